What follows belongs to an exercise in optimizing a design on an open flow for small area; a production flow would make more cautious choices. Where RTL was checked, it was by simulation tests only, not by an equivalence proof against the original. Runs are listed by start time; runs that overlapped did not see each other's results, and the first one shown may already differ from the original design. Some runs may be left out. An edit can pass the tests and still lose a function that they never use. Only the layout flow was run in runs 9 to 11; the RTL was not checked for function there. The flow treats the clock pin as an ideal source, which a real chip does not have. Power is estimated from default activity; no workload was simulated.

===== design/flow/run.sh =====
#!/bin/bash
# synth_recipe.tcl (not shown) runs the flow's synth.tcl, then flattens the netlist and writes it again
# the make line also repeats each setting of config.mk as NAME=value (left out here)
make -C /OpenROAD-flow-scripts/flow DESIGN_CONFIG=/design/flow/config.mk WORK_HOME=/design/flow/orfs CLKGATE_MAP_FILE= SYNTH_SCRIPT=/design/flow/synth_recipe.tcl finish

===== design/flow/config.mk =====
export PLATFORM = sky130hd
export DESIGN_NAME = apb_logi
export DESIGN_NICKNAME = apb_logi
export VERILOG_FILES = /design/flow/design.v
export SDC_FILE = /design/flow/constraint.sdc
export NUM_CORES = 4
export LEC_CHECK = 0
export CAP_MARGIN = 20
export CORE_MARGIN = 2
export CORE_UTILIZATION = 40
export SLEW_MARGIN = 20

===== design/flow/constraint.sdc =====
create_clock -name core_clock -period 5.0 [get_ports {pclk}]
set_input_delay 1.0000 -clock core_clock [delete_from_list [all_inputs] [get_ports {pclk}]]
set_output_delay 1.0000 -clock core_clock [all_outputs]
set_load 0.01 [all_outputs]

===== design/flow/design.v =====
module apb_logi (input pclk,
                  input reset_n,
                  input [31:0]paddress,
                  input pwrite,
                  input pselx,
                  input penable,
                  input [31:0]pwdata,
                  output reg pslverr,                 
                  output reg pready,
                  output reg [31:0]prdata
                  );
reg [31:0]read_only;
reg [31:0]write_only;
reg [31:0]read_write;
reg [31:0]fixed_only;
reg psel1;
reg penable1;
reg [31:0]address1;
reg pwrite1;
reg [31:0]pwdata1;
always@(posedge pclk)
begin
   psel1<=pselx;
   penable1<=penable;
   address1<=paddress;
   pwrite1<=pwrite;
   pwdata1<=pwdata;
end
always@(posedge pclk)
begin
   read_only<=write_only;
   if(~reset_n)
      begin
      prdata<=0;
      pslverr<=0;
      pready<=0;
      read_only<=0;
      write_only<=0;
      read_write<=0;
      fixed_only<=32'hAA;
      end
   else if(penable && pselx && ~penable1 && psel1 &&(pwdata==pwdata1) && (paddress==address1) && (pwrite==pwrite1))
    begin
           pslverr<=0;
           pready<=0;
           prdata<=0;    
           case(paddress)
               32'd0:     begin 
                              if(pwrite)
                                    begin
                                    pready<=1;
                                    pslverr<=0;
                                    end
                             else
                                    begin
                                    pready<=1;
                                    prdata<=read_only;
                                    end 
                            end
              32'd4:      begin
                                if(pwrite)
                                    begin
                                    pready<=1;
                                    read_write<=pwdata;
                                    end
                                else
                                    begin
                                   	pready<=1;
	                                prdata<=read_write;
                                    end
                         end
               32'd8:     begin
                                if(pwrite)
                                    begin
                                    pready<=1;
                                    write_only<=pwdata;
                                    end
                                else
                                    begin
                                    pready<=1; 
                                    pslverr<=1;
                                    prdata<=32'd0;
                                    end
                           end
             32'd12:      begin
                               if(pwrite)
                                    begin
                                    pready<=1;
                                    pslverr<=1;              
                                    end
                               else
                                    begin
                                    pready<=1;
                                    prdata<=fixed_only;
                                    end
                          end
             default:     begin
                                   if(pwrite)
                                    begin
                                    pready<=1;
                                    pslverr<=1;              
                                    end
                               else
                                    begin
                                    pready<=1;
                                    pslverr<=1;              
                                    prdata<=32'h40;
													                 end
                       end
              endcase
      end
  else if( penable && pselx && ~penable1 && psel1 && ((pwdata!=pwdata1) || (paddress!=address1) || (pwrite!=pwrite1)))
            begin
             pready<=1;
              pslverr<=1;
	    if(!pwrite1)
		prdata<=32'h0;
           end
   else if( penable && pselx && ~penable1 && ~psel1 )
            begin
             pready<=1;
              pslverr<=1;
		 if(!pwrite1)
		prdata<=32'h0;	  
           end
   else if( ~penable)
           begin
            pready<=0;
            pslverr<=0;
            prdata<=0;
          end
               else
                        begin
                        pready<=0;
                        pslverr<=0;
                        prdata<=0;
                        end               
end
endmodule

==> run notes, run 1 <==
* Actual transition at the worst max-transition pin: between 800 and 900 ps
- Worst Hold Launch: write_only[29]$_SDFFE_PN0P_
- The area growth from synthesis to layout is 24.2%.
- Worst Reg-to-Reg Cells: 7
- HPWL after detailed placement: 11.4 mm
- Pin count of the biggest net entering global routing: 80
* Dpl cells: 969
- For this run, the number of Yosys warnings is 1.
- The first detailed-routing pass ran for 4 iterations.
- Maximum buffer depth of the clock tree: 2
* Simple-gate portion of the synthesized area: 0.131
* Flip-flop and latch count after synthesis: 197
- Sink of the worst hold path: read_only[29]$_SDFF_PN0_
- Top Family by Delay on Critical Path: simple AND/OR/NAND/NOR gates
- Share of the synthesized netlist area taken by xor and xnor gates: 0.0813
* Hold/Removal Path Class: reg2reg
- The finished layout holds 1001 standard cells, fillers aside.
- Type of element capturing the critical path: flip-flop
* Final Hold Viols: 0
- In this run the critical register-to-register path is captured at read_write[27]$_SDFFE_PN0P_.
- In the final layout, the share of cells above drive strength 1 is 0.0941.
* Post-route cell area: between 8000 and 9000 um^2
* Final setup violating endpoints: 0
- After filler insertion, the fill cell instance count of the layout stands at 1578.
- Full die area: 18800 um^2
- After layout, the design draws a total of 0.00303 W.
- Main combinational cell family by area after synthesis: multiplexers
- The worst setup path is of the in2reg kind.
* Critical path required time: ~5300 ps
- The first routing iteration left around 220 violations.
- The via count of the first global-routing pass was 4868.
- DIE HEIGHT: 137 um
- The H-tree generated during clock tree synthesis spans 4 levels.
- At the placement stage, the worst setup path has a slack of 975 ps.
- Critical Path Slowest Stage Cell: sky130_fd_sc_hd__clkdlybuf4s50_1
- TritonCTS built the clock tree.
* Worst rel slew slack: 0.464
* Post-synthesis sequential area ratio: 0.555
- The congestion estimate from routability-driven global placement came to 0.807.
* Gate count after technology mapping: 665
- Layout net count: 832
* Startpoint type of the worst setup path: input port
- Derived from the worst setup path, the maximum achievable clock frequency is 277 MHz.
- In this design, the stage delay of the slowest critical-path cell is 650 ps.
- In the routed design, unresolved DRC markers number 0.
- Summed over all failing endpoints, the final setup total negative slack is 0 ps.
- Yosys attributes the largest share of cell area to sky130_fd_sc_hd__dfxtp_1 (55%), sky130_fd_sc_hd__mux2i_1 (14%), sky130_fd_sc_hd__nand2_1 (8.3%).
- Post-synth top area share: 0.555
- Once detail routing completed, the nets flagged for antenna violations numbered 0.
* Top_reg_cell synth: sky130_fd_sc_hd__dfxtp_1
- The repair_antennas step left the layout with diodes totalling 0.
* Post-CTS setup repair buffer count: 0
- Total global routing overflow: 0
- Placed standard-cell area: 8280 um^2
- PortBufs: 102
- The number of clock buffers added by TritonCTS is 17.
- In this run the power density over the cells is between 300 and 400 nW/um^2.
- Number of buffers inserted by hold repair at cts: 0
* Vias per cell: 4.67
- Outcome: complete, no violations
* Total I/O pin count: 103
- The total area inside the core boundary comes to 17400 um^2.
* Share of synthesized area spent on multiplexers: 0.179
- Clock skew on the completed layout was measured at 10.3 ps.
- Walking the worst path, the cells encountered are clkdlybuf4s50_1, xor2_1, nor4_1, nand2_1, nor4_4, nand4_2, buf_12, mux2i_1.
* Synthesized cell area: 7110 um^2
* Final period demand of the worst path: between 3000 and 4000 ps
* Antenna violations before repair: 0
* Mean Syn Cell Area: ~11 um^2
- The fraction of the mapped netlist area in compound gates is 0.00669.
* Synth Net Count: about 730
- Counting every sink on the clock net gives 197.
* Pins Over Slew Limit: 0
* List of most frequent post-synthesis cells: sky130_fd_sc_hd__dfxtp_1 (197), sky130_fd_sc_hd__nand2_1 (158), sky130_fd_sc_hd__mux2i_1 (97)
* Number of gates resized after CTS: 0
* Period Utilization, post-route: 0.721
* Cell type with the highest aggregate area in the netlist: sky130_fd_sc_hd__dfxtp_1
- sky130_fd_sc_hd__dfxtp_1 is the most common cell in the netlist.
- For flop-to-flop paths, the worst setup slack is 2170 ps.
- Wire length of the first global-routing pass: 25.1 mm
* Critical path buffers and inverters: 2
- Maximum resistive drop on vdd: 0.240 mV
- Summed over all layers, the routed wires come to ~16 mm.
- Worst-Skew Late Latency: 430 ps
- The initial utilization of the core area, before any placement, comes to 0.409.
* Row count: 48
- Adder-cell share of the synthesized area: 0
- Of all flip-flops after synthesis, the portion carrying an async set or reset was 0.
- Across the run, the number of max-cap violations was 0.
- The tree is rooted in a sky130_fd_sc_hd__clkbuf_16.
* Worst hold path cell count: 2
- Number of enable flip-flop cells after synthesis: 0
- After layout, the worst setup slack is 1390 ps.
- Setup repair after global routing left no endpoint under its margin.
* Biggest fanout along the worst timing path: 24
- After clock tree synthesis, the clock-pin slew on the worst setup and hold paths is ~70 ps.
- Critical path data arrival time: 3920 ps
- Horiz. Die Dim: roughly 140 um
- Yosys cell types: 32
* Leakage dissipation: 3.95 nW
- Critical R2R Launch: pwdata1[23]$_DFF_P_
- After detailed routing, the average wire length per cell comes to ~16 um.
- All-layer global routing usage: 0.179
- The routed layout has 4672 vias.
-- metal layers --
| layer | GRT usage | vias up | part of all wire |
|---|---|---|---|
| met3 | 0.0456 | 18 | 0.036 |
| met5 | 0 | - | 0 |
| li1 | - | 2366 | - |
| met1 | 0.225 | 2210 | 0.47 |
| met2 | 0.300 | 78 | 0.48 |
| met4 | 0.0544 | 0 | 0.013 |
-- metrics by stage --
step / hold WS (ps) / util
5_1_grt: 449 / 0.508
4_1_cts: 436 / 0.508
3_5_place_dp: 417 / 0.477
2_1_floorplan: 404 / -
3_3_place_gp: 410 / 0.477
6_report: 433 / 0.508
-- cell families after synthesis --
| logic type | Yosys count |
|---|---|
| buf+inv | 64 |
| simple gates | 208 |
| mux | 124 |
| flops | 197 |
| xor+xnor | 66 |
| compound gates | 6 |
-- sequential cells by signal, indices dropped and copies added (netlist names) --
name,count
pwdata1,32
pslverr,1
pwrite1,1
pready,1
read_write,32
read_only,32
write_only,32
psel1,1
penable1,1
prdata,32
address1,32
-- worst min-delay path, cell delays in order (launching register included) --
cell                      delay (ps)
sky130_fd_sc_hd__dfxtp_1         310
sky130_fd_sc_hd__nand2_1          50
sky130_fd_sc_hd__inv_1            50
-- worst max path at each step --
stage,start,endpoint,slack [ps],cells past startpoint
4_1_cts,paddress[3],read_write[27]$_SDFFE_PN0P_,1430,8
5_1_grt,paddress[3],read_write[16]$_SDFFE_PN0P_,1240,8
6_report,paddress[3],read_write[27]$_SDFFE_PN0P_,1390,8
3_5_place_dp,paddress[3],read_write[27]$_SDFFE_PN0P_,980,8
3_3_place_gp,pwdata[24],read_write[24]$_SDFFE_PN0P_,1040,8
2_1_floorplan,paddress[3],write_only[10]$_SDFFE_PN0P_,2340,9
-- final cells by class --
cell class / instances / area, um^2 / area share
multi-input cells: 404 / 2840 / 0.322
repair buffers: 111 / 1100 / 0.124
inverters: 32 / 120 / 0.0136
clock inverters: 11 / 78.8 / 0.00893
clock buffers: 21 / 460 / 0.0522
well taps: 225 / 282 / 0.0319
flip-flops and latches: 197 / 3940 / 0.447
-- placed cells by master (no fill, tap or decap), drive strengths merged, types with 7 or more instances in the layout --
cell type      count
clkbuf            21
dfxtp            197
mux2i             97
xnor2             10
nand4              7
inv               33
xor2              56
buf               10
nand2            159
mux2              27
clkdlybuf4s50    101
nor4              23
-- where the power goes --
part	switching, W	internal, W
sequential	0.0000118	0.00160
clock	0.000587	0.000663
combinational	0.0000894	0.0000838
==> run 2: changes to the inputs <==
==> design/flow/design.v (replaced) <==
module apb_logi (input pclk,
                 input reset_n,
                 input [31:0] paddress,
                 input pwrite,
                 input pselx,
                 input penable,
                 input [31:0] pwdata,
                 output reg pslverr,
                 output reg pready,
                 output [31:0] prdata
                 );
reg        en1;
reg [2:0]  code1;
reg [31:0] wd1;
reg [31:0] rw;
reg [31:0] wo;
reg        zrw, zwo;
reg        srw, swo, saa;
wire adr_ok = ~|{paddress[31:4], paddress[1:0]};
wire refused = (paddress[3] & ~paddress[2] & ~pwrite) |
               (paddress[3] &  paddress[2] &  pwrite);
wire valid = pselx & adr_ok & ~refused;
wire [2:0] code = valid ? {paddress[3:2], pwrite} : 3'b100;
wire first = penable & pselx & ~en1;
wire match = valid & (code1 == code) & (pwdata == wd1);
wire ok = first & match;
always @(posedge pclk) begin
   en1   <= penable;
   code1 <= code;
   wd1   <= pwdata;
   pready  <= reset_n & first;
   pslverr <= reset_n & first & ~match;
   srw <= ok & (code == 3'b010) & ~zrw;
   swo <= ok & (code == 3'b000) & ~zwo;
   saa <= ok & (code == 3'b110);
   if (ok & (code == 3'b011))
      rw <= pwdata;
   if (ok & (code == 3'b101))
      wo <= pwdata;
   if (~reset_n) begin
      zrw <= 1'b1;
      zwo <= 1'b1;
   end else begin
      if (ok & (code == 3'b011))
         zrw <= 1'b0;
      if (ok & (code == 3'b101))
         zwo <= 1'b0;
   end
end
assign prdata = ({32{srw}} & rw) | ({32{swo}} & wo) | ({32{saa}} & 32'h000000AA);
endmodule
==> run notes, run 2 <==
- Worst Reg-to-Reg Cells: 5 (-2)
- The worst hold path begins at zwo$_SDFFE_PN1P_.
* # H-tree levels: 3 (-1)
- The startpoint identified for the worst register-to-register timing path is wd1[23]$_DFF_P_.
- Pin count of the biggest net entering global routing: 33 (-59%)
- Antenna violations before repair: 0 (unchanged)
- Core footprint: 9200 um^2 (-47%)
- Post-synthesis sequential area ratio: 0.738 (+0.183)
* Pins Over Slew Limit: 0 (unchanged)
- The number of different library cells in the post-synthesis netlist came to 29 (-9.4%).
* Count of inserted antenna diode cells: 0 (unchanged)
- Overall Power: 0.00161 W (-47%)
- The power density over the cells came to 310 nW/um^2 (-9.8%).
- Num CTS Buffers: 9 (-8)
* Worst setup skew after layout: 10.5 ps (+0.253 ps)
* Full die area: 10200 um^2 (-46%)
- Largest registers: rw: 32 flops, wd1: 32 flops, wo: 32 flops
- Gate count after technology mapping: 230 (-65%)
* Final period demand of the worst path: 3460 ps (-147 ps)
- Hold/Removal Path Class: reg2reg
- The largest fanout of any net on the critical path came to 25 (+4.2%).
* Number of DRC markers after the initial detailed-route iteration: 33 (-85%)
- Area growth from synthesis to layout: 37.5%
- Critical path data arrival time: 3510 ps (-410 ps)
* List of most frequent post-synthesis cells: sky130_fd_sc_hd__edfxtp_1 (64), sky130_fd_sc_hd__dfxtp_1 (43), sky130_fd_sc_hd__a22o_1 (28)
- Vias per cell: 5.08 (+8.9%)
* First drt pass iteration count: 4 (unchanged)
* Total I/O pin count: 103 (unchanged)
* Endpoint of the most critical register-to-register path: rw[7]$_DFFE_PP_
* Critical path required time: 5050 ps (-260 ps)
* DIE HEIGHT: 101 um (-26%)
- The max-cap violation count was 0 (unchanged).
- The cell row count was 35 (-27%).
- Final Routed Wirelength: 7.25 mm (-55%)
- Number of synthesis warnings: 1 (unchanged)
* Type of element capturing the critical path: flip-flop
* Sink of the worst hold path: zwo$_SDFFE_PN1P_
* TritonCTS clock tree: done
- Routability Congestion: 0.785 (-2.7%)
- Vias in the first global route: 2350 (-52%)
- Total global routing overflow: 0 (unchanged)
* Post-route cell area: 5180 um^2 (-41%)
* Share of post-route cells with drive strength above 1: 0.0780 (-0.0160)
- Top area cells in the synthesized netlist: sky130_fd_sc_hd__edfxtp_1 (51%), sky130_fd_sc_hd__dfxtp_1 (23%), sky130_fd_sc_hd__a22o_1 (6.5%)
- The chip width came to 101 um (-26%).
* Final std cells w/o fill: 457 (-54%)
* Flip-flop and latch count after synthesis: 107 (-46%)
- The final clock period utilization by the worst path was 0.692 (-0.0293).
- Maximum buffer depth of the clock tree: 2 (unchanged)
- Cell type with the highest aggregate area in the netlist: sky130_fd_sc_hd__edfxtp_1
- Slack of the worst reg-to-reg path: 2370 ps (+200 ps)
- All-layer global routing usage: 0.150 (-0.0287)
- Most frequent cell after synthesis: sky130_fd_sc_hd__edfxtp_1
- The run finished with no timing, DRC or antenna violations.
* Placed standard-cell area: 4970 um^2 (-40%)
- Initial core utilization: 0.410 (about the same)
- Maximum resistive drop on vdd: 0.185 mV (-23%)
* Post-CTS setup repair buffer count: 0 (unchanged)
- The area share of the largest cell type after synthesis came to 0.510 (-0.0450).
- Largest stage delay on the critical path: 700 ps (+50 ps)
- Walking the worst path, the cells encountered are clkdlybuf4s50_1, xor2_1, nor4_1, nand4_1, nor4_4, buf_12.
- Antenna Violating Nets Remaining: 0 (unchanged)
* Buffer cell driving the clock tree root: sky130_fd_sc_hd__clkbuf_8
- The global-route wire length before repair came to 11.4 mm (-55%).
- Setup TNS: 0 ps (unchanged)
* Actual transition at the worst max-transition pin: 758 ps (-46.0 ps)
- Routed length per instance: 15.9 um (-1.0%)
- Worst-Skew Late Latency: 350 ps (-80 ps)
* Synth async-reset ratio: 0 (unchanged)
* Fmax: 289 MHz (+4.2%)
- Critical Path Slowest Stage Cell: sky130_fd_sc_hd__nor4_4
* Leading cell types in the layout, fill and taps excluded: sky130_fd_sc_hd__clkdlybuf4s50_1 (102), sky130_fd_sc_hd__edfxtp_1 (64), sky130_fd_sc_hd__dfxtp_1 (43), sky130_fd_sc_hd__a22o_1 (28), sky130_fd_sc_hd__xor2_1 (24)
- Leaving out fill and tap cells, the most frequent cell in the layout is sky130_fd_sc_hd__clkdlybuf4s50_1.
- RSZ-0062 raised after global routing: false
* Final Hold Viols: 0 (unchanged)
* Number of enable flip-flop cells after synthesis: 64 (+64)
- Leakage dissipation: 1.80 nW (-54%)
- Final worst slack: 1540 ps (+147 ps)
* Dpl cells: 441 (-54%)
* Number of gates resized after CTS: 0 (unchanged)
- Filler cell count in the final layout: 773 (-51%)
- PortBufs: 102 (unchanged)
- Synthesized cell area: 3770 um^2 (-47%)
* Worst hold path cell count: 2 (unchanged)
- The clock net sink count is 107 (-46%).
* Startpoint type of the worst setup path: input port
- The half-perimeter wire length after detailed placement is 5.02 mm (-56%).
- The total vias in the final route was 2322 (-50%).
* Clock-pin slew on the worst setup and hold paths: 90 ps (+20 ps)
- The average instance area after synthesis was 16.4 um^2 (+53%).
- Residual DRC count: 0 (unchanged)
* Placement Setup Slack: 1110 ps (+136 ps)
- Synth Net Count: 299 (-59%)
* Final setup violating endpoints: 0 (unchanged)
- Layout net count: 410 (-51%)
- Critical path type: in2reg
* Launching instance or port of the critical path: pwdata[15]
- Worst rel slew slack: 0.490 (+0.0260)
* Top_reg_cell synth: sky130_fd_sc_hd__edfxtp_1
* Number of buffers inserted by hold repair at cts: 0 (unchanged)
==> run 2: cell types whose count changed in the layout (fill, tap and decap cells not counted), moves of 30 or more <==
cell | before | now
sky130_fd_sc_hd__inv_1 | 32 | 2
sky130_fd_sc_hd__xor2_1 | 56 | 24
sky130_fd_sc_hd__mux2i_1 | 97 | 0
sky130_fd_sc_hd__edfxtp_1 | 0 | 64
sky130_fd_sc_hd__dfxtp_1 | 197 | 43
sky130_fd_sc_hd__nand2_1 | 158 | 2
==> run 2: stage by stage <==
step / util / hold slack, ps
floorplan: - / 432
global placement: 0.540 / 449
detailed placement: 0.540 / 450
CTS: 0.563 / 465
global route: 0.563 / 503
finish: 0.563 / 468
==> run 2: critical path, delay by kind of cell <==
| kind | cells | cell delay [ps] |
|---|---|---|
| xor gates and xnor gates | 1 | 170 |
| buffers and inverters | 2 | 760 |
| and+or+nand+nor | 3 | 1560 |
==> run 2: per-layer routing <==
layer / wire length (um) / share of wire / GRT usage
met5: 0 / 0 / 0
met3: 425 / 0.059 / 0.0298
met2: 3520 / 0.49 / 0.251
met4: 148 / 0.020 / 0.0717
met1: 3150 / 0.44 / 0.186
==> run 2: kinds of logic (layout without fill, tap and decap cells) <==
kind of cell           Yosys count  after routing  share of synthesized area
flip-flops                     107            107                      0.738
AND/OR/NAND/NOR                 42             42                     0.0860
buffers and inverters            9            125                    0.00930
AO/OA/AOI/OAI                   36             36                     0.0827
XOR/XNOR                        36             36                     0.0837
==> run 2: area by class of cell <==
class | count | area [um^2] | area share
Sequential cell | 107 | 2780 | 0.537
Tap cell | 111 | 139 | 0.0268
Inverter | 2 | 7.51 | 0.00145
Timing Repair Buffer | 107 | 1070 | 0.207
Multi-Input combinational cell | 114 | 968 | 0.187
Clock buffer | 12 | 135 | 0.0261
Clock inverter | 4 | 76.3 | 0.0147
==> run 2: how the worst max path moves through the flow <==
stage / end / cells past startpoint / slack, ps
2_1_floorplan: rw[0]$_DFFE_PP_ / 4 / 780
3_3_place_gp: rw[16]$_DFFE_PP_ / 6 / 1160
3_5_place_dp: rw[15]$_DFFE_PP_ / 6 / 1110
4_1_cts: rw[7]$_DFFE_PP_ / 6 / 1480
5_1_grt: rw[12]$_DFFE_PP_ / 6 / 1340
6_report: rw[7]$_DFFE_PP_ / 6 / 1540
==> run 2: power by group <==
part	switching [W]	leakage, nW	total [W]	internal (W)
clock	0.000269	0.101	0.000554	0.000285
sequential	0.00000610	0.934	0.000952	0.000946
combinational	0.0000362	0.768	0.000100	0.0000643
==> run 3: changes to the inputs <==
==> design/flow/flow/run.sh (new file) <==
#!/bin/bash
set -euo pipefail
export BUFFER_PORTS_ARGS="-buffer_cell sky130_fd_sc_hd__buf_1"
export CTS_ARGS="-sink_clustering_enable -repair_clock_nets -dont_use_dummy_load -buf_list sky130_fd_sc_hd__clkbuf_8 -sink_clustering_size 40 -sink_clustering_max_diameter 150"
bash standard.sh > standard.log 2>&1
==> design/flow/standard.sh (new file) <==
#!/bin/bash
# synth_recipe.tcl (not shown) runs the flow's synth.tcl, then flattens the netlist and writes it again
# the make line also repeats each setting of config.mk as NAME=value (left out here)
make -C /OpenROAD-flow-scripts/flow DESIGN_CONFIG=/design/flow/config.mk WORK_HOME=/design/flow/orfs CLKGATE_MAP_FILE= SYNTH_SCRIPT=/design/flow/synth_recipe.tcl "${@:-finish}"
--- a/design/flow/config.mk
+++ b/design/flow/config.mk
@@ -7,5 +7,5 @@
 export LEC_CHECK = 0
-export CAP_MARGIN = 20
+export CAP_MARGIN = 0
 export CORE_MARGIN = 2
 export CORE_UTILIZATION = 40
-export SLEW_MARGIN = 20
+export SLEW_MARGIN = 0
removed: design/flow/run.sh
==> run notes, run 3 <==
* Synth Net Count: 299 (unchanged)
- The worst hold path begins at zwo$_SDFFE_PN1P_.
* Fmax: 328 MHz (+13%)
- The wire length per cell after detailed routing came to 15.8 um (-0.13%).
- Vias in the first global route: 2241 (-4.6%)
* DIE HEIGHT: 101 um (unchanged)
* Yosys cell types: 29 (unchanged)
- In this run the critical register-to-register path is captured at wo[9]$_DFFE_PP_.
- The number of DRC markers in iteration 0 was 58 (+76%).
- Leakage dissipation: 1.50 nW (-17%)
- The core occupancy in the finished layout came to 0.483 (-0.0803).
- The maximum clock skew at final layout is 35.5 ps (+25.0 ps).
* Layout net count: 410 (unchanged)
- Synth async-reset ratio: 0 (unchanged)
- The antenna cell count came to 0 (unchanged).
- Clock-pin slew on the worst setup and hold paths: 70 ps (-20 ps)
* Routability Congestion: 0.739 (-5.9%)
* Area growth from synthesis to layout: 17.9%
- The total vias in the final route was 2290 (-1.4%).
- Pin count of the biggest net entering global routing: 29 (-12%)
- Period Utilization, post-route: 0.610 (-0.0820)
* # H-tree levels: 3 (unchanged)
* Actual transition at the worst max-transition pin: 726 ps (-32.4 ps)
* Flip-flop and latch count after synthesis: 107 (unchanged)
- Hold/Removal Path Class: reg2reg
- The cell count after synthesis is 230 (unchanged).
- The total setup buffers inserted after CTS is 0 (unchanged).
* Horiz. Die Dim: 101 um (unchanged)
* Total I/O pin count: 103 (unchanged)
- STA classifies the critical path startpoint as an input port.
- The largest fanout of any net on the critical path is 28 (+12%).
- Largest registers: rw: 32 flops, wd1: 32 flops, wo: 32 flops
* RSZ-0062 raised after global routing: false
- All-layer global routing usage: 0.142 (-0.00816)
- The number of failing setup endpoints in the final timing report was 0 (unchanged).
* Leading cell types in the layout, fill and taps excluded: sky130_fd_sc_hd__buf_1 (102), sky130_fd_sc_hd__edfxtp_1 (64), sky130_fd_sc_hd__dfxtp_1 (43), sky130_fd_sc_hd__a22o_1 (28), sky130_fd_sc_hd__xor2_1 (24)
- Vias per cell: 5.09 (+0.16%)
- TritonCTS clock tree: done
- First drt pass iteration count: 4 (unchanged)
- Final Routed Wirelength: 7.13 mm (-1.7%)
- Top_reg_cell synth: sky130_fd_sc_hd__edfxtp_1
* Pins Over Slew Limit: 0 (unchanged)
- Initial core utilization: 0.410 (unchanged)
- Row count: 35 (unchanged)
- Share of post-route cells with drive strength above 1: 0.0678 (-0.0102)
- Critical Path Slowest Stage Cell: sky130_fd_sc_hd__nor4_4
* Mean Syn Cell Area: 16.4 um^2 (unchanged)
- Filler cell count in the final layout: 831 (+7.5%)
* Count of maximum capacitance violations: 0 (unchanged)
* Antenna Violating Nets Remaining: 0 (unchanged)
* Number of gates resized after CTS: 0 (unchanged)
- Top Family by Delay on Critical Path: simple AND/OR/NAND/NOR gates
- The total overflow reported by the global router is 0 (unchanged).
* Synthesized cell area: 3770 um^2 (unchanged)
- The slack of the worst reg-to-reg path was 2400 ps (+30 ps).
- Number of enable flip-flop cells after synthesis: 64 (unchanged)
- Buffer cell driving the clock tree root: sky130_fd_sc_hd__clkbuf_8
* Num CTS Buffers: 9 (unchanged)
- The yosys synthesis warning count is 1 (unchanged).
- The number of buffers inserted by hold repair at cts was 0 (unchanged).
- STA classifies the critical path endpoint as a flip-flop.
* Maximum resistive drop on vdd: 0.119 mV (-36%)
- Core footprint: 9200 um^2 (unchanged)
* Post-synthesis sequential area ratio: 0.738 (unchanged)
- Worst hold path cell count: 2 (unchanged)
- Critical path buffers and inverters: 2 (unchanged)
* Post-route cell area: 4440 um^2 (-14%)
- Worst Reg-to-Reg Cells: 5 (unchanged)
- The half-perimeter wire length after detailed placement was 4.99 mm (-0.57%).
* Overall Power: 0.00141 W (-12%)
- Sink of the worst hold path: zwo$_SDFFE_PN1P_
* Total power per unit cell area: 319 nW/um^2 (+2.7%)
- The overall die area came to 10200 um^2 (unchanged).
- Worst rel slew slack: 0.512 (+0.0218)
- Antenna violations before repair: 0 (unchanged)
- Residual DRC count: 0 (unchanged)
- Critical path required time: 4990 ps (-60 ps)
- Setup TNS: 0 ps (unchanged)
* Final period demand of the worst path: 3050 ps (-410 ps)
- Cells along the critical path: buf_1, xor2_1, nor4_1, nand4_1, nor4_4, buf_4
* Critical path data arrival time: 3040 ps (-470 ps)
* List of most frequent post-synthesis cells: sky130_fd_sc_hd__edfxtp_1 (64), sky130_fd_sc_hd__dfxtp_1 (43), sky130_fd_sc_hd__a22o_1 (28)
- The worst register-to-register path begins at wd1[23]$_DFF_P_.
* Wire length of the first global-routing pass: 10.9 mm (-4.5%)
- Maximum buffer depth of the clock tree: 2 (unchanged)
* Top area cells in the synthesized netlist: sky130_fd_sc_hd__edfxtp_1 (51%), sky130_fd_sc_hd__dfxtp_1 (23%), sky130_fd_sc_hd__a22o_1 (6.5%)
- Placed standard-cell area: 4320 um^2 (-13%)
- The clock net sink count is 107 (unchanged).
- The run finished with no timing, DRC or antenna violations.
- Most frequent standard cell in the layout excluding fill and tap cells: sky130_fd_sc_hd__buf_1
* Cell type with the highest aggregate area in the netlist: sky130_fd_sc_hd__edfxtp_1
- The area share of the largest cell type after synthesis was 0.510 (unchanged).
- PortBufs: 102 (unchanged)
* Largest stage delay on the critical path: 510 ps (-190 ps)
* Most frequent cell after synthesis: sky130_fd_sc_hd__edfxtp_1
- Critical path type: in2reg
- The final hold violation count was 0 (unchanged).
- Worst-Skew Late Latency: 360 ps (about the same)
[run 3: cell counts after synthesis]
Identical to the previous run, type by type.
[run 3: stage by stage]
step	std cells	setup WS, ps	hold WS (ps)
finish	450	1950	480
CTS	450	1860	478
floorplan	230	777	432
detailed placement	441	1520	463
global route	450	1620	521
global placement	441	1520	443
[run 3: layout make-up]
type | count | area [um^2] | share of cell area
Tap cell | 111 | 139 | 0.0313
Sequential cell | 107 | 2780 | 0.626
Timing Repair Buffer | 107 | 420 | 0.0946
Multi-Input combinational cell | 114 | 968 | 0.218
Inverter | 2 | 7.51 | 0.00169
Clock buffer | 9 | 124 | 0.0279
[run 3: logic make-up after synthesis]
kind of cell / after synthesis / share of synthesized area
AOI/OAI and AO/OA: 36 / 0.0827
and+or+nand+nor: 42 / 0.0860
xor gates and xnor gates: 36 / 0.0837
DFF: 107 / 0.738
buffers and inverters: 9 / 0.00930
[run 3: worst max-delay path by stage]
| stage | startpoint | to | slack, ps | cells after the start |
|---|---|---|---|---|
| after floorplan | paddress[10] | rw[0]$_DFFE_PP_ | 780 | 4 |
| final | pwdata[23] | wo[9]$_DFFE_PP_ | 1950 | 6 |
| after global routing | pwdata[19] | wo[1]$_DFFE_PP_ | 1620 | 6 |
| after CTS | pwdata[28] | wo[1]$_DFFE_PP_ | 1860 | 6 |
| after detailed placement | pwdata[28] | wo[17]$_DFFE_PP_ | 1520 | 6 |
| after global placement | pwdata[23] | wo[9]$_DFFE_PP_ | 1520 | 6 |
[run 3: routing by layer]
metal | global-route usage | vias to the layer above | wire (um)
met5 | 0 | - | 0
met4 | 0.0561 | 0 | 97
met3 | 0.0361 | 10 | 443
met2 | 0.233 | 84 | 3470
met1 | 0.179 | 1091 | 3120
li1 | - | 1105 | -
[run 3: worst reg2reg max path: stages, from the launching register on]
cell                      delay, ps
sky130_fd_sc_hd__dfxtp_1        320
sky130_fd_sc_hd__xor2_1         150
sky130_fd_sc_hd__nor4_1         370
sky130_fd_sc_hd__nand4_1        420
sky130_fd_sc_hd__nor4_4         520
sky130_fd_sc_hd__buf_4          450
[run 3: power breakdown]
group	switching (W)	internal, W	total, W	leakage [nW]
clock network	0.000235	0.000162	0.000397	0.0647
registers	0.00000616	0.000946	0.000952	0.934
logic	0.0000364	0.0000288	0.0000653	0.504
total	0.000278	0.00114	0.00141	1.50
==> run 4: changes to the inputs <==
==> design/flow/flow/run.sh (replaced) <==
#!/bin/bash
# Standard ORFS layout, with the smallest buffer on the ports and no dummy
# loads in the clock tree.
set -euo pipefail
export BUFFER_PORTS_ARGS="-buffer_cell sky130_fd_sc_hd__buf_1"
export CTS_ARGS="-sink_clustering_enable -repair_clock_nets -dont_use_dummy_load"
bash standard.sh > standard.log 2>&1
--- a/design/flow/config.mk
+++ b/design/flow/config.mk
@@ -7,5 +7,5 @@
 export LEC_CHECK = 0
-export CAP_MARGIN = 0
+export CAP_MARGIN = 20
 export CORE_MARGIN = 2
 export CORE_UTILIZATION = 40
-export SLEW_MARGIN = 0
+export SLEW_MARGIN = 20
==> run notes, run 4 <==
* Count of maximum capacitance violations: 0 (unchanged)
- Horiz. Die Dim: 101 um (unchanged)
- By startpoint and endpoint, the worst setup path is classified as in2reg.
- Number of DRC markers after the initial detailed-route iteration: 58 (unchanged)
- DIE HEIGHT: 101 um (unchanged)
- The worst IR drop on VDD came to 0.119 mV (unchanged).
- The number of different library cells in the post-synthesis netlist came to 29 (unchanged).
* Grt met3 use: 0.0361 (unchanged)
- The clock share of power was 0.281 (about the same).
- Final setup violating endpoints: 0 (unchanged)
- The top cell types in the final layout, fill and taps aside, are sky130_fd_sc_hd__buf_1 (102), sky130_fd_sc_hd__edfxtp_1 (64), sky130_fd_sc_hd__dfxtp_1 (43), sky130_fd_sc_hd__a22o_1 (28), sky130_fd_sc_hd__xor2_1 (24).
- The antenna cell count was 0 (unchanged).
- Leakage dissipation: 1.50 nW (unchanged)
* Antenna Violating Nets Remaining: 0 (unchanged)
- The global-route usage over all layers is 0.142 (unchanged).
* Clock-pin slew on the worst setup and hold paths: 70 ps (about the same)
- For this run, the leading register cell type out of synthesis is sky130_fd_sc_hd__edfxtp_1.
* Row count: 35 (unchanged)
* Hold/Removal Path Class: reg2reg
- The cell-internal power was 0.00114 W (unchanged).
* Cells along the critical path: buf_1, xor2_1, nor4_1, nand4_1, nor4_4, buf_4
- The maximum single-stage delay on the critical path came to 510 ps (about the same).
- The DRC violation count after routing came to 0 (unchanged).
* Share of post-route cells with drive strength above 1: 0.0678 (unchanged)
- First drt pass iteration count: 4 (unchanged)
- Gate count after technology mapping: 230 (unchanged)
* Setup TNS: 0 ps (unchanged)
- The via count of the first global-routing pass came to 2241 (unchanged).
* Worst-Skew Late Latency: 360 ps (about the same)
- Total I/O pin count: 103 (unchanged)
- Met1 track utilization from global routing: 0.179 (unchanged)
- HPWL after detailed placement: 4.99 mm (unchanged)
- Yosys instantiated no cell more often than sky130_fd_sc_hd__edfxtp_1.
- Total power per unit cell area: 319 nW/um^2 (unchanged)
* Post-synthesis sequential area ratio: 0.738 (unchanged)
- The largest registers in the layout are rw: 32 flops, wd1: 32 flops, wo: 32 flops.
- Leaving out fill and tap cells, the most frequent cell in the layout is sky130_fd_sc_hd__buf_1.
* Synth Net Count: 299 (unchanged)
- After synthesis, the most frequently instantiated cells are sky130_fd_sc_hd__edfxtp_1 (64), sky130_fd_sc_hd__dfxtp_1 (43), sky130_fd_sc_hd__a22o_1 (28).
- Buffer cell driving the clock tree root: sky130_fd_sc_hd__clkbuf_8
- The final hold violation count is 0 (unchanged).
- The total power draw came to 0.00141 W (unchanged).
- The data required time of the critical path is 4990 ps (about the same).
* Clock sink count: 107 (unchanged)
- Filler cell count in the final layout: 831 (unchanged)
- The number of buffers inserted by hold repair at cts came to 0 (unchanged).
- The detail-routed via count per cell is 5.09 (unchanged).
* Core footprint: 9200 um^2 (unchanged)
* Flip-flop and latch count after synthesis: 107 (unchanged)
- Met2 usage: 0.233 (unchanged)
* Combinational Power Share: 0.046 (about the same)
- Count of vias placed by the detailed router: 2290 (unchanged)
- The overall die area was 10200 um^2 (unchanged).
- TritonCTS clock tree: done
- Num CTS Buffers: 9 (unchanged)
- The maximum clock skew at final layout is 35.5 ps (unchanged).
- The transition time at the pin with the least slew margin came to 726 ps (unchanged).
- The area growth from synthesis to layout was 17.9% (unchanged).
- The part of the total power dissipated in sequential elements is 0.673 (about the same).
- The final clock period utilization by the worst path is 0.610 (unchanged).
- The critical path arrival is 3040 ps (about the same).
* Critical Path Slowest Stage Cell: sky130_fd_sc_hd__nor4_4
- In the post-synthesis netlist, the biggest area contributors are sky130_fd_sc_hd__edfxtp_1 (51%), sky130_fd_sc_hd__dfxtp_1 (23%), sky130_fd_sc_hd__a22o_1 (6.5%).
* Total global routing overflow: 0 (unchanged)
- RSZ-0062 raised after global routing: false
* Startpoint type of the worst setup path: input port
- The cell count after placement is 441 (unchanged).
- Fmax: 328 MHz (unchanged)
* Pins Over Slew Limit: 0 (unchanged)
* Layout net count: 410 (unchanged)
* Final std cells w/o fill: 450 (unchanged)
- Initial core utilization: 0.410 (unchanged)
- Post-Route Utilization: 0.483 (unchanged)
- The area share of the largest cell type after synthesis is 0.510 (unchanged).
- STA classifies the critical path endpoint as a flip-flop.
- The shortest clock period the worst path allows after layout is 3050 ps (unchanged).
- The maximum count of clock buffers along a single path is 2 (unchanged).
- The layer flagged by global routing as most heavily used is met2.
* Switching component of the power: 0.000278 W (unchanged)
- Final Routed Wirelength: 7.13 mm (unchanged)
- Cell type with the highest aggregate area in the netlist: sky130_fd_sc_hd__edfxtp_1
* Wire length of the first global-routing pass: 10.9 mm (unchanged)
- Routed length per instance: 15.8 um (unchanged)
- The total setup buffers inserted after CTS is 0 (unchanged).
- The share of async-settable or async-resettable flops after synthesis was 0 (unchanged).
* Antenna violations before repair: 0 (unchanged)
* Routability Congestion: 0.739 (unchanged)
- The number of I/O port buffers is 102 (unchanged).
* Outcome: complete, no violations
- Pin count of the biggest net entering global routing: 29 (unchanged)
* Number of synthesis warnings: 1 (unchanged)
- The largest fanout of any net on the critical path is 28 (unchanged).
* Number of gates resized after CTS: 0 (unchanged)
* Worst rel slew slack: 0.512 (unchanged)
- Number of enable flip-flop cells after synthesis: 64 (unchanged)
- Mean Syn Cell Area: 16.4 um^2 (unchanged)
* # H-tree levels: 3 (unchanged)
- Switching part of the total: 0.196 (unchanged)
* Synthesized cell area: 3770 um^2 (unchanged)
[run 4: path summary, 6_finish.rpt]
check	startpoint	to	slack (ps)	depth (start not counted)
worst max-delay path	pwdata[23]	wo[9]$_DFFE_PP_	1950	6
worst min-delay path	zwo$_SDFFE_PN1P_	zwo$_SDFFE_PN1P_	480	2
worst max register to register	wd1[23]$_DFF_P_	wo[9]$_DFFE_PP_	2400	5
worst min register to register	zwo$_SDFFE_PN1P_	zwo$_SDFFE_PN1P_	480	2
[run 4: per-stage QoR]
| step | worst slack [ps] | area, um^2 | hold slack (ps) |
|---|---|---|---|
| 2_1_floorplan | 777 | 3770 | 432 |
| 3_3_place_gp | 1520 | 4320 | 443 |
| 3_5_place_dp | 1520 | 4320 | 463 |
| 4_1_cts | 1860 | 4440 | 478 |
| 5_1_grt | 1620 | 4440 | 521 |
| 6_report | 1950 | 4440 | 480 |
[run 4: per-layer routing]
metal | part of all wire | up-vias
li1 | - | 1105
met1 | 0.44 | 1091
met2 | 0.49 | 84
met3 | 0.062 | 10
met4 | 0.014 | 0
met5 | 0 | -
[run 4: area by class of cell]
cell class,count,area [um^2],area share
clock buffers,9,124,0.0279
inverters,2,7.51,0.00169
multi-input cells,114,968,0.218
flip-flops and latches,107,2780,0.626
well taps,111,139,0.0313
repair buffers,107,420,0.0946
[run 4: power by group through the flow]
stage | clock network (W) | registers [W] | logic, W
finish | 0.000397 | 0.000952 | 0.0000653
CTS | 0.000413 | 0.000952 | 0.0000665
detailed placement | 0 | 0.000972 | 0.0000659
global route | 0.000446 | 0.000953 | 0.0000736
floorplan | 0 | 0.000972 | 0.0000263
global placement | 0 | 0.000972 | 0.0000646
[run 4: cell families after synthesis]
logic type,count (synthesis),share of synthesized area
AO/OA/AOI/OAI,36,0.0827
XOR/XNOR,36,0.0837
flip-flops,107,0.738
buffers and inverters,9,0.00930
AND/OR/NAND/NOR,42,0.0860
[run 4: critical path: cells and delay by family]
kind / cells / cell delay [ps]
buffers and inverters: 2 / 570
xor gates and xnor gates: 1 / 150
and+or+nand+nor: 3 / 1300
==> run 5: changes to the inputs <==
--- a/design/flow/design.v
+++ b/design/flow/design.v
@@ -11,3 +11,2 @@
                  );
-reg        en1;
 reg [2:0]  code1;
@@ -23,3 +22,3 @@
 wire [2:0] code = valid ? {paddress[3:2], pwrite} : 3'b100;
-wire first = penable & pselx & ~en1;
+wire first = penable & pselx & (code1 != 3'b111);
 wire match = valid & (code1 == code) & (pwdata == wd1);
@@ -27,4 +26,3 @@
 always @(posedge pclk) begin
-   en1   <= penable;
-   code1 <= code;
+   code1 <= penable ? 3'b111 : code;
    wd1   <= pwdata;
==> design/flow/flow/run.sh (replaced) <==
#!/bin/bash
# Standard ORFS layout, except:
#  - synthesis is the standard synthesis with an area-oriented ABC script
#    (flow/abc_area.script) for the combinational logic; registers are untouched;
#  - the ports are buffered with the smallest buffer;
#  - no dummy loads in the clock tree.
set -euo pipefail
W=$PWD
cat > $W/area_synth.tcl <<EOT
puts "area_synth: ABC script $W/flow/abc_area.script"
proc abc {args} {
  set i [lsearch \$args -script]
  set args [lreplace \$args \$i [expr {\$i+1}] -script $W/flow/abc_area.script]
  yosys abc {*}\$args
}
source $W/synth_recipe.tcl
EOT
export BUFFER_PORTS_ARGS="-buffer_cell sky130_fd_sc_hd__buf_1"
export CTS_ARGS="-sink_clustering_enable -repair_clock_nets -dont_use_dummy_load"
bash standard.sh SYNTH_SCRIPT=$W/area_synth.tcl finish > standard.log 2>&1
==> design/flow/flow/abc_area.script (new file) <==
strash
&get -n
&st
&syn2
&dch -f
&nf -a
&st
&dch -f
&nf -a
&put
topo
==> run notes, run 5 <==
- Critical Path Slowest Stage Cell: sky130_fd_sc_hd__nor3_1
* DIE HEIGHT: 99.4 um (-1.6%)
* Clock-pin slew on the worst setup and hold paths: 70 ps (about the same)
- Most frequent standard cell in the layout excluding fill and tap cells: sky130_fd_sc_hd__buf_1
- Final Routed Wirelength: 6.96 mm (-2.4%)
* Startpoint type of the worst setup path: input port
- The worst hold path belongs to the class reg2reg.
- The critical path arrival came to 3290 ps (+250 ps).
- Maximum resistive drop on vdd: 0.132 mV (+11%)
- Post-route cell area: 4340 um^2 (-2.2%)
- Area growth from synthesis to layout: 19.3%
- Worst-Skew Late Latency: 360 ps (about the same)
- Critical path type: in2reg
* TritonCTS clock tree: done
* # H-tree levels: 3 (unchanged)
- Number of enable flip-flop cells after synthesis: 64 (unchanged)
- The wire length per cell after detailed routing came to 15.6 um (-1.3%).
- Buffer cell driving the clock tree root: sky130_fd_sc_hd__clkbuf_8
* RSZ-0062 raised after global routing: false
* Full die area: 9880 um^2 (-3.3%)
* Cell type with the highest aggregate area in the netlist: sky130_fd_sc_hd__edfxtp_1
* Antenna violations before repair: 0 (unchanged)
* Count of inserted antenna diode cells: 0 (unchanged)
- The half-perimeter wire length after detailed placement is 4.80 mm (-3.9%).
* Top metal layer carrying routed signals: met4
- Total global routing overflow: 0 (unchanged)
- Num CTS Buffers: 9 (unchanged)
- Residual DRC count: 0 (unchanged)
- The transition time at the pin with the least slew margin came to 667 ps (-58.3 ps).
- Ranked by total cell area, the synthesized netlist is headed by sky130_fd_sc_hd__edfxtp_1 (53%), sky130_fd_sc_hd__dfxtp_1 (23%), sky130_fd_sc_hd__xnor2_1 (8.7%).
- Layout net count: 408 (-0.49%)
- The number of I/O port buffers is 102 (unchanged).
* Wire length of the first global-routing pass: 11.0 mm (+0.44%)
* Cells along the critical path: buf_1, nor4_1, nand4_1, nor3_1, nand2_1, a2111oi_4, buf_4
- Most frequent cell after synthesis: sky130_fd_sc_hd__edfxtp_1
* Horiz. Die Dim: 99.4 um (-1.6%)
- The tightest slew margin relative to the limit was 0.552 (+0.0399).
- Period Utilization, post-route: 0.662 (+0.0518)
- Leakage dissipation: 1.37 nW (-8.8%)
- The fraction of final layout cells with drive strength greater than 1 came to 0.0475 (-0.0204).
- Count of maximum capacitance violations: 0 (unchanged)
- The number of different library cells in the post-synthesis netlist was 22 (-24%).
- Gate count after technology mapping: 221 (-3.9%)
* Initial core utilization: 0.415 (+0.00568)
* Post-synthesis sequential area ratio: 0.759 (+0.0204)
* Clock sink count: 106 (-0.93%)
- The summed instance area of the synthesized netlist was 3640 um^2 (-3.4%).
- The cell row count was 34 (-2.9%).
* Fmax: 302 MHz (-7.8%)
- Final worst slack: 1690 ps (-259 ps)
* Final Hold Viols: 0 (unchanged)
- Largest stage delay on the critical path: 610 ps (+100 ps)
- The detailed-router iteration count before antenna repair was 4 (unchanged).
- Total I/O pin count: 103 (unchanged)
* Routed length on met3: 363 um (-18%)
- The final count of pins violating max slew is 0 (unchanged).
- Flip-flop and latch count after synthesis: 106 (-0.93%)
* Worst setup skew after layout: 34.4 ps (-1.16 ps)
- Top Family by Delay on Critical Path: simple AND/OR/NAND/NOR gates
- The routed length on met2 was 3.31 mm (-4.6%).
- The detail-routed via count per cell was 5.00 (-1.7%).
- M1 WL: 3.16 mm (+1.4%)
- Critical path buffers and inverters: 2 (unchanged)
- Biggest fanout along the worst timing path: 33 (+18%)
- The global-route usage over all layers was 0.146 (+0.00417).
* Maximum buffer depth of the clock tree: 2 (unchanged)
- Sorting the synthesized cells by how often they occur yields sky130_fd_sc_hd__edfxtp_1 (64), sky130_fd_sc_hd__dfxtp_1 (42), sky130_fd_sc_hd__xnor2_1 (36).
- Largest registers: rw: 32 flops, wd1: 32 flops, wo: 32 flops
* Synth async-reset ratio: 0 (unchanged)
- Number of DRC markers after the initial detailed-route iteration: 58 (unchanged)
- The core outline area came to 8760 um^2 (-4.7%).
- In the synthesized netlist the dominant register cell turns out to be sky130_fd_sc_hd__edfxtp_1.
- Antenna Violating Nets Remaining: 0 (unchanged)
- Placement Setup Slack: 1340 ps (-181 ps)
* Number of gates resized after CTS: 0 (unchanged)
- The total vias in the final route was 2225 (-2.8%).
* Outcome: complete, no violations
- Mean Syn Cell Area: 16.5 um^2 (+0.55%)
- Final period demand of the worst path: 3310 ps (+259 ps)
- The placed cell area came to 4220 um^2 (-2.3%).
* Vias in the first global route: 2232 (-0.40%)
- Filler cell count in the final layout: 784 (-5.7%)
- The sum of negative setup slack came to 0 ps (unchanged).
* Overall Power: 0.00141 W (-0.26%)
- Final setup violating endpoints: 0 (unchanged)
* Post-CTS setup repair buffer count: 0 (unchanged)
* Routability Congestion: 0.768 (+4.0%)
- The number of nets produced by synthesis is 290 (-3.0%).
* Leading cell types in the layout, fill and taps excluded: sky130_fd_sc_hd__buf_1 (102), sky130_fd_sc_hd__edfxtp_1 (64), sky130_fd_sc_hd__dfxtp_1 (42), sky130_fd_sc_hd__xnor2_1 (36), sky130_fd_sc_hd__a22o_1 (28)
- Type of element capturing the critical path: flip-flop
- Post-synth top area share: 0.528 (+0.0179)
* Total power per unit cell area: 325 nW/um^2 (+2.0%)
- The data required time of the critical path came to 4980 ps (about the same).
- Number of buffers inserted by hold repair at cts: 0 (unchanged)
- Pin count of the biggest net entering global routing: 34 (+17%)
* Number of synthesis warnings: 1 (unchanged)
run 5: cell types whose count changed after synthesis, moves of 3 or more:
cell	previous run	this run
sky130_fd_sc_hd__xnor2_1	12	36
sky130_fd_sc_hd__and2_1	3	0
sky130_fd_sc_hd__and2_0	0	3
sky130_fd_sc_hd__nand4_1	7	11
sky130_fd_sc_hd__xor2_1	24	0
sky130_fd_sc_hd__clkbuf_1	6	0
sky130_fd_sc_hd__nor4_2	6	0
sky130_fd_sc_hd__nor4b_1	3	0
run 5: layer usage:
metal,track usage,up-vias
met4,0.0664,0
met5,0,-
met3,0.0309,11
met1,0.185,1050
met2,0.241,75
li1,-,1089
run 5: area by class of cell:
cell class                      count  area, um^2  area share
Clock buffer                        9         124      0.0285
Inverter                            2        7.51     0.00173
Multi-Input combinational cell    113         895       0.206
Sequential cell                   106        2760       0.636
Tap cell                          108         135      0.0311
Timing Repair Buffer              107         420      0.0968
run 5: path summary, 6_finish.rpt:
check	start	slack [ps]	depth (start not counted)	end
worst max register to register	wd1[22]$_DFF_P_	2260	6	wo[25]$_DFFE_PP_
worst min-delay path	zrw$_SDFFE_PN1P_	440	1	srw$_DFF_P_
worst max-delay path	paddress[19]	1690	7	wo[25]$_DFFE_PP_
worst min register to register	zrw$_SDFFE_PN1P_	440	1	srw$_DFF_P_
run 5: logic make-up (layout without fill, tap and decap cells):
family,after synthesis,after routing,share of synthesized area
buffers and inverters,2,118,0.00206
AND/OR/NAND/NOR,39,39,0.0639
XOR/XNOR,36,36,0.0866
flip-flops,106,106,0.759
AO/OA/AOI/OAI,38,38,0.0887
run 5: metrics by stage:
step | utilization | cells | hold slack, ps
global placement | 0.482 | 436 | 423
floorplan | - | 221 | 404
CTS | 0.496 | 445 | 434
finish | 0.496 | 445 | 436
global route | 0.496 | 445 | 450
detailed placement | 0.482 | 436 | 421
run 5: power breakdown:
| part | total (W) | switching (W) | internal, W | leakage, nW |
|---|---|---|---|---|
| combinational | 0.0000683 | 0.0000344 | 0.0000339 | 0.380 |
| sequential | 0.000945 | 0.00000643 | 0.000939 | 0.927 |
| clock | 0.000398 | 0.000236 | 0.000162 | 0.0647 |
==> run 6: changes to the inputs <==
--- a/design/flow/config.mk
+++ b/design/flow/config.mk
@@ -10,2 +10,3 @@
 export CORE_UTILIZATION = 40
+export PLACE_DENSITY = 0.9
 export SLEW_MARGIN = 20
==> run notes, run 6 <==
- First drt pass iteration count: 4 (unchanged)
- By area, the combinational part of the netlist is dominated by compound AO/OA/AOI/OAI gates.
- Total I/O pin count: 103 (unchanged)
- Slack of the worst reg-to-reg path: 2000 ps (-260 ps)
* Largest registers: rw: 32 flops, wd1: 32 flops, wo: 32 flops
- The post-CTS clock slew at the launch and capture registers of the worst setup and hold paths was 80 ps (about the same).
- The floorplan die height came to 99.4 um (unchanged).
* Count of vias placed by the detailed router: 2268 (+1.9%)
- Fmax: 270 MHz (-11%)
- Setup repair after global routing left no endpoint under its margin.
- Number of buffers inserted by hold repair at cts: 0 (unchanged)
* Actual transition at the worst max-transition pin: 767 ps (+99.8 ps)
- The global-route usage over all layers is 0.156 (+0.0105).
- Complex-gate fraction of the synthesized area: 0.0887 (unchanged)
* Antenna violations before repair: 0 (unchanged)
- The number of DRC markers in iteration 0 came to 68 (+17%).
- The number of different library cells in the post-synthesis netlist came to 22 (unchanged).
- The total overflow reported by the global router was 0 (unchanged).
- Worst rel slew slack: 0.486 (-0.0659)
- In this run the worst hold path is classified as reg2reg.
* Startpoint type of the worst setup path: input port
- Clock sink count: 106 (unchanged)
- The data required time of the critical path was 5010 ps (+30 ps).
* Synthesized cell area: 3640 um^2 (unchanged)
* Routed length per instance: 16.3 um (+4.2%)
- Period Utilization, post-route: 0.740 (+0.0789)
- Area growth from synthesis to layout: 19.0%
- Adder-cell share of the synthesized area: 0 (unchanged)
- The chip width was 99.4 um (unchanged).
- The average instance area after synthesis is 16.5 um^2 (unchanged).
- Number of synthesis warnings: 1 (unchanged)
- Count of inserted antenna diode cells: 0 (unchanged)
- The maximum count of clock buffers along a single path was 2 (unchanged).
* Type of element capturing the critical path: flip-flop
- Full die area: 9880 um^2 (unchanged)
- Post-synthesis sequential area ratio: 0.759 (unchanged)
- The global-route wire length before repair came to 11.8 mm (+8.1%).
- The final hold violation count came to 0 (unchanged).
- TritonCTS clock tree: done
- The maximum clock skew at final layout was 37.7 ps (+3.33 ps).
- Post-CTS setup repair buffer count: 0 (unchanged)
- The detail-routed via count per cell is 5.12 (+2.4%).
- Core footprint: 8760 um^2 (unchanged)
- The effective utilization at floorplan was 0.415 (unchanged).
- Filler cell count in the final layout: 773 (-1.4%)
* Leading cell types in the layout, fill and taps excluded: sky130_fd_sc_hd__buf_1 (102), sky130_fd_sc_hd__edfxtp_1 (64), sky130_fd_sc_hd__dfxtp_1 (40), sky130_fd_sc_hd__xnor2_1 (36), sky130_fd_sc_hd__a22o_1 (28)
* Worst-Skew Late Latency: 370 ps (about the same)
- The cell count after synthesis was 221 (unchanged).
- The number of clock buffers inserted by TritonCTS came to 9 (unchanged).
- Buffer cell driving the clock tree root: sky130_fd_sc_hd__clkbuf_8
* Critical path data arrival time: 3710 ps (+420 ps)
* Final std cells w/o fill: 443 (-0.45%)
- The final wirelength came to 7.22 mm (+3.7%).
* Dpl cells: 434 (-0.46%)
* PortBufs: 102 (unchanged)
- Flip-flop and latch count after synthesis: 106 (unchanged)
* Top_reg_cell synth: sky130_fd_sc_hd__edfxtp_1
- The maximum number of pins on one net before global-route repair came to 33 (-2.9%).
- The count of nets left with antenna violations after detail routing was 0 (unchanged).
- By count the netlist is led by sky130_fd_sc_hd__edfxtp_1 (64), sky130_fd_sc_hd__dfxtp_1 (42), sky130_fd_sc_hd__xnor2_1 (36).
- The shortest clock period the worst path allows after layout was 3700 ps (+394 ps).
* Synth async-reset ratio: 0 (unchanged)
* Final setup violating endpoints: 0 (unchanged)
- Cell type with the highest aggregate area in the netlist: sky130_fd_sc_hd__edfxtp_1
* Worst hold margin: 448 ps (+12.0 ps)
* Share of post-route cells with drive strength above 1: 0.0478 (+0.000283)
* Residual DRC count: 0 (unchanged)
- The sum of negative setup slack was 0 ps (unchanged).
- The multiplexer fraction of the synthesized cell area came to 0 (unchanged).
- The leakage dissipation is 1.36 nW (-0.72%).
- Biggest fanout along the worst timing path: 25 (-24%)
- Simple-gate portion of the synthesized area: 0.0639 (unchanged)
- The half-perimeter wire length after detailed placement is 5.16 mm (+7.4%).
- By area the synthesized netlist is led by sky130_fd_sc_hd__edfxtp_1 (53%), sky130_fd_sc_hd__dfxtp_1 (23%), sky130_fd_sc_hd__xnor2_1 (8.7%).
- The worst IR drop on VDD came to 0.182 mV (+37%).
- Layout net count: 406 (-0.49%)
- Pins Over Slew Limit: 0 (unchanged)
* Count of maximum capacitance violations: 0 (unchanged)
* Routability Congestion: 0.842 (+9.6%)
- Number of gates resized after CTS: 0 (unchanged)
* Row count: 34 (unchanged)
- The area share of the largest cell type after synthesis came to 0.528 (unchanged).
* Number of enable flip-flop cells after synthesis: 64 (unchanged)
* Critical path type: in2reg
- Most frequent cell after synthesis: sky130_fd_sc_hd__edfxtp_1
- Vias in the first global route: 2375 (+6.4%)
- The XOR/XNOR share of the synthesized area came to 0.0866 (unchanged).
- The number of H-tree levels came to 3 (unchanged).
- Leaving out fill and tap cells, the most frequent cell in the layout is sky130_fd_sc_hd__buf_1.
- Total power per unit cell area: 326 nW/um^2 (+0.43%)
- The number of nets produced by synthesis was 290 (unchanged).
* Outcome: complete, no violations
## run 6: per-layer routing
layer  global-route usage  wire (um)  vias up
met2                0.273       3670       82
met4               0.0474         84        0
met5                    0          0        -
met1                0.178       2960     1090
met3               0.0597        500        7
li1                     -          -     1089
## run 6: path summary, 6_finish.rpt
kind / from / to / depth (start not counted)
worst max-delay path: paddress[19] / wo[7]$_DFFE_PP_ / 7
worst min-delay path: zrw$_SDFFE_PN1P_ / srw$_DFF_P_ / 1
worst max register to register: code1[2]$_SDFF_PP1_ / wo[7]$_DFFE_PP_ / 6
worst min register to register: zrw$_SDFFE_PN1P_ / srw$_DFF_P_ / 1
## run 6: power by group
part	leakage [nW]	internal, W	switching, W
registers	0.928	0.000939	0.00000682
logic	0.369	0.0000339	0.0000343
clock network	0.0647	0.000162	0.000238
total	1.36	0.00113	0.000279
## run 6: area by class of cell
cell class	count	area (um^2)	share of cell area
Inverter	2	7.51	0.00173
Sequential cell	106	2770	0.638
Tap cell	108	135	0.0312
Multi-Input combinational cell	113	895	0.207
Timing Repair Buffer	105	405	0.0936
Clock buffer	9	124	0.0286
## run 6: logic make-up after synthesis
| group | count (synthesis) |
|---|---|
| xor gates and xnor gates | 36 |
| buffers and inverters | 2 |
| AOI/OAI and AO/OA | 38 |
| DFF | 106 |
| and+or+nand+nor | 39 |
## run 6: per-stage QoR
stage                     power, W  worst slack, ps   util  instance area [um^2]
final                      0.00141             1300  0.494                  4330
after global routing       0.00147             1010  0.494                  4330
after CTS                  0.00143             1290  0.494                  4330
after detailed placement   0.00103              864  0.480                  4210
after global placement     0.00103             1190  0.480                  4210
after floorplan           0.000995              236      -                  3650
## run 6: critical path, cell delays in order
cell and delay [ps]:
sky130_fd_sc_hd__buf_1 70, sky130_fd_sc_hd__nor4_1 310, sky130_fd_sc_hd__nand4_1 250, sky130_fd_sc_hd__nor3_1 630
sky130_fd_sc_hd__nand2_1 290, sky130_fd_sc_hd__a2111oi_4 700, sky130_fd_sc_hd__buf_4 450
==> run 7: changes to the inputs <==
--- a/design/flow/config.mk
+++ b/design/flow/config.mk
@@ -9,4 +9,4 @@
 export CORE_MARGIN = 2
-export CORE_UTILIZATION = 40
-export PLACE_DENSITY = 0.9
+export CORE_UTILIZATION = 65
+export PLACE_DENSITY = 0.85
 export SLEW_MARGIN = 20
==> run notes, run 7 <==
- The most common cell in the synthesized netlist is sky130_fd_sc_hd__edfxtp_1.
* First drt pass iteration count: 4 (unchanged)
- Among all flip-flop cells after synthesis, the most frequent one is sky130_fd_sc_hd__edfxtp_1.
* Number of buffers inserted by hold repair at cts: 0 (unchanged)
- Number of DRC markers after the initial detailed-route iteration: 157 (+130%)
- Top area cells in the synthesized netlist: sky130_fd_sc_hd__edfxtp_1 (53%), sky130_fd_sc_hd__dfxtp_1 (23%), sky130_fd_sc_hd__xnor2_1 (8.7%)
* Most frequent standard cell in the layout excluding fill and tap cells: sky130_fd_sc_hd__buf_1
- Buffer cell driving the clock tree root: sky130_fd_sc_hd__clkbuf_8
- The final count of pins violating max slew came to 0 (unchanged).
* Number of enable flip-flop cells after synthesis: 64 (unchanged)
- The final estimated routing congestion in global placement came to 0.874 (+3.8%).
- Vias in the first global route: 2248 (-5.3%)
- Critical path data arrival time: 3300 ps (-410 ps)
- Among all stages on the critical path, the largest delay is contributed by sky130_fd_sc_hd__nor3_1.
- Area growth from synthesis to layout: 17.9%
* Maximum resistive drop on vdd: 0.244 mV (+34%)
- Final setup violating endpoints: 0 (unchanged)
- Synth Net Count: 290 (unchanged)
* Post-synth top area share: 0.528 (unchanged)
- Worst rel slew slack: 0.533 (+0.0474)
- The number of H-tree levels was 3 (unchanged).
- Count of inserted antenna diode cells: 0 (unchanged)
* List of most frequent post-synthesis cells: sky130_fd_sc_hd__edfxtp_1 (64), sky130_fd_sc_hd__dfxtp_1 (42), sky130_fd_sc_hd__xnor2_1 (36)
- The transition time at the pin with the least slew margin came to 695 ps (-72.3 ps).
- The number of I/O port buffers is 102 (unchanged).
- The fmax came to 302 MHz (+12%).
- RSZ-0062 raised after global routing: false
* Antenna Violating Nets Remaining: 0 (unchanged)
* Count of vias placed by the detailed router: 2303 (+1.5%)
- Total I/O pin count: 103 (unchanged)
* Final Routed Wirelength: 6.69 mm (-7.4%)
- The wire length per cell after detailed routing came to 16.4 um (+0.57%).
- Cells along the critical path: buf_1, xnor2_1, and2_0, nor3_1, nand2_1, a2111oi_4, buf_4
- The cell count after synthesis was 221 (unchanged).
- The data required time of the critical path came to 4990 ps (-20 ps).
- The DRC violation count after routing was 0 (unchanged).
* Biggest fanout along the worst timing path: 33 (+32%)
- The max-cap violation count is 0 (unchanged).
- Flip-flop and latch count after synthesis: 106 (unchanged)
- Cell type with the highest aggregate area in the netlist: sky130_fd_sc_hd__edfxtp_1
- The maximum clock skew at final layout was 23.5 ps (-14.2 ps).
- Post-CTS setup repair buffer count: 0 (unchanged)
- Synth async-reset ratio: 0 (unchanged)
- Share of post-route cells with drive strength above 1: 0.0476 (-0.000142)
- Full die area: 6220 um^2 (-37%)
* All-layer global routing usage: 0.227 (+0.0708)
- Core footprint: 5470 um^2 (-38%)
- The floorplan die height is 78.8 um (-21%).
- Number of gates resized after CTS: 0 (unchanged)
- The number of nets in the layout came to 407 (+0.25%).
- The flow ran to the end and the layout has no timing, DRC or antenna violations.
- Pin count of the biggest net entering global routing: 34 (+3.0%)
* Placed standard-cell area: 4170 um^2 (-0.92%)
- The final non-filler cell area came to 4290 um^2 (-0.90%).
- Total global routing overflow: 0 (unchanged)
* Type of element capturing the critical path: flip-flop
- Synthesized cell area: 3640 um^2 (unchanged)
- The number of different library cells in the post-synthesis netlist came to 22 (unchanged).
- In the layout the commonest cells are sky130_fd_sc_hd__buf_1 (102), sky130_fd_sc_hd__edfxtp_1 (64), sky130_fd_sc_hd__dfxtp_1 (41), sky130_fd_sc_hd__xnor2_1 (36), sky130_fd_sc_hd__a22o_1 (28).
- Among cell families on the critical path, the largest total delay comes from simple AND/OR/NAND/NOR gates.
* Final Hold Viols: 0 (unchanged)
- Horiz. Die Dim: 78.8 um (-21%)
* Total power per unit cell area: 327 nW/um^2 (+0.32%)
* Largest registers: rw: 32 flops, wd1: 32 flops, wo: 32 flops
- Final period demand of the worst path: 3310 ps (-393 ps)
- The global-route wire length before repair was 10.3 mm (-13%).
* Mean Syn Cell Area: 16.5 um^2 (unchanged)
- Number of synthesis warnings: 1 (unchanged)
- Setup TNS: 0 ps (unchanged)
- The maximum count of clock buffers along a single path is 2 (unchanged).
- Vias per cell: 5.64 (+10%)
- Leakage dissipation: 1.37 nW (+0.36%)
- The clock net sink count was 106 (unchanged).
* Hold/Removal Path Class: reg2reg
- Critical path type: in2reg
- The effective utilization at floorplan came to 0.665 (+0.250).
- Period Utilization, post-route: 0.662 (-0.0785)
- Clock-pin slew on the worst setup and hold paths: 80 ps (about the same)
- HPWL after detailed placement: 4.64 mm (-10%)
- Worst-Skew Late Latency: 350 ps (-20 ps)
- Row count: 27 (-21%)
- The buffering stage count on the worst path with inverters included is 2 (unchanged).
- Antenna violations before repair: 0 (unchanged)
* Post-synthesis sequential area ratio: 0.759 (unchanged)
- TritonCTS clock tree: done
* Num CTS Buffers: 9 (unchanged)
- Startpoint type of the worst setup path: input port
* Largest stage delay on the critical path: 580 ps (-120 ps)
## run 7: cell count changes in the layout (fill, tap and decap cells not counted), sizes merged
cell	delta
buf	+1
## run 7: cell type report
cell class | instances | area [um^2]
Tap cell | 72 | 90.1
Multi-Input combinational cell | 113 | 895
Inverter | 2 | 7.51
Clock buffer | 9 | 124
Sequential cell | 106 | 2760
Fill cell | 345 | 1180
Timing Repair Buffer | 106 | 413
## run 7: kinds of logic (layout without fill, tap and decap cells)
group / count (synthesis) / count (layout) / synth area share
DFF: 106 / 106 / 0.759
and+or+nand+nor: 39 / 39 / 0.0639
AOI/OAI and AO/OA: 38 / 38 / 0.0887
xor gates and xnor gates: 36 / 36 / 0.0866
buffers and inverters: 2 / 117 / 0.00206
## run 7: path summary, 6_finish.rpt
check                           slack, ps             start         endpoint  cells after the start
worst max register to register       2300   wd1[27]$_DFF_P_  wo[8]$_DFFE_PP_                      6
worst max-delay path                 1690       paddress[2]  wo[8]$_DFFE_PP_                      7
worst min register to register        440  zrw$_SDFFE_PN1P_      srw$_DFF_P_                      1
worst min-delay path                  440  zrw$_SDFFE_PN1P_      srw$_DFF_P_                      1
## run 7: through the flow
step                 util  hold slack [ps]  cells  total power [W]  setup slack [ps]
floorplan               -              404    221         0.000995               236
global placement    0.762              426    399          0.00103              1510
detailed placement  0.762              431    399          0.00103              1400
CTS                 0.784              444    408          0.00141              1760
global route        0.784              461    408          0.00145              1510
finish              0.784              440    408          0.00140              1690
## run 7: report_power, final
group	switching [W]	total, W	internal [W]
clock network	0.000229	0.000391	0.000162
logic	0.0000345	0.0000683	0.0000339
registers	0.00000711	0.000946	0.000939
total	0.000270	0.00140	0.00113
## run 7: metal layers
layer / vias up / share of wire / global-route usage
li1: 1091 / - / -
met1: 1093 / 0.39 / 0.266
met2: 106 / 0.52 / 0.399
met3: 13 / 0.062 / 0.0523
met4: 0 / 0.025 / 0.105
met5: - / 0 / 0
## run 7: worst reg2reg max path, delay by kind of cell, from the launching register on
kind	cells	cell delay, ps
DFF	1	320
and+or+nand+nor	3	1040
buffers and inverters	1	430
xor gates and xnor gates	1	190
AOI/OAI and AO/OA	1	330
==> run 8: changes to the inputs <==
--- a/design/flow/flow/run.sh
+++ b/design/flow/flow/run.sh
@@ -5,3 +5,3 @@
 #  - the ports are buffered with the smallest buffer;
-#  - no dummy loads in the clock tree.
+#  - the clock tree is built by flow/clock_tree.tcl instead of ORFS's CTS step.
 set -euo pipefail
@@ -18,3 +18,8 @@
 export BUFFER_PORTS_ARGS="-buffer_cell sky130_fd_sc_hd__buf_1"
-export CTS_ARGS="-sink_clustering_enable -repair_clock_nets -dont_use_dummy_load"
-bash standard.sh SYNTH_SCRIPT=$W/area_synth.tcl finish > standard.log 2>&1
+bash standard.sh SYNTH_SCRIPT=$W/area_synth.tcl place > standard_place.log 2>&1
+export RESULTS=$W/orfs/results/sky130hd/apb_logi/base
+export CLK_LEAVES=4 CLK_LEAF_BUF=sky130_fd_sc_hd__clkbuf_16 CLK_ROOTS=0 CLK_ROOT_BUF=sky130_fd_sc_hd__clkbuf_8
+export CELL_PAD=0
+openroad -no_init -exit $W/flow/clock_tree.tcl > clock_tree.log 2>&1
+cp $RESULTS/3_place.sdc $RESULTS/4_cts.sdc
+bash standard.sh SYNTH_SCRIPT=$W/area_synth.tcl finish > standard_finish.log 2>&1
==> design/flow/flow/clock_tree.tcl (new file) <==
# Clock tree built by hand in place of ORFS's CTS step: the flip-flops are
# split by k-means on their placed positions into $CLK_LEAVES groups, each
# driven by one $CLK_LEAF_BUF placed at its centre. With CLK_ROOTS > 0 the
# leaf buffers are in turn grouped under $CLK_ROOTS buffers of $CLK_ROOT_BUF.
set R $::env(RESULTS)
set P $::env(FLOW_HOME)/platforms/sky130hd
read_liberty $P/lib/sky130_fd_sc_hd__tt_025C_1v80.lib
read_db $R/3_place.odb
read_sdc $R/3_place.sdc
source $P/setRC.tcl

proc kmeans {pts K} {
  set s [lsort -integer -index 0 $pts]
  set n [llength $s]
  set cs {}
  for {set k 0} {$k < $K} {incr k} {
    set p [lindex $s [expr {int(($k + 0.5) * $n / $K)}]]
    lappend cs [list [lindex $p 0] [lindex $p 1]]
  }
  for {set it 0} {$it < 50} {incr it} {
    set groups {}
    for {set k 0} {$k < $K} {incr k} { lappend groups {} }
    foreach p $pts {
      set best 0
      set bd 1e18
      for {set k 0} {$k < $K} {incr k} {
        set c [lindex $cs $k]
        set d [expr {abs([lindex $p 0] - [lindex $c 0]) + abs([lindex $p 1] - [lindex $c 1])}]
        if {$d < $bd} { set bd $d; set best $k }
      }
      lset groups $best [concat [lindex $groups $best] [list $p]]
    }
    set cs {}
    foreach g $groups {
      set sx 0; set sy 0; set m [llength $g]
      if {$m == 0} { lappend cs {0 0}; continue }
      foreach p $g { set sx [expr {$sx + [lindex $p 0]}]; set sy [expr {$sy + [lindex $p 1]}] }
      lappend cs [list [expr {$sx / $m}] [expr {$sy / $m}]]
    }
  }
  return [list $groups $cs]
}

proc buffer_groups {pts K cell prefix} {
  lassign [kmeans $pts $K] groups cs
  set out {}
  set i 0
  foreach g $groups c $cs {
    if {[llength $g] == 0} continue
    set pl {}
    foreach p $g { lappend pl [get_pins [lindex $p 2]] }
    set x [expr {[lindex $c 0] / 1000.0}]
    set y [expr {[lindex $c 1] / 1000.0}]
    puts "clock_tree: ${prefix}$i drives [llength $g] pins at ($x, $y)"
    insert_buffer -buffer_cell $cell -net pclk -load_pins $pl -location [list $x $y] \
      -buffer_name ${prefix}$i -net_name ${prefix}net$i
    lappend out [list [lindex $c 0] [lindex $c 1] ${prefix}$i/A]
    incr i
  }
  return $out
}

set sinks {}
foreach inst [[ord::get_db_block] getInsts] {
  if {![[$inst getMaster] isSequential]} continue
  set loc [$inst getLocation]
  lappend sinks [list [lindex $loc 0] [lindex $loc 1] "[$inst getName]/CLK"]
}
puts "clock_tree: [llength $sinks] flip-flops"
set leaves [buffer_groups $sinks $::env(CLK_LEAVES) $::env(CLK_LEAF_BUF) clkleaf_]
if {$::env(CLK_ROOTS) > 0} {
  buffer_groups $leaves $::env(CLK_ROOTS) $::env(CLK_ROOT_BUF) clkroot_
}
foreach net [[ord::get_db_block] getNets] {
  if {[string match clk* [$net getName]] || [$net getName] eq "pclk"} {
    $net setSigType CLOCK
  }
}

set_placement_padding -global -left $::env(CELL_PAD) -right $::env(CELL_PAD)
detailed_placement
check_placement -verbose
set_propagated_clock [all_clocks]
estimate_parasitics -placement
report_clock_skew
report_worst_slack -min
report_worst_slack -max
report_check_types -max_slew -max_capacitance -violators
write_db $R/4_1_cts.odb
--- a/design/flow/config.mk
+++ b/design/flow/config.mk
@@ -9,4 +9,3 @@
 export CORE_MARGIN = 2
-export CORE_UTILIZATION = 65
-export PLACE_DENSITY = 0.85
+export CORE_UTILIZATION = 40
 export SLEW_MARGIN = 20
==> run notes, run 8 <==
* Synthesized cell area: 3640 um^2 (unchanged)
- Count of maximum capacitance violations: 0 (unchanged)
* Post-synth top area share: 0.528 (unchanged)
- The antenna cell count was 0 (unchanged).
- The number of DRC markers in iteration 0 is 73 (-54%).
- Total global routing overflow: 0 (unchanged)
* Critical path data arrival time: 3300 ps (about the same)
* Gate count after technology mapping: 221 (unchanged)
* Type of element capturing the critical path: flip-flop
* Yosys cell types: 22 (unchanged)
- Biggest fanout along the worst timing path: 33 (unchanged)
- The post-placement setup slack came to 1340 ps (-57.3 ps).
* Maximum resistive drop on vdd: 0.169 mV (-31%)
- The final estimated routing congestion in global placement is 0.768 (-12%).
- The core occupancy in the finished layout came to 0.493 (-0.291).
* Leading cell types in the layout, fill and taps excluded: sky130_fd_sc_hd__buf_1 (102), sky130_fd_sc_hd__edfxtp_1 (64), sky130_fd_sc_hd__dfxtp_1 (42), sky130_fd_sc_hd__xnor2_1 (36), sky130_fd_sc_hd__a22o_1 (28)
- The slack of the worst reg-to-reg path is 2230 ps (-70 ps).
* Startpoint type of the worst setup path: input port
- sky130_fd_sc_hd__edfxtp_1 takes more of the synthesized area than any other cell.
- The portion of the post-synthesis area used by sequential elements was 0.759 (unchanged).
* PortBufs: 102 (unchanged)
* Outcome: complete, no violations
- Synth Net Count: 290 (unchanged)
- Flip-flop and latch count after synthesis: 106 (unchanged)
- Period Utilization, post-route: 0.699 (+0.0369)
* Wire length of the first global-routing pass: 10.8 mm (+4.2%)
* Final Routed Wirelength: 6.82 mm (+2.0%)
- Among all flip-flop cells after synthesis, the most frequent one is sky130_fd_sc_hd__edfxtp_1.
- The cell row count is 34 (+26%).
* Pins Over Slew Limit: 0 (unchanged)
* List of most frequent post-synthesis cells: sky130_fd_sc_hd__edfxtp_1 (64), sky130_fd_sc_hd__dfxtp_1 (42), sky130_fd_sc_hd__xnor2_1 (36)
- The effective utilization at floorplan was 0.415 (-0.250).
- The average instance area after synthesis was 16.5 um^2 (unchanged).
* Most frequent cell after synthesis: sky130_fd_sc_hd__edfxtp_1
* Final Hold Viols: 0 (unchanged)
* All-layer global routing usage: 0.134 (-0.0933)
- Full die area: 9880 um^2 (+59%)
* Antenna violations before repair: 0 (unchanged)
- Count of vias placed by the detailed router: 2201 (-4.4%)
- The leakage dissipation was 1.36 nW (-0.77%).
* Endpoint of the most critical register-to-register path: wo[23]$_DFFE_PP_
* Vias in the first global route: 2194 (-2.4%)
- Setup repair after global routing left no endpoint under its margin.
- The shortest clock period the worst path allows after layout came to 3490 ps (+185 ps).
* Critical path required time: 4810 ps (-180 ps)
- The final non-filler cell area is 4320 um^2 (+0.64%).
- The transition time at the pin with the least slew margin came to 678 ps (-16.9 ps).
- Placed standard-cell area: 4220 um^2 (+1.2%)
* Vias per cell: 5.00 (-11%)
* Worst rel slew slack: 0.545 (+0.0114)
* HPWL after detailed placement: 4.80 mm (+3.4%)
* Pin count of the biggest net entering global routing: 34 (unchanged)
* DIE HEIGHT: 99.4 um (+26%)
* Hold/Removal Path Class: reg2reg
- The wire length per cell after detailed routing was 15.5 um (-5.4%).
- The number of enable flip-flop cells after synthesis is 64 (unchanged).
- The library cell used most frequently in the layout, excluding fill and tap cells, is sky130_fd_sc_hd__buf_1.
- By area the synthesized netlist is led by sky130_fd_sc_hd__edfxtp_1 (53%), sky130_fd_sc_hd__dfxtp_1 (23%), sky130_fd_sc_hd__xnor2_1 (8.7%).
- The number of nets in the layout was 403 (-0.98%).
* Critical R2R Launch: code1[2]$_SDFF_PP1_
- Core footprint: 8760 um^2 (+60%)
* Area growth from synthesis to layout: 18.7%
- Share of post-route cells with drive strength above 1: 0.0331 (-0.0145)
* Worst hold path cell count: 1 (unchanged)
* First drt pass iteration count: 4 (unchanged)
* Horiz. Die Dim: 99.4 um (+26%)
- Final worst slack: 1510 ps (-185 ps)
* Total I/O pin count: 103 (unchanged)
- The DRC violation count after routing is 0 (unchanged).
- Worst Hold Launch: zrw$_SDFFE_PN1P_
* Total power per unit cell area: 315 nW/um^2 (-3.9%)
* Fmax: 286 MHz (-5.3%)
- Critical path type: in2reg
- The maximum clock skew at final layout is 21.3 ps (-2.12 ps).
- The yosys synthesis warning count came to 1 (unchanged).
- Largest registers: rw: 32 flops, wd1: 32 flops, wo: 32 flops
- The count of nets left with antenna violations after detail routing was 0 (unchanged).
* Clock-pin slew on the worst setup and hold paths: 110 ps (+30 ps)
* Sink of the worst hold path: srw$_DFF_P_
* Worst-Skew Late Latency: 170 ps (-180 ps)
* Overall Power: 0.00136 W (-3.3%)
* Setup TNS: 0 ps (unchanged)
* Synth async-reset ratio: 0 (unchanged)
* Final setup violating endpoints: 0 (unchanged)
- The number of cell instances on the worst register-to-register path was 6 (unchanged).
[run 8: final cells by class]
| cell class | count | area [um^2] |
|---|---|---|
| Fill cell | 783 | 4440 |
| Sequential cell | 106 | 2760 |
| Multi-Input combinational cell | 113 | 895 |
| Timing Repair Buffer | 107 | 420 |
| Tap cell | 108 | 135 |
| Clock buffer | 4 | 100 |
| Inverter | 2 | 7.51 |
[run 8: cell families (layout without fill, tap and decap cells)]
family,after synthesis,after routing,synth area share
buffers and inverters,2,113,0.00206
AND/OR/NAND/NOR,39,39,0.0639
XOR/XNOR,36,36,0.0866
flip-flops,106,106,0.759
AO/OA/AOI/OAI,38,38,0.0887
[run 8: worst max-delay path by stage]
stage | from | to | cells after the start
finish | paddress[19] | wo[23]$_DFFE_PP_ | 7
global route | paddress[19] | wo[23]$_DFFE_PP_ | 7
detailed placement | paddress[19] | wo[13]$_DFFE_PP_ | 7
global placement | paddress[3] | wo[22]$_DFFE_PP_ | 7
floorplan | paddress[19] | rw[0]$_DFFE_PP_ | 5
[run 8: where the power goes]
part           switching, W  total (W)  internal, W
Sequential       0.00000640   0.000945     0.000939
Clock              0.000199   0.000346     0.000147
Combinational     0.0000341  0.0000680    0.0000339
Total              0.000239    0.00136      0.00112
[run 8: worst max-delay path: stages]
cell                        delay [ps]
sky130_fd_sc_hd__buf_1              70
sky130_fd_sc_hd__nor4_1            300
sky130_fd_sc_hd__nand4_1           210
sky130_fd_sc_hd__nor3_1            620
sky130_fd_sc_hd__nand2_1           270
sky130_fd_sc_hd__a2111oi_4         360
sky130_fd_sc_hd__buf_4             450
[run 8: layer usage]
layer  routed length [um]  GRT usage  share of wire
met5                    0          0              0
met3                  365     0.0134          0.054
met4                   71     0.0105          0.010
met2                 3320      0.242           0.49
met1                 3070      0.184           0.45
[run 8: stage by stage]
step,cells,hold slack [ps]
floorplan,221,404
global placement,436,423
finish,440,441
global route,440,455
detailed placement,436,421
==> run 9: changes to the inputs <==
--- a/design/flow/design.v
+++ b/design/flow/design.v
@@ -15,3 +15,3 @@
 reg [31:0] wo;
-reg        zrw, zwo;
+reg        wrw, wwo;
 reg        srw, swo, saa;
@@ -30,4 +30,4 @@
    pslverr <= reset_n & first & ~match;
-   srw <= ok & (code == 3'b010) & ~zrw;
-   swo <= ok & (code == 3'b000) & ~zwo;
+   srw <= ok & (code == 3'b010) & wrw;
+   swo <= ok & (code == 3'b000) & wwo;
    saa <= ok & (code == 3'b110);
@@ -38,9 +38,9 @@
    if (~reset_n) begin
-      zrw <= 1'b1;
-      zwo <= 1'b1;
+      wrw <= 1'b0;
+      wwo <= 1'b0;
    end else begin
       if (ok & (code == 3'b011))
-         zrw <= 1'b0;
+         wrw <= 1'b1;
       if (ok & (code == 3'b101))
-         zwo <= 1'b0;
+         wwo <= 1'b1;
    end
--- a/design/flow/flow/run.sh
+++ b/design/flow/flow/run.sh
@@ -20,3 +20,4 @@
 export RESULTS=$W/orfs/results/sky130hd/apb_logi/base
-export CLK_LEAVES=4 CLK_LEAF_BUF=sky130_fd_sc_hd__clkbuf_16 CLK_ROOTS=0 CLK_ROOT_BUF=sky130_fd_sc_hd__clkbuf_8
+export CLK_LEAVES=4 CLK_LEAF_BUF=sky130_fd_sc_hd__buf_16 CLK_ROOTS=0 CLK_ROOT_BUF=sky130_fd_sc_hd__buf_8
+export CLK_LEAF_SIZES="sky130_fd_sc_hd__buf_16 sky130_fd_sc_hd__buf_12 sky130_fd_sc_hd__buf_8 sky130_fd_sc_hd__buf_6 sky130_fd_sc_hd__buf_4" CLK_SLEW_TARGET=0.115
 export CELL_PAD=0
--- a/design/flow/flow/clock_tree.tcl
+++ b/design/flow/flow/clock_tree.tcl
@@ -81,4 +81,40 @@
 detailed_placement
+set_propagated_clock [all_clocks]
+estimate_parasitics -placement
+
+# Largest slew (ns) at the clock pins that buffer inst drives.
+proc sink_slew {inst} {
+  set mx 0
+  set net [[[ord::get_db_block] findInst $inst] findITerm X]
+  foreach it [[$net getNet] getITerms] {
+    if {[$it isOutputSignal]} continue
+    set s [get_property [get_pins [[$it getInst] getName]/[[$it getMTerm] getName]] slew_max]
+    if {$s > $mx} { set mx $s }
+  }
+  return $mx
+}
+
+# Shrink each leaf buffer while the slew at its flip-flops stays under
+# CLK_SLEW_TARGET (ns).
+set sizes $::env(CLK_LEAF_SIZES)
+foreach inst [get_cells clkleaf_*] {
+  set name [get_name $inst]
+  set cur [get_name [get_lib_cells -of_objects $inst]]
+  set i [lsearch $sizes $cur]
+  while {$i + 1 < [llength $sizes]} {
+    set nxt [lindex $sizes [expr {$i + 1}]]
+    replace_cell $inst $nxt
+    estimate_parasitics -placement
+    if {[sink_slew $name] > $::env(CLK_SLEW_TARGET)} {
+      replace_cell $inst $cur
+      estimate_parasitics -placement
+      break
+    }
+    set cur $nxt
+    incr i
+  }
+  puts "clock_tree: $name is $cur, slew [sink_slew $name]"
+}
+detailed_placement
 check_placement -verbose
-set_propagated_clock [all_clocks]
 estimate_parasitics -placement
==> run notes, run 9 <==
* Total I/O pin count: 103 (unchanged)
- Main combinational cell family by area after synthesis: compound AO/OA/AOI/OAI gates
- Initial core utilization: 0.415 (about the same)
- Count of vias placed by the detailed router: 2224 (+1.0%)
- The number of I/O port buffers came to 102 (unchanged).
- Flip-flop and latch count after synthesis: 106 (unchanged)
* Final Routed Wirelength: 6.92 mm (+1.4%)
* Share of synthesized area spent on multiplexers: 0 (unchanged)
- The biggest area contributor in the post-synthesis netlist is sky130_fd_sc_hd__edfxtp_1.
- Setup repair after global routing left no endpoint under its margin.
- STA classifies the critical path startpoint as an input port.
- The global-route wire length before repair came to 10.7 mm (-0.32%).
- Post-synth top area share: 0.528 (about the same)
* Internal power summed over all cells: 0.00111 W (-1.2%)
- The max-cap violation count is 0 (unchanged).
- The worst-case setup margin in the final layout is 1550 ps (+48.3 ps).
- The wire length per cell after detailed routing is 15.8 um (+1.9%).
- The worst hold slack is 478 ps (+36.7 ps).
- The number of different library cells in the post-synthesis netlist came to 20 (-9.1%).
- The maximum number of pins on one net before global-route repair was 33 (-2.9%).
- The core outline area is 8760 um^2 (unchanged).
- The maximum clock skew at final layout is 13.3 ps (-8.07 ps).
* Hold/Removal Path Class: reg2reg
* Full die area: 9880 um^2 (about the same)
- The number of nets in the layout came to 401 (-0.50%).
- By startpoint and endpoint, the worst setup path is classified as in2reg.
- Final Hold Viols: 0 (unchanged)
- The switching part of the total is 0.178 (+0.00159).
- Top_reg_cell synth: sky130_fd_sc_hd__edfxtp_1
- Critical path required time: 4810 ps (about the same)
- The source-to-sink clock delay at the later pin of the worst-skew pair came to 140 ps (-30 ps).
- Count of inserted antenna diode cells: 0 (unchanged)
- Synthesized cell area: 3640 um^2 (about the same)
- The post-CTS clock slew at the launch and capture registers of the worst setup and hold paths was 110 ps (about the same).
- The switching power came to 0.000239 W (about the same).
- Among all stages on the critical path, the largest delay is contributed by sky130_fd_sc_hd__nor3_1.
* All-layer global routing usage: 0.135 (+0.000952)
- The number of failing setup endpoints in the final timing report was 0 (unchanged).
- The leakage dissipation was 1.35 nW (-0.37%).
- List of most frequent post-synthesis cells: sky130_fd_sc_hd__edfxtp_1 (64), sky130_fd_sc_hd__dfxtp_1 (42), sky130_fd_sc_hd__xnor2_1 (36)
- Relative to the synthesized area, the layout overhead comes to 18.4%.
* Vias in the first global route: 2161 (-1.5%)
* Launching instance or port of the critical path: paddress[19]
- The buffering stage count on the worst path with inverters included came to 2 (unchanged).
- Final period demand of the worst path: 3450 ps (-48.3 ps)
- The half-perimeter wire length after detailed placement is 4.89 mm (+1.9%).
- The fmax was 290 MHz (+1.4%).
- The fraction of final layout cells with drive strength greater than 1 was 0.0364 (+0.00323).
- On the critical path the largest part of the delay comes from simple AND/OR/NAND/NOR gates.
- The portion of the post-synthesis area used by sequential elements was 0.759 (about the same).
- The yosys synthesis warning count is 1 (unchanged).
* Leading cell types in the layout, fill and taps excluded: sky130_fd_sc_hd__buf_1 (102), sky130_fd_sc_hd__edfxtp_1 (64), sky130_fd_sc_hd__dfxtp_1 (42), sky130_fd_sc_hd__xnor2_1 (36), sky130_fd_sc_hd__a22o_1 (28)
- The cell row count came to 34 (unchanged).
- Largest registers: rw: 32 flops, wd1: 32 flops, wo: 32 flops
- Horiz. Die Dim: 99.4 um (about the same)
- Cells along the critical path: buf_1, nor4_1, nand4_1, nor3_1, nand2_1, a2111oi_4, buf_4
- Worst rel slew slack: 0.511 (-0.0332)
- The count of nets left with antenna violations after detail routing came to 0 (unchanged).
- The fraction of the mapped netlist area in adder cells is 0 (unchanged).
- Routability Congestion: 0.769 (+0.12%)
- The post-placement setup slack was 1400 ps (+53.5 ps).
* Type of element capturing the critical path: flip-flop
- Critical path data arrival time: 3260 ps (-40 ps)
* Number of enable flip-flop cells after synthesis: 64 (unchanged)
- DIE HEIGHT: 99.4 um (about the same)
- The final clock period utilization by the worst path was 0.689 (-0.00966).
- Clk pwr share: 0.247 (-0.008)
* Complex-gate fraction of the synthesized area: 0.0901 (+0.00141)
* Number of DRC markers after the initial detailed-route iteration: 71 (-2.7%)
* Maximum resistive drop on vdd: 0.156 mV (-7.7%)
* Simple-gate portion of the synthesized area: 0.0643 (+0.000366)
- Biggest fanout along the worst timing path: 23 (-30%)
- The sum of negative setup slack is 0 ps (unchanged).
* Total global routing overflow: 0 (unchanged)
- Largest stage delay on the critical path: 610 ps (about the same)
* Combinational Power Share: 0.050 (about the same)
- Share of the synthesized netlist area taken by xor and xnor gates: 0.0866 (about the same)
* Filler cell count in the final layout: 788 (+0.64%)
- Synth async-reset ratio: 0 (unchanged)
* Outcome: complete, no violations
- Top area cells in the synthesized netlist: sky130_fd_sc_hd__edfxtp_1 (53%), sky130_fd_sc_hd__dfxtp_1 (23%), sky130_fd_sc_hd__xnor2_1 (8.7%)
* Antenna violations before repair: 0 (unchanged)
* First drt pass iteration count: 4 (unchanged)
* Residual DRC count: 0 (unchanged)
* Most frequent cell after synthesis: sky130_fd_sc_hd__edfxtp_1
- Vias per cell: 5.08 (+1.5%)
* Actual transition at the worst max-transition pin: 726 ps (+48.3 ps)
- The part of the total power dissipated in sequential elements is 0.702 (+0.007).
- Synth Net Count: 287 (-1.0%)
- The cell count after synthesis was 218 (-1.4%).
* Total power per unit cell area: 312 nW/um^2 (-0.72%)
* Pins Over Slew Limit: 0 (unchanged)
- The startpoint identified for the worst hold timing path is wrw$_SDFFE_PN0P_.
- Mean Syn Cell Area: 16.7 um^2 (+1.3%)
- In this run the critical register-to-register path is launched from code1[2]$_SDFF_PP1_.
- Most frequent standard cell in the layout excluding fill and tap cells: sky130_fd_sc_hd__buf_1
[run 9: final timing paths]
| path | cells past startpoint | to | slack, ps |
|---|---|---|---|
| worst max register to register | 6 | wo[25]$_DFFE_PP_ | 2250 |
| worst min-delay path | 1 | wrw$_SDFFE_PN0P_ | 480 |
| worst min register to register | 1 | wrw$_SDFFE_PN0P_ | 480 |
| worst max-delay path | 7 | wo[25]$_DFFE_PP_ | 1550 |
[run 9: kinds of logic after synthesis]
logic type,Yosys count
AOI/OAI and AO/OA,38
and+or+nand+nor,38
DFF,106
xor gates and xnor gates,36
[run 9: per-stage QoR]
stage               total power, W  instance area [um^2]   util  std cells
floorplan                 0.000995                  3650      -        218
global placement           0.00103                  4230  0.482        434
detailed placement         0.00103                  4230  0.482        434
global route               0.00139                  4310  0.492        438
finish                     0.00135                  4310  0.492        438
[run 9: worst reg2reg max path, stage by stage, from the launching register on]
cell                        delay, ps
sky130_fd_sc_hd__dfxtp_1          350
sky130_fd_sc_hd__xnor2_1          230
sky130_fd_sc_hd__nand4_1          140
sky130_fd_sc_hd__nor4_1           630
sky130_fd_sc_hd__nand4_1          340
sky130_fd_sc_hd__a2111oi_4        360
sky130_fd_sc_hd__buf_4            370
[run 9: layout make-up]
class,instances,area (um^2),area share
Sequential cell,106,2760,0.641
Tap cell,108,135,0.0314
Timing Repair Buffer,108,428,0.0993
Multi-Input combinational cell,112,901,0.209
Clock buffer,4,82.6,0.0192
[run 9: per-layer routing]
layer	wire length [um]	track usage	vias to the layer above
met5	0	0	-
met4	80	0.0105	0
met3	396	0.0112	6
met2	3340	0.241	90
met1	3090	0.189	1050
li1	-	-	1078
[run 9: power by group through the flow]
stage,Clock [W],Sequential [W],Combinational [W]
after floorplan,0,0.000965,0.0000303
after global placement,0,0.000965,0.0000678
after detailed placement,0,0.000965,0.0000686
after global routing,0.000370,0.000947,0.0000764
final,0.000333,0.000945,0.0000678
==> run 10: changes to the inputs <==
==> design/flow/flow/abc_area.script (replaced) <==
strash
&get -n
&st
&syn2
&dch -f
&nf -a
&st
&dch -f
&nf -a
&put
buffer -c
topo
==> run notes, run 10 <==
- The final count of pins violating max slew came to 0 (unchanged).
* Critical Path Slowest Stage Cell: sky130_fd_sc_hd__nor3_1
- The number of nets in the layout is 399 (-0.50%).
- The maximum clock skew at final layout was 24.8 ps (+11.5 ps).
* Number of DRC markers after the initial detailed-route iteration: 57 (-20%)
* HPWL after detailed placement: 5.00 mm (+2.2%)
- Clock-pin slew on the worst setup and hold paths: 110 ps (about the same)
- Initial core utilization: 0.411 (-0.00391)
- The count of nets left with antenna violations after detail routing is 0 (unchanged).
* Final period demand of the worst path: 3600 ps (+157 ps)
* Wire length of the first global-routing pass: 10.8 mm (+0.45%)
- Biggest fanout along the worst timing path: 33 (+43%)
- PortBufs: 102 (unchanged)
- Top area cells in the synthesized netlist: sky130_fd_sc_hd__edfxtp_1 (51%), sky130_fd_sc_hd__dfxtp_1 (22%), sky130_fd_sc_hd__xnor2_1 (8.3%)
* Critical path required time: 4770 ps (-40 ps)
- By instance count, the leading cell after synthesis is sky130_fd_sc_hd__edfxtp_1.
- The final clock period utilization by the worst path is 0.721 (+0.0314).
- Count of vias placed by the detailed router: 2195 (-1.3%)
- The fraction of final layout cells with drive strength greater than 1 is 0.155 (+0.119).
- RSZ-0062 raised after global routing: false
- Maximum resistive drop on vdd: 0.177 mV (+13%)
- Multi-input gate area in the final layout: 955 um^2 (+6.0%)
- Worst-Skew Late Latency: 140 ps (about the same)
- The worst setup path is captured at a flip-flop.
* Largest registers: rw: 32 flops, wd1: 32 flops, wo: 32 flops
- The I/O pin total was 103 (unchanged).
- Vias in the first global route: 2127 (-1.6%)
- The critical path in this run is classified as in2reg.
* Final Hold Viols: 0 (unchanged)
* Hold/Removal Path Class: reg2reg
* Critical path data arrival time: 3380 ps (+120 ps)
- Routability Congestion: 0.761 (-1.0%)
- The core outline area is 9200 um^2 (+4.9%).
* Total power per unit cell area: 312 nW/um^2 (-0.21%)
* Mean Syn Cell Area: 16.8 um^2 (+0.72%)
- Final setup violating endpoints: 0 (unchanged)
- Synth async-reset ratio: 0 (unchanged)
- Startpoint type of the worst setup path: input port
- The max-cap violation count came to 0 (unchanged).
- The leakage dissipation was 1.37 nW (+1.1%).
- Critical path buffers and inverters: 2 (unchanged)
- The library cell used most frequently in the layout, excluding fill and tap cells, is sky130_fd_sc_hd__buf_1.
* Filler cell count in the final layout: 858 (+8.9%)
* List of most frequent post-synthesis cells: sky130_fd_sc_hd__edfxtp_1 (64), sky130_fd_sc_hd__dfxtp_1 (42), sky130_fd_sc_hd__xnor2_1 (36)
* Fmax: 278 MHz (-4.4%)
- The maximum single-stage delay on the critical path was 660 ps (+50 ps).
- The cell count after placement is 435 (+0.23%).
- The tightest slew margin relative to the limit is 0.515 (+0.00374).
- Grouping stages by cell kind, the critical path spends the most delay in simple AND/OR/NAND/NOR gates.
* Final std cells w/o fill: 439 (+0.23%)
* Area taken by flip-flops and latches: 2760 um^2 (unchanged)
- Post-synth top area share: 0.508 (-0.0201)
* Pin count of the biggest net entering global routing: 34 (+3.0%)
* Leading cell types in the layout, fill and taps excluded: sky130_fd_sc_hd__buf_1 (102), sky130_fd_sc_hd__edfxtp_1 (64), sky130_fd_sc_hd__dfxtp_1 (42), sky130_fd_sc_hd__xnor2_1 (36), sky130_fd_sc_hd__a22o_2 (28)
- Outcome: complete, no violations
- In the synthesized netlist the dominant register cell turns out to be sky130_fd_sc_hd__edfxtp_1.
- The detail-routed via count per cell came to 5.00 (-1.5%).
- The yosys synthesis warning count came to 1 (unchanged).
- The sum of negative setup slack is 0 ps (unchanged).
- The cell row count came to 35 (+2.9%).
* Cell type with the highest aggregate area in the netlist: sky130_fd_sc_hd__edfxtp_1
- The summed instance area of the synthesized netlist was 3780 um^2 (+4.0%).
- The number of nets produced by synthesis came to 294 (+2.4%).
- The chip width was 101 um (+1.9%).
- The detailed-router iteration count before antenna repair is 4 (unchanged).
- Post-synthesis sequential area ratio: 0.730 (-0.0289)
* Area growth from synthesis to layout: 15.1%
- The number of enable flip-flop cells after synthesis came to 64 (unchanged).
* Antenna violations before repair: 0 (unchanged)
- The transition time at the pin with the least slew margin was 722 ps (-4.47 ps).
* Residual DRC count: 0 (unchanged)
- The number of different library cells in the post-synthesis netlist came to 22 (+10%).
- DIE HEIGHT: 101 um (+1.9%)
- Count of inserted antenna diode cells: 0 (unchanged)
* Full die area: 10300 um^2 (+3.8%)
- The final wirelength was 7.07 mm (+2.2%).
* Total global routing overflow: 0 (unchanged)
* Gate count after technology mapping: 225 (+3.2%)
* Flip-flop and latch count after synthesis: 106 (unchanged)
* Cells along the critical path: buf_1, nor4_1, nand4_1, nor3_1, nand2_1, a2111oi_4, buf_4
- Routed length per instance: 16.1 um (+2.0%)
- The global-route usage over all layers is 0.132 (-0.00305).
==> run 10: changes by cell type in the layout (fill, tap and decap cells not counted), sizes merged <==
cell	delta
or2b	+2
nand2b	-2
buf	-2
==> run 10: cell type report <==
class	instances	area share
Timing Repair Buffer	106	0.0948
Sequential cell	106	0.634
Clock buffer	4	0.0201
Multi-Input combinational cell	112	0.219
Tap cell	111	0.0319
==> run 10: per-stage QoR <==
| step | power, W | setup slack [ps] | util | hold slack, ps | area (um^2) |
|---|---|---|---|---|---|
| after floorplan | 0.000997 | 233 | - | 433 | 3790 |
| after global placement | 0.00103 | 1390 | 0.464 | 451 | 4270 |
| after detailed placement | 0.00104 | 1260 | 0.464 | 463 | 4270 |
| after global routing | 0.00140 | 1140 | 0.474 | 515 | 4360 |
| final | 0.00136 | 1400 | 0.474 | 486 | 4360 |
==> run 10: final timing paths <==
check | from | to | slack [ps] | cells past startpoint
min reg2reg | wrw$_SDFFE_PN0P_ | wrw$_SDFFE_PN0P_ | 490 | 1
max | paddress[19] | wo[10]$_DFFE_PP_ | 1400 | 7
min | wrw$_SDFFE_PN0P_ | wrw$_SDFFE_PN0P_ | 490 | 1
max reg2reg | wd1[14]$_DFF_P_ | wo[10]$_DFFE_PP_ | 2420 | 6
==> run 10: cell families after synthesis <==
kind of cell    Yosys count  share of synthesized area
xor+xnor                 36                     0.0833
compound gates           38                     0.0976
simple gates             38                     0.0651
buf+inv                   7                     0.0238
flops                   106                      0.730
==> run 10: metal layers <==
layer,part of all wire,track usage
met3,0.057,0.0145
met5,0,0
met1,0.46,0.180
met2,0.47,0.233
met4,0.014,0.0177
==> run 10: report_power, final <==
part           internal, W  switching, W  total [W]  leakage, nW
Sequential        0.000939    0.00000639   0.000945        0.927
Clock             0.000143      0.000199   0.000342       0.0409
Combinational    0.0000344     0.0000355  0.0000699        0.398
Total              0.00112      0.000241    0.00136         1.37
==> run 11: changes to the inputs <==
==> design/flow/flow/abc_area.script (replaced) <==
strash
&get -n
&st
&syn2
&dch -f
&nf -a
&st
&dch -f
&nf -a
&put
buffer -c
topo
stime -c
upsize -c
dnsize -c
==> run notes, run 11 <==
- In this design, the critical path's most frequently occurring cell is sky130_fd_sc_hd__nand4_1.
- The number of different library cells in the post-synthesis netlist is 27 (+23%).
- The summed instance area of the synthesized netlist was 3740 um^2 (-1.2%).
- Routed length per instance: 15.7 um (-2.4%)
- The maximum clock skew at final layout came to 9.79 ps (-15.0 ps).
- The transition time at the pin with the least slew margin is 702 ps (-19.7 ps).
* Flip-flop and latch count after synthesis: 106 (unchanged)
- The final wirelength came to 6.92 mm (-2.2%).
* Share of post-route cells with drive strength above 1: 0.0578 (-0.0977)
* Horiz. Die Dim: 101 um (-0.57%)
* DIE HEIGHT: 101 um (-0.57%)
- Worst Hold Launch: wwo$_SDFFE_PN0P_
- Full die area: 10100 um^2 (-1.1%)
- Final worst slack: 1480 ps (+79.6 ps)
- The number of DRC markers in iteration 0 was 43 (-25%).
* Clock-pin slew on the worst setup and hold paths: 90 ps (-20 ps)
* Core footprint: 9150 um^2 (-0.48%)
- Placed standard-cell area: 4290 um^2 (+0.38%)
- Leading cell types in the layout, fill and taps excluded: sky130_fd_sc_hd__buf_1 (102), sky130_fd_sc_hd__edfxtp_1 (64), sky130_fd_sc_hd__dfxtp_1 (42), sky130_fd_sc_hd__xnor2_1 (36), sky130_fd_sc_hd__a22o_1 (28)
- Total I/O pin count: 103 (unchanged)
- Maximum resistive drop on vdd: 0.157 mV (-12%)
- The data required time of the critical path was 4790 ps (+20 ps).
- List of most frequent post-synthesis cells: sky130_fd_sc_hd__edfxtp_1 (64), sky130_fd_sc_hd__dfxtp_1 (42), sky130_fd_sc_hd__xnor2_1 (36)
- Total power per unit cell area: 308 nW/um^2 (-1.0%)
- PortBufs: 102 (unchanged)
- Leaving out fill and tap cells, the most frequent cell in the layout is sky130_fd_sc_hd__buf_1.
* Vias per cell: 5.08 (+1.6%)
- The number of enable flip-flop cells after synthesis was 64 (unchanged).
- RSZ-0062 raised after global routing: false
- The via count of the first global-routing pass is 2193 (+3.1%).
- Layout net count: 400 (+0.25%)
* Mean Syn Cell Area: 16.6 um^2 (-1.2%)
- Outcome: complete, no violations
- The critical path arrival came to 3310 ps (-70 ps).
* Type of element capturing the critical path: flip-flop
* Worst-Skew Late Latency: 140 ps (about the same)
- Leakage dissipation: 1.36 nW (-0.33%)
* Wire length of the first global-routing pass: 10.9 mm (+0.64%)
- Final setup violating endpoints: 0 (unchanged)
- The cell row count is 35 (unchanged).
- Critical R2R Launch: code1[2]$_SDFF_PP1_
- Count of inserted antenna diode cells: 0 (unchanged)
* Final Hold Viols: 0 (unchanged)
* HPWL after detailed placement: 4.90 mm (-2.0%)
- The share of async-settable or async-resettable flops after synthesis came to 0 (unchanged).
- All-layer global routing usage: 0.134 (+0.00204)
- Antenna violations before repair: 0 (unchanged)
- The critical path is of the in2reg type.
* Initial core utilization: 0.408 (-0.00295)
* Area growth from synthesis to layout: 16.8%
- The total overflow reported by the global router is 0 (unchanged).
* Hold/Removal Path Class: reg2reg
- Cells along the critical path: buf_1, xnor2_1, nand4_1, nor4_1, nand4_1, a2111oi_4, buf_4
* Largest registers: rw: 32 flops, wd1: 32 flops, wo: 32 flops
- The post-placement setup slack came to 1290 ps (+29.9 ps).
* Synth Net Count: 294 (unchanged)
- The total vias in the final route was 2235 (+1.8%).
- Sorting the synthesized cells by area gives the leading types as sky130_fd_sc_hd__edfxtp_1 (51%), sky130_fd_sc_hd__dfxtp_1 (22%), sky130_fd_sc_hd__xnor2_1 (8.4%).
- The maximum number of pins on one net before global-route repair is 34 (unchanged).
- Startpoint type of the worst setup path: input port
- Post-synthesis sequential area ratio: 0.739 (+0.00880)
- The final count of pins violating max slew came to 0 (unchanged).
- Top_reg_cell synth: sky130_fd_sc_hd__edfxtp_1
- Critical Path Slowest Stage Cell: sky130_fd_sc_hd__nor4_1
- The count of nets left with antenna violations after detail routing came to 0 (unchanged).
- Most frequent cell after synthesis: sky130_fd_sc_hd__edfxtp_1
* Fmax: 284 MHz (+2.3%)
* Setup TNS: 0 ps (unchanged)
* Worst rel slew slack: 0.528 (+0.0132)
* Final period demand of the worst path: 3520 ps (-79.6 ps)
* Period Utilization, post-route: 0.705 (-0.0159)
- The yosys synthesis warning count is 1 (unchanged).
- The max-cap violation count was 0 (unchanged).
- Launching instance or port of the critical path: paddress[3]
- Cell type with the highest aggregate area in the netlist: sky130_fd_sc_hd__edfxtp_1
- Biggest fanout along the worst timing path: 33 (unchanged)
- Routability Congestion: 0.727 (-4.5%)
- First drt pass iteration count: 4 (unchanged)
- Gate count after technology mapping: 225 (unchanged)
* Post-route cell area: 4370 um^2 (+0.20%)
* Largest stage delay on the critical path: 600 ps (-60 ps)
* Post-synth top area share: 0.514 (+0.00612)
* Residual DRC count: 0 (unchanged)
[run 11: report_power, final]
part / total (W) / switching [W] / internal, W
combinational: 0.0000720 / 0.0000372 / 0.0000348
clock: 0.000329 / 0.000199 / 0.000130
sequential: 0.000945 / 0.00000641 / 0.000939
total: 0.00135 / 0.000242 / 0.00110
[run 11: final timing paths]
| path | endpoint | slack, ps | depth (start not counted) |
|---|---|---|---|
| max | wo[0]$_DFFE_PP_ | 1480 | 7 |
| min | wwo$_SDFFE_PN0P_ | 480 | 1 |
| max reg2reg | wo[0]$_DFFE_PP_ | 2160 | 6 |
| min reg2reg | wwo$_SDFFE_PN0P_ | 480 | 1 |
[run 11: per-stage QoR]
stage	power, W	hold WS, ps	instances	util
after global placement	0.00104	459	436	0.468
final	0.00135	478	440	0.477
after floorplan	0.000998	433	225	-
after detailed placement	0.00104	463	436	0.468
after global routing	0.00140	497	440	0.477
[run 11: critical path, delay by kind of cell]
| kind | cells | cell delay, ps |
|---|---|---|
| AOI/OAI and AO/OA | 1 | 340 |
| and+or+nand+nor | 3 | 1110 |
| xor gates and xnor gates | 1 | 280 |
| buffers and inverters | 2 | 590 |
[run 11: kinds of logic (layout without fill, tap and decap cells)]
kind of cell,after synthesis,in the layout,synth area share
buffers and inverters,7,111,0.00803
and+or+nand+nor,38,38,0.0793
xor gates and xnor gates,36,36,0.0843
DFF,106,106,0.739
AOI/OAI and AO/OA,38,38,0.0894
[run 11: layout make-up]
class	count	area, um^2
Fill cell	821	4790
Sequential cell	106	2760
Timing Repair Buffer	107	420
Clock buffer	4	80.1
Multi-Input combinational cell	112	963
Tap cell	111	139
[run 11: layer usage]
metal,vias up,part of all wire,GRT usage,routed length (um)
li1,1075,-,-,-
met1,1068,0.46,0.191,3170
met2,84,0.46,0.230,3210
met3,8,0.068,0.0139,467
met4,0,0.011,0.0137,74
met5,-,0,0,0
==> run 12: changes to the inputs <==
--- a/design/flow/design.v
+++ b/design/flow/design.v
@@ -11,3 +11,3 @@
                  );
-reg [2:0]  code1;
+reg [3:0]  st;
 reg [31:0] wd1;
@@ -16,3 +16,2 @@
 reg        wrw, wwo;
-reg        srw, swo, saa;
 wire adr_ok = ~|{paddress[31:4], paddress[1:0]};
@@ -22,13 +21,13 @@
 wire [2:0] code = valid ? {paddress[3:2], pwrite} : 3'b100;
-wire first = penable & pselx & (code1 != 3'b111);
-wire match = valid & (code1 == code) & (pwdata == wd1);
+wire first = penable & pselx & ~st[3];
+wire match = valid & (st[2:0] == code) & (pwdata == wd1);
 wire ok = first & match;
+wire [2:0] sel = {ok & (code == 3'b110),
+                  ok & (code == 3'b000) & wwo,
+                  ok & (code == 3'b010) & wrw};
 always @(posedge pclk) begin
-   code1 <= penable ? 3'b111 : code;
-   wd1   <= pwdata;
+   st  <= penable ? {1'b1, sel} : {1'b0, code};
+   wd1 <= pwdata;
    pready  <= reset_n & first;
    pslverr <= reset_n & first & ~match;
-   srw <= ok & (code == 3'b010) & wrw;
-   swo <= ok & (code == 3'b000) & wwo;
-   saa <= ok & (code == 3'b110);
    if (ok & (code == 3'b011))
@@ -47,3 +46,3 @@
 end
-assign prdata = ({32{srw}} & rw) | ({32{swo}} & wo) | ({32{saa}} & 32'h000000AA);
+assign prdata = ({32{st[0]}} & rw) | ({32{st[1]}} & wo) | ({32{st[2]}} & 32'h000000AA);
 endmodule
==> design/flow/flow/abc_area.script (replaced) <==
strash
&get -n
&st
&syn2
&dch -f
&nf -a
&st
&dch -f
&nf -a
&put
topo
==> run notes, run 12 <==
- The flow ran to the end and the layout has no timing, DRC or antenna violations.
- The half-perimeter wire length after detailed placement was 4.66 mm (-4.8%).
- Routed length on met2: 3.26 mm (+1.6%)
- The global-route wire length before repair was 10.9 mm (about the same).
- The portion of the post-synthesis area used by sequential elements came to 0.757 (+0.0184).
- RSZ-0062 raised after global routing: false
- Post-Route Utilization: 0.483 (+0.00582)
- The total overflow reported by the global router was 0 (unchanged).
* M1 WL: 3.32 mm (+4.7%)
* Synthesized cell area: 3590 um^2 (-3.8%)
- Final setup violating endpoints: 0 (unchanged)
- The fmax came to 266 MHz (-6.4%).
- Pin count of the biggest net entering global routing: 34 (unchanged)
- The detail-routed via count per cell was 5.05 (-0.52%).
- The shortest clock period the worst path allows after layout was 3760 ps (+239 ps).
- The final hold violation count was 0 (unchanged).
* Top metal layer carrying routed signals: met4
- Count of maximum capacitance violations: 0 (unchanged)
- Post-synth top area share: 0.535 (+0.0206)
* Layout net count: 397 (-0.75%)
* Clock-pin slew on the worst setup and hold paths: 100 ps (about the same)
* Actual transition at the worst max-transition pin: 839 ps (+137 ps)
* Most frequent cell after synthesis: sky130_fd_sc_hd__edfxtp_1
* Synth Net Count: 287 (-2.4%)
- Top_reg_cell synth: sky130_fd_sc_hd__edfxtp_1
* Number of DRC markers after the initial detailed-route iteration: 126 (+190%)
- Slack of the worst reg-to-reg path: 1680 ps (-480 ps)
* Yosys cell types: 23 (-15%)
- Endpoint of the most critical register-to-register path: rw[13]$_DFFE_PP_
- The worst setup path is of the in2reg kind.
- Worst hold path cell count: 1 (unchanged)
- Worst setup skew after layout: 21.6 ps (+11.8 ps)
- Cell type with the highest aggregate area in the netlist: sky130_fd_sc_hd__edfxtp_1
- The number of I/O port buffers was 102 (unchanged).
* List of most frequent post-synthesis cells: sky130_fd_sc_hd__edfxtp_1 (64), sky130_fd_sc_hd__dfxtp_1 (40), sky130_fd_sc_hd__xor2_1 (31)
- The startpoint identified for the worst hold timing path is wwo$_SDFFE_PN0P_.
- Flip-flop and latch count after synthesis: 104 (-1.9%)
* Routed length per instance: 16.3 um (+3.5%)
- The amount of wire on met3 after detailed routing came to 414 um (-11%).
- Top area cells in the synthesized netlist: sky130_fd_sc_hd__edfxtp_1 (53%), sky130_fd_sc_hd__dfxtp_1 (22%), sky130_fd_sc_hd__xor2_1 (7.6%)
- The yosys synthesis warning count was 1 (unchanged).
- Sink of the worst hold path: wwo$_SDFFE_PN0P_
* Initial core utilization: 0.412 (+0.00372)
- In the final layout, the registers with the most flip-flops are rw: 32 flops, wd1: 32 flops, wo: 32 flops.
* Final Routed Wirelength: 7.06 mm (+2.1%)
- Antenna violations before repair: 0 (unchanged)
* First drt pass iteration count: 4 (unchanged)
* Leading cell types in the layout, fill and taps excluded: sky130_fd_sc_hd__buf_1 (102), sky130_fd_sc_hd__edfxtp_1 (64), sky130_fd_sc_hd__dfxtp_1 (40), sky130_fd_sc_hd__xor2_1 (31), sky130_fd_sc_hd__a22o_1 (28)
- All-layer global routing usage: 0.137 (+0.00317)
- The share of async-settable or async-resettable flops after synthesis was 0 (unchanged).
- Area growth from synthesis to layout: 17.1%
- The final clock period utilization by the worst path was 0.753 (+0.0479).
- The fraction of final layout cells with drive strength greater than 1 was 0.0245 (-0.0332).
- The power density over the cells was 315 nW/um^2 (+2.0%).
- The data required time of the critical path is 4760 ps (-30 ps).
- The largest fanout of any net on the critical path came to 33 (unchanged).
- Total I/O pin count: 103 (unchanged)
- Count of vias placed by the detailed router: 2193 (-1.9%)
- The worst setup path is launched from an input port.
- Leaving out fill and tap cells, the most frequent cell in the layout is sky130_fd_sc_hd__buf_1.
* Horiz. Die Dim: 98.8 um (-1.9%)
- The antenna cell count was 0 (unchanged).
- The core outline area was 8720 um^2 (-4.7%).
- Type of element capturing the critical path: flip-flop
- The average instance area after synthesis came to 16.5 um^2 (-0.76%).
- The critical path arrival is 3520 ps (+210 ps).
- The final count of pins violating max slew was 0 (unchanged).
- Vias in the first global route: 2136 (-2.6%)
* DIE HEIGHT: 98.8 um (-1.9%)
- The DRC violation count after routing was 0 (unchanged).
- Setup TNS: 0 ps (unchanged)
- The startpoint identified for the worst register-to-register timing path is st[1]$_DFF_P_.
- The tightest slew margin relative to the limit is 0.441 (-0.0877).
- The total power draw was 0.00132 W (-1.6%).
- The number of cell instances on the worst register-to-register path is 7 (+1).
- Leakage dissipation: 1.37 nW (+0.85%)
- The final estimated routing congestion in global placement is 0.870 (+20%).
- The overall die area came to 9760 um^2 (-3.7%).
- The cell count after synthesis was 218 (-3.1%).
* Row count: 34 (-2.9%)
- Number of enable flip-flop cells after synthesis: 64 (unchanged)
- Worst-Skew Late Latency: 140 ps (about the same)
- The worst IR drop on VDD was 0.172 mV (+9.7%).
- Hold/Removal Path Class: reg2reg
* Antenna Violating Nets Remaining: 0 (unchanged)
==> run 12: cell types whose count changed after synthesis, sizes merged, moves of 2 or more <==
cell / delta
nand4: -6
nand3b: +2
xnor2: -33
o22ai: +3
and4: -2
and2: -2
nor4: +6
nand2b: -2
clkbuf: -6
clkinv: +3
dfxtp: -2
xor2: +31
==> run 12: metrics by stage <==
step | setup WS, ps | hold slack [ps] | instance area, um^2 | std cells
2_1_floorplan | 1510 | 440 | 3590 | 218
3_3_place_gp | 1050 | 450 | 4130 | 430
3_5_place_dp | 1010 | 455 | 4130 | 430
5_1_grt | 954 | 490 | 4210 | 434
6_report | 1240 | 475 | 4210 | 434
==> run 12: where the power goes <==
part           total [W]  switching (W)  internal (W)
Combinational  0.0000651      0.0000364     0.0000287
Clock           0.000330       0.000200      0.000130
Sequential      0.000930     0.00000698      0.000923
Total            0.00132       0.000243       0.00108
==> run 12: worst max-delay path by stage <==
stage / to / slack [ps] / cells after the start / start
2_1_floorplan: wo[0]$_DFFE_PP_ / 1510 / 6 / paddress[2]
3_3_place_gp: rw[12]$_DFFE_PP_ / 1050 / 7 / paddress[2]
3_5_place_dp: rw[13]$_DFFE_PP_ / 1010 / 7 / paddress[2]
5_1_grt: rw[22]$_DFFE_PP_ / 950 / 7 / paddress[2]
6_report: rw[13]$_DFFE_PP_ / 1240 / 7 / paddress[2]
==> run 12: final cells by class <==
type / count / area [um^2]
clock buffers: 4 / 80.1
fillers: 782 / 4510
inverters: 3 / 11.3
multi-input cells: 111 / 863
flip-flops and latches: 104 / 2720
well taps: 108 / 135
repair buffers: 104 / 398
==> run 12: metal layers <==
metal,track usage,vias up
met3,0.0170,4
li1,-,1078
met5,0,-
met1,0.196,1028
met2,0.235,83
met4,0.0105,0
==> run 12: kinds of logic (layout without fill, tap and decap cells) <==
group,Yosys count,count (layout),share of synthesized area
AND/OR/NAND/NOR,37,37,0.0620
AO/OA/AOI/OAI,40,40,0.0947
buffers and inverters,3,111,0.00313
flip-flops,104,104,0.757
XOR/XNOR,34,34,0.0828
==> run 12: critical path, cell delays in order <==
cell,delay [ps]
sky130_fd_sc_hd__buf_1,280
sky130_fd_sc_hd__xor2_1,150
sky130_fd_sc_hd__nor4_1,300
sky130_fd_sc_hd__nand4_1,180
sky130_fd_sc_hd__or4_1,550
sky130_fd_sc_hd__nor4_1,240
sky130_fd_sc_hd__and3_2,790
==> run 13: changes to the inputs <==
==> design/flow/flow/abc_area.script (replaced) <==
strash
&get -n
&st
&dc2
&dch -f
&nf -a -F 20 -A 20 -E 100
&put
topo
==> run notes, run 13 <==
* Top area cells in the synthesized netlist: sky130_fd_sc_hd__edfxtp_1 (54%), sky130_fd_sc_hd__dfxtp_1 (22%), sky130_fd_sc_hd__a22o_1 (6.8%)
* Clock-pin slew on the worst setup and hold paths: 110 ps (about the same)
- The detail-routed via count per cell is 5.00 (-0.96%).
- Type of element capturing the critical path: flip-flop
- Horiz. Die Dim: 98.7 um (-0.10%)
- Number of DRC markers after the initial detailed-route iteration: 98 (-22%)
* Switching part of the total: 0.179 (-0.00456)
- The core outline area is 8720 um^2 (unchanged).
* Residual DRC count: 0 (unchanged)
- Placed standard-cell area: 4160 um^2 (+0.61%)
* Cell type with the highest aggregate area in the netlist: sky130_fd_sc_hd__edfxtp_1
* Number of enable flip-flop cells after synthesis: 64 (unchanged)
* All-layer global routing usage: 0.126 (-0.0109)
- The data required time of the critical path came to 4790 ps (+30 ps).
- Most frequent standard cell in the layout excluding fill and tap cells: sky130_fd_sc_hd__buf_1
- The tightest min-delay check is of the reg2reg type.
* Overall Power: 0.00131 W (-1.2%)
- The I/O pin total is 103 (unchanged).
- Flip-flop and latch count after synthesis: 104 (unchanged)
* Critical path type: in2reg
- The total vias in the final route came to 2177 (-0.73%).
- The critical path arrival was 3870 ps (+350 ps).
- Post-route cell area: 4230 um^2 (+0.48%)
- Routability Congestion: 0.724 (-17%)
- Total power per unit cell area: 309 nW/um^2 (-1.7%)
* Actual transition at the worst max-transition pin: 690 ps (-149 ps)
- Period Utilization, post-route: 0.817 (+0.0640)
- The final count of pins violating max slew is 0 (unchanged).
- STA classifies the critical path startpoint as an input port.
- Largest registers: rw: 32 flops, wd1: 32 flops, wo: 32 flops
* Final Hold Viols: 0 (unchanged)
- Routed length per instance: 15.1 um (-7.2%)
* Area growth from synthesis to layout: 17.9%
- Maximum resistive drop on vdd: 0.257 mV (+50%)
- Final std cells w/o fill: 435 (+0.23%)
* Leading cell types in the layout, fill and taps excluded: sky130_fd_sc_hd__buf_1 (102), sky130_fd_sc_hd__edfxtp_1 (64), sky130_fd_sc_hd__dfxtp_1 (40), sky130_fd_sc_hd__a22o_1 (28), sky130_fd_sc_hd__xnor2_1 (17)
* Mean Syn Cell Area: 16.6 um^2 (+0.72%)
- The antenna cell count came to 0 (unchanged).
- The number of different library cells in the post-synthesis netlist is 24 (+4.3%).
* Share of post-route cells with drive strength above 1: 0.0336 (+0.00910)
- The fmax was 245 MHz (-7.8%).
* PortBufs: 102 (unchanged)
- The floorplan die height came to 98.7 um (-0.10%).
* HPWL after detailed placement: 4.55 mm (-2.4%)
* Outcome: complete, no violations
* Final period demand of the worst path: 4080 ps (+320 ps)
- The leakage dissipation was 1.36 nW (-0.93%).
- First drt pass iteration count: 4 (unchanged)
* Filler cell count in the final layout: 764 (-2.3%)
- The summed instance area of the synthesized netlist is 3590 um^2 (-0.21%).
- The yosys synthesis warning count is 1 (unchanged).
- The max-cap violation count is 0 (unchanged).
* Worst setup skew after layout: 16.5 ps (-5.11 ps)
- Combinational Power Share: 0.050 (about the same)
- The portion of the post-synthesis area used by sequential elements is 0.759 (+0.00159).
- The cell count after synthesis was 216 (-0.92%).
- The total overflow reported by the global router is 0 (unchanged).
- Antenna violations before repair: 0 (unchanged)
- Biggest fanout along the worst timing path: 33 (unchanged)
- Synth async-reset ratio: 0 (unchanged)
- The sum of negative setup slack came to 0 ps (unchanged).
- Switching component of the power: 0.000234 W (-3.7%)
* Antenna Violating Nets Remaining: 0 (unchanged)
- Clk pwr share: 0.239 (-0.010)
- The number of nets in the layout was 398 (+0.25%).
* Top_reg_cell synth: sky130_fd_sc_hd__edfxtp_1
* Final setup violating endpoints: 0 (unchanged)
* Worst rel slew slack: 0.537 (+0.0961)
* Dpl cells: 431 (+0.23%)
- The cell row count is 34 (unchanged).
* Post-synth top area share: 0.536 (+0.00112)
- By instance count, the leading cell after synthesis is sky130_fd_sc_hd__edfxtp_1.
- Vias in the first global route: 2034 (-4.8%)
* Full die area: 9740 um^2 (-0.20%)
* Post-Route Utilization: 0.485 (+0.00230)
- Worst-Skew Late Latency: 140 ps (about the same)
- The number of nets produced by synthesis came to 285 (-0.70%).
- Internal power summed over all cells: 0.00107 W (-0.67%)
- Final Routed Wirelength: 6.57 mm (-7.0%)
- The effective utilization at floorplan came to 0.411 (-0.000861).
* Wire length of the first global-routing pass: 10.1 mm (-7.2%)
- The part of the total power dissipated in sequential elements is 0.710 (+0.008).
* List of most frequent post-synthesis cells: sky130_fd_sc_hd__edfxtp_1 (64), sky130_fd_sc_hd__dfxtp_1 (40), sky130_fd_sc_hd__a22o_1 (28)
- The maximum number of pins on one net before global-route repair was 34 (unchanged).
- Setup repair after global routing left no endpoint under its margin.
## run 13: changes by cell type after synthesis, moves of 2 or more
cell / before / now
sky130_fd_sc_hd__o22ai_1: 3 / 1
sky130_fd_sc_hd__xnor2_1: 3 / 17
sky130_fd_sc_hd__nor4_1: 16 / 12
sky130_fd_sc_hd__xor2_1: 31 / 16
sky130_fd_sc_hd__nand3b_1: 2 / 0
sky130_fd_sc_hd__nand2_1: 3 / 6
sky130_fd_sc_hd__nand4_1: 5 / 8
sky130_fd_sc_hd__nor3b_1: 1 / 3
sky130_fd_sc_hd__nor3_1: 3 / 1
## run 13: critical path: stages
cell	delay, ps
sky130_fd_sc_hd__buf_1	70
sky130_fd_sc_hd__nor4_1	310
sky130_fd_sc_hd__nand4_1	190
sky130_fd_sc_hd__a311oi_1	510
sky130_fd_sc_hd__or4b_1	530
sky130_fd_sc_hd__nor4_1	540
sky130_fd_sc_hd__and4_2	310
sky130_fd_sc_hd__buf_4	390
## run 13: worst paths after layout
kind,start,end,slack (ps),cells past startpoint
setup / recovery,paddress[1],rw[20]$_DFFE_PP_,920,8
hold / removal,st[3]$_DFF_P_,pready$_DFF_P_,460,1
setup reg to reg,st[0]$_DFF_P_,rw[20]$_DFFE_PP_,1620,7
hold reg to reg,st[3]$_DFF_P_,pready$_DFF_P_,460,1
## run 13: routing by layer
metal | share of wire | vias to the layer above | global-route usage
met5 | 0 | - | 0
met4 | 0.015 | 0 | 0.0158
met3 | 0.058 | 8 | 0.0113
met2 | 0.46 | 85 | 0.217
met1 | 0.47 | 1010 | 0.181
li1 | - | 1074 | -
## run 13: logic make-up (layout without fill, tap and decap cells)
group	after synthesis	after routing	synth area share
and+or+nand+nor	36	36	0.0593
buffers and inverters	2	113	0.00209
DFF	104	104	0.759
xor gates and xnor gates	33	33	0.0806
AOI/OAI and AO/OA	41	41	0.0991
## run 13: layout make-up
type                    count  area [um^2]  area share
clock buffers               4         75.1      0.0177
multi-input cells         110          870       0.206
repair buffers            107          420      0.0994
inverters                   2         7.51     0.00177
well taps                 108          135      0.0319
flip-flops and latches    104         2720       0.644
## run 13: metrics by stage
stage / worst slack (ps) / hold WS, ps
6_report: 917 / 460
5_1_grt: 622 / 485
3_5_place_dp: 785 / 446
3_3_place_gp: 1020 / 442
2_1_floorplan: 536 / 409
## run 13: power by group through the flow
stage	registers (W)	logic, W	clock network [W]
6_report	0.000929	0.0000659	0.000313
5_1_grt	0.000931	0.0000741	0.000349
3_3_place_gp	0.000949	0.0000656	0
3_5_place_dp	0.000949	0.0000666	0
2_1_floorplan	0.000948	0.0000282	0
==> run 14: changes to the inputs <==
==> design/flow/flow/abc_area.script (replaced) <==
strash
&get -n
&st
&syn2
&dch -f
&nf -a
&st
&dch -f
&nf -a
&put
topo
--- a/design/flow/config.mk
+++ b/design/flow/config.mk
@@ -9,3 +9,4 @@
 export CORE_MARGIN = 2
-export CORE_UTILIZATION = 40
+export CORE_UTILIZATION = 60
+export PLACE_DENSITY = 0.85
 export SLEW_MARGIN = 20
==> run notes, run 14 <==
- The run finished with no timing, DRC or antenna violations.
* Largest registers: rw: 32 flops, wd1: 32 flops, wo: 32 flops
- Fmax: 266 MHz (+8.5%)
- Final Routed Wirelength: 6.66 mm (+1.4%)
* Yosys cell types: 23 (-4.2%)
* Top_reg_cell synth: sky130_fd_sc_hd__edfxtp_1
* Total power per unit cell area: 316 nW/um^2 (+2.1%)
- The number of antenna violations at the first check in global routing is 0 (unchanged).
* Routability Congestion: 0.840 (+16%)
- The kind of cell with the highest combined delay along the critical path is simple AND/OR/NAND/NOR gates.
* All-layer global routing usage: 0.194 (+0.0682)
* Post-Route Utilization: 0.713 (+0.227)
- Startpoint type of the worst setup path: input port
* RSZ-0062 raised after global routing: false
* Launching instance or port of the critical path: paddress[2]
- Pins Over Slew Limit: 0 (unchanged)
- The number of cell instances on the worst register-to-register path is 7 (unchanged).
- The overall die area was 6630 um^2 (-32%).
- The transition time at the pin with the least slew margin is 807 ps (+117 ps).
- Horiz. Die Dim: 81.4 um (-18%)
* Slack of the worst reg-to-reg path: 1860 ps (+240 ps)
- The average instance area after synthesis came to 16.5 um^2 (-0.71%).
* Endpoint of the most critical register-to-register path: wo[23]$_DFFE_PP_
* Critical path data arrival time: 3530 ps (-340 ps)
- HPWL after detailed placement: 4.60 mm (+1.1%)
* Worst-Skew Late Latency: 130 ps (about the same)
- The biggest area contributor in the post-synthesis netlist is sky130_fd_sc_hd__edfxtp_1.
- Post-synthesis sequential area ratio: 0.757 (-0.00159)
- The startpoint identified for the worst register-to-register timing path is st[0]$_DFF_P_.
- The worst IR drop on VDD is 0.232 mV (-9.8%).
- The leakage dissipation is 1.37 nW (+0.94%).
* Count of vias placed by the detailed router: 2259 (+3.8%)
* Vias per cell: 5.63 (+13%)
* Largest stage delay on the critical path: 790 ps (+250 ps)
* Most frequent standard cell in the layout excluding fill and tap cells: sky130_fd_sc_hd__buf_1
* Worst setup skew after layout: 11.9 ps (-4.64 ps)
- Period Utilization, post-route: 0.753 (-0.0641)
- The worst setup path is of the in2reg kind.
- Biggest fanout along the worst timing path: 33 (unchanged)
- Pin count of the biggest net entering global routing: 34 (unchanged)
* Critical Path Slowest Stage Cell: sky130_fd_sc_hd__and3b_2
* Post-synth top area share: 0.535 (-0.00112)
- The yosys synthesis warning count is 1 (unchanged).
- The number of nets produced by synthesis is 287 (+0.70%).
- The post-placement setup slack is 1100 ps (+311 ps).
- Area growth from synthesis to layout: 16.0%
* Antenna Violating Nets Remaining: 0 (unchanged)
- The worst-case setup margin in the final layout was 1240 ps (+320 ps).
- The wire length per cell after detailed routing came to 16.6 um (+9.9%).
- DIE HEIGHT: 81.4 um (-18%)
- Hold/Removal Path Class: reg2reg
* Share of post-route cells with drive strength above 1: 0.0245 (-0.00910)
- Cells along the critical path: buf_1, xor2_1, nor4_1, nand4_1, or4_1, nor4_1, and3b_2
- Wire length of the first global-routing pass: 9.92 mm (-1.6%)
- Number of DRC markers after the initial detailed-route iteration: 133 (+36%)
* Type of element capturing the critical path: flip-flop
* Number of enable flip-flop cells after synthesis: 64 (unchanged)
* Flip-flop and latch count after synthesis: 104 (unchanged)
- Total global routing overflow: 0 (unchanged)
- Final Hold Viols: 0 (unchanged)
* Most frequent cell after synthesis: sky130_fd_sc_hd__edfxtp_1
- List of most frequent post-synthesis cells: sky130_fd_sc_hd__edfxtp_1 (64), sky130_fd_sc_hd__dfxtp_1 (40), sky130_fd_sc_hd__xor2_1 (31)
* Leading cell types in the layout, fill and taps excluded: sky130_fd_sc_hd__buf_1 (102), sky130_fd_sc_hd__edfxtp_1 (64), sky130_fd_sc_hd__dfxtp_1 (40), sky130_fd_sc_hd__xor2_1 (31), sky130_fd_sc_hd__a22o_1 (28)
- The buffering stage count on the worst path with inverters included is 1 (-1).
- The sum of negative setup slack was 0 ps (unchanged).
- Final period demand of the worst path: 3760 ps (-320 ps)
* Critical path required time: 4770 ps (-20 ps)
* Worst rel slew slack: 0.462 (-0.0747)
* Synth async-reset ratio: 0 (unchanged)
- The via count of the first global-routing pass is 2158 (+6.1%).
- PortBufs: 102 (unchanged)
- The core outline area was 5850 um^2 (-33%).
* Initial core utilization: 0.614 (+0.203)
- Clock-pin slew on the worst setup and hold paths: 90 ps (-20 ps)
- Cell depth of the worst setup path: 7 (-1)
- Top area cells in the synthesized netlist: sky130_fd_sc_hd__edfxtp_1 (53%), sky130_fd_sc_hd__dfxtp_1 (22%), sky130_fd_sc_hd__xor2_1 (7.6%)
- The number of failing setup endpoints in the final timing report is 0 (unchanged).
- The summed instance area of the synthesized netlist is 3590 um^2 (+0.21%).
- Critical Path Sink: wo[23]$_DFFE_PP_
* Count of maximum capacitance violations: 0 (unchanged)
* First drt pass iteration count: 4 (unchanged)
- The DRC violation count after routing came to 0 (unchanged).
- The cell that appears most often on the critical path is sky130_fd_sc_hd__nor4_1.
- The number of nets in the layout came to 397 (-0.25%).
- Worst hold margin: 487 ps (+27.1 ps)
* Count of inserted antenna diode cells: 0 (unchanged)
- The I/O pin total was 103 (unchanged).
- The cell row count was 28 (-18%).
- Gate count after technology mapping: 218 (+0.93%)
[run 14: cell count changes in the layout (fill, tap and decap cells not counted), sizes merged, moves of 3 or more]
| cell | delta |
|---|---|
| buf | -3 |
| nand2 | -3 |
| nand4 | -3 |
| nor4 | +4 |
| xnor2 | -14 |
| xor2 | +15 |
[run 14: report_power, final]
group	internal (W)	switching [W]
Clock	0.000130	0.000189
Combinational	0.0000287	0.0000378
Sequential	0.000923	0.00000744
Total	0.00108	0.000234
[run 14: layer usage]
layer,share of wire,global-route usage
met1,0.42,0.259
met2,0.50,0.352
met3,0.067,0.0222
met4,0.012,0.0254
met5,0,0
[run 14: worst min-delay path by stage]
stage / from / end / slack (ps) / depth (start not counted)
after floorplan: wrw$_SDFFE_PN0P_ / wrw$_SDFFE_PN0P_ / 440 / 1
after global placement: wwo$_SDFFE_PN0P_ / wwo$_SDFFE_PN0P_ / 450 / 1
after detailed placement: wwo$_SDFFE_PN0P_ / wwo$_SDFFE_PN0P_ / 470 / 1
after global routing: wrw$_SDFFE_PN0P_ / wrw$_SDFFE_PN0P_ / 530 / 1
final: wwo$_SDFFE_PN0P_ / wwo$_SDFFE_PN0P_ / 490 / 1
[run 14: logic make-up after synthesis]
| group | after synthesis | synth area share |
|---|---|---|
| AO/OA/AOI/OAI | 40 | 0.0947 |
| buffers and inverters | 3 | 0.00313 |
| XOR/XNOR | 34 | 0.0828 |
| flip-flops | 104 | 0.757 |
| AND/OR/NAND/NOR | 37 | 0.0620 |
[run 14: layout make-up]
type | count | area [um^2]
inverters | 3 | 11.3
well taps | 75 | 93.8
repair buffers | 104 | 398
fillers | 393 | 1680
multi-input cells | 111 | 863
clock buffers | 4 | 80.1
flip-flops and latches | 104 | 2720
[run 14: per-stage QoR]
step / std cells / instance area, um^2 / total power [W]
after floorplan: 218 / 3590 / 0.000974
after global routing: 401 / 4170 / 0.00135
after detailed placement: 397 / 4090 / 0.00102
after global placement: 397 / 4090 / 0.00101
final: 401 / 4170 / 0.00132
==> run 15: changes to the inputs <==
--- a/design/flow/config.mk
+++ b/design/flow/config.mk
@@ -9,4 +9,4 @@
 export CORE_MARGIN = 2
-export CORE_UTILIZATION = 60
-export PLACE_DENSITY = 0.85
+export CORE_UTILIZATION = 40
+export PLACE_DENSITY = 0.95
 export SLEW_MARGIN = 20
==> run notes, run 15 <==
- Outcome: complete, no violations
* Flip-flop and latch count after synthesis: 104 (unchanged)
* Setup TNS: 0 ps (unchanged)
- The area share of the largest cell type after synthesis was 0.535 (unchanged).
- Final worst slack: 1140 ps (-95.6 ps)
- Number of synthesis warnings: 1 (unchanged)
- The number of nets produced by synthesis came to 287 (unchanged).
- The number of failing setup endpoints in the final timing report is 0 (unchanged).
- The data required time of the critical path came to 4760 ps (about the same).
- List of most frequent post-synthesis cells: sky130_fd_sc_hd__edfxtp_1 (64), sky130_fd_sc_hd__dfxtp_1 (40), sky130_fd_sc_hd__xor2_1 (31)
- Setup repair after global routing left no endpoint under its margin.
* Total global routing overflow: 0 (unchanged)
- The worst hold slack is 492 ps (+5.51 ps).
- Slack of the worst reg-to-reg path: 1910 ps (+50 ps)
- The core outline area came to 8720 um^2 (+49%).
- Gate count after technology mapping: 218 (unchanged)
- The floorplan die height came to 98.8 um (+21%).
- Count of inserted antenna diode cells: 0 (unchanged)
* Worst rel slew slack: 0.451 (-0.0112)
- In this run the critical register-to-register path is launched from st[1]$_DFF_P_.
* Placement Setup Slack: 1010 ps (-85.2 ps)
- Launching instance or port of the critical path: paddress[2]
* Count of maximum capacitance violations: 0 (unchanged)
- The half-perimeter wire length after detailed placement is 4.92 mm (+7.0%).
* Number of DRC markers after the initial detailed-route iteration: 64 (-52%)
* First drt pass iteration count: 4 (unchanged)
- sky130_fd_sc_hd__edfxtp_1 takes more of the synthesized area than any other cell.
- Overall Power: 0.00131 W (-0.70%)
- The count of nets left with antenna violations after detail routing came to 0 (unchanged).
* PortBufs: 102 (unchanged)
- The I/O pin total is 103 (unchanged).
- The path class of the tightest hold or removal check is reg2reg.
- Mean Syn Cell Area: 16.5 um^2 (unchanged)
- Endpoint of the most critical register-to-register path: wo[10]$_DFFE_PP_
- The global-route usage over all layers was 0.139 (-0.0553).
- In the final layout, the registers with the most flip-flops are rw: 32 flops, wd1: 32 flops, wo: 32 flops.
* Pins Over Slew Limit: 0 (unchanged)
- The number of different library cells in the post-synthesis netlist is 23 (unchanged).
- Initial core utilization: 0.412 (-0.202)
* Most frequent cell after synthesis: sky130_fd_sc_hd__edfxtp_1
- Full die area: 9760 um^2 (+47%)
- Critical path type: in2reg
* Top_reg_cell synth: sky130_fd_sc_hd__edfxtp_1
* Startpoint type of the worst setup path: input port
* Vias per cell: 5.12 (-9.2%)
- The maximum number of pins on one net before global-route repair is 34 (unchanged).
- The final estimated routing congestion in global placement is 0.772 (-8.0%).
- Residual DRC count: 0 (unchanged)
- The total vias in the final route is 2220 (-1.7%).
* Biggest fanout along the worst timing path: 33 (unchanged)
- Period Utilization, post-route: 0.772 (+0.0191)
- Maximum resistive drop on vdd: 0.162 mV (-30%)
- Vias in the first global route: 2389 (+11%)
- Most frequent standard cell in the layout excluding fill and tap cells: sky130_fd_sc_hd__buf_1
* Leakage dissipation: 1.37 nW (-0.14%)
* Layout net count: 397 (unchanged)
- The summed instance area of the synthesized netlist is 3590 um^2 (unchanged).
- Worst Reg-to-Reg Cells: 6 (-1)
- In the layout the commonest cells are sky130_fd_sc_hd__buf_1 (102), sky130_fd_sc_hd__edfxtp_1 (64), sky130_fd_sc_hd__dfxtp_1 (40), sky130_fd_sc_hd__xor2_1 (31), sky130_fd_sc_hd__a22o_1 (28).
- The global-route wire length before repair was 11.3 mm (+14%).
- The core occupancy in the finished layout is 0.482 (-0.230).
- The count of cells along the worst hold path was 1 (unchanged).
* Routed length per instance: 16.2 um (-2.7%)
- Synth async-reset ratio: 0 (unchanged)
* Worst setup skew after layout: 18.4 ps (+6.54 ps)
- Top area cells in the synthesized netlist: sky130_fd_sc_hd__edfxtp_1 (53%), sky130_fd_sc_hd__dfxtp_1 (22%), sky130_fd_sc_hd__xor2_1 (7.6%)
- Total power per unit cell area: 311 nW/um^2 (-1.6%)
- The cell row count is 34 (+21%).
- Worst-Skew Late Latency: 140 ps (about the same)
* Clock-pin slew on the worst setup and hold paths: 110 ps (+20 ps)
- Area growth from synthesis to layout: 17.0%
* Type of element capturing the critical path: flip-flop
* Final period demand of the worst path: 3860 ps (+95.6 ps)
- Share of post-route cells with drive strength above 1: 0.0245 (unchanged)
- The critical path arrival came to 3620 ps (+90 ps).
- The final hold violation count was 0 (unchanged).
- Horiz. Die Dim: 98.8 um (+21%)
- The worst hold path begins at wrw$_SDFFE_PN0P_.
- The path with the worst hold slack has its endpoint at wrw$_SDFFE_PN0P_.
- Number of enable flip-flop cells after synthesis: 64 (unchanged)
- Post-synthesis sequential area ratio: 0.757 (unchanged)
- Fmax: 259 MHz (-2.5%)
- Actual transition at the worst max-transition pin: 824 ps (+16.8 ps)
- Antenna violations before repair: 0 (unchanged)
* Final Routed Wirelength: 7.01 mm (+5.3%)
[run 15: cell count changes in the layout (fill, tap and decap cells not counted)]
cell                     previous run  this run
sky130_fd_sc_hd__buf_12             4         3
sky130_fd_sc_hd__buf_8              0         1
[run 15: final cells by class]
cell class	count	area [um^2]
sequential	104	2720
inverter	3	11.3
clock buffer	4	75.1
tap	108	135
multi-input combinational	111	863
fill	744	4520
timing repair buffer	104	398
[run 15: where the power goes]
group | leakage [nW] | switching, W | total (W) | internal (W)
Combinational | 0.424 | 0.0000359 | 0.0000646 | 0.0000287
Clock | 0.0356 | 0.000192 | 0.000312 | 0.000121
Sequential | 0.910 | 0.00000735 | 0.000930 | 0.000923
Total | 1.37 | 0.000235 | 0.00131 | 0.00107
[run 15: layer usage]
metal / global-route usage / vias to the layer above / wire length [um]
li1: - / 1075 / -
met3: 0.0191 / 7 / 441
met5: 0 / - / 0
met4: 0.0232 / 0 / 102
met2: 0.262 / 79 / 3620
met1: 0.172 / 1059 / 2850
[run 15: kinds of logic (layout without fill, tap and decap cells)]
kind of cell,after synthesis,count (layout),share of synthesized area
AOI/OAI and AO/OA,40,40,0.0947
xor gates and xnor gates,34,34,0.0828
DFF,104,104,0.757
buffers and inverters,3,111,0.00313
and+or+nand+nor,37,37,0.0620
[run 15: through the flow]
step                instance area, um^2  cells
detailed placement                 4130    430
global placement                   4130    430
finish                             4210    434
floorplan                          3590    218
global route                       4210    434
[run 15: worst max-delay path by stage]
stage / end / slack [ps] / cells after the start
floorplan: wo[0]$_DFFE_PP_ / 1510 / 6
global placement: rw[19]$_DFFE_PP_ / 1270 / 7
detailed placement: wo[19]$_DFFE_PP_ / 1010 / 7
global route: wo[22]$_DFFE_PP_ / 970 / 7
finish: wo[10]$_DFFE_PP_ / 1140 / 7
[run 15: worst max-delay path, stage by stage]
cell and delay, ps:
sky130_fd_sc_hd__buf_1 280, sky130_fd_sc_hd__xor2_1 140, sky130_fd_sc_hd__nor4_1 310, sky130_fd_sc_hd__nand4_1 190, sky130_fd_sc_hd__or4_1 570, sky130_fd_sc_hd__nor4_1 300, sky130_fd_sc_hd__and3b_2 810

[afterwards: timing with drivers on the ports]
How much do the figures lean on ideal ports? The routed layouts below were timed once more, with nothing changed but the port constraints. Step 1: set_driving_cell puts a clkbuf_16 on pclk and a buf_2 on each other input, an assumption about the parent block. Step 2 adds t to the input delays and takes it off the output delays; t is the mean of the earliest and latest rising clock arrival at the registers after step 1. Input paths then give back, and output paths get back, about the clock's delay inside the block. a / b / c = ideal / step 1 / step 2; a / b = the first two.
run | t (ns) | setup slack, ns | worst setup path at the end | latest minus earliest clock arrival (ns)
run 1 | 0.468 | 1.394 / 1.414 / 0.946 | input to register | 0.010 / 0.010
run 2 | 0.379 | 1.541 / 1.545 / 1.167 | input to register | 0.011 / 0.011
run 3 | 0.373 | 1.951 / 1.953 / 1.579 | input to register | 0.036 / 0.035
run 4 | 0.373 | 1.951 / 1.953 / 1.579 | input to register | 0.036 / 0.035
run 5 | 0.373 | 1.692 / 1.695 / 1.322 | input to register | 0.035 / 0.035
run 6 | 0.381 | 1.298 / 1.294 / 0.914 | input to register | 0.038 / 0.037
run 7 | 0.373 | 1.690 / 1.695 / 1.321 | input to register | 0.024 / 0.023
run 8 | 0.231 | 1.506 / 1.552 / 1.321 | input to register | 0.021 / 0.021
run 9 | 0.220 | 1.554 / 1.620 / 1.400 | input to register | 0.013 / 0.013
run 10 | 0.221 | 1.397 / 1.467 / 1.246 | input to register | 0.025 / 0.025
run 11 | 0.212 | 1.476 / 1.537 / 1.324 | input to register | 0.010 / 0.011
run 12 | 0.216 | 1.237 / 1.284 / 1.068 | input to register | 0.022 / 0.022
run 13 | 0.212 | 0.917 / 0.979 / 0.767 | input to register | 0.017 / 0.017
run 14 | 0.209 | 1.237 / 1.291 / 1.082 | input to register | 0.011 / 0.012
run 15 | 0.211 | 1.142 / 1.196 / 0.986 | input to register | 0.019 / 0.019
After both steps setup and hold are still met in every run listed. The setup slack of run 1, which loses most, moves by +0.020 ns with the drivers and by -0.448 ns with both steps.
